From an optimization exercise on the open Yosys and OpenROAD flow, aimed at small area; shortcuts taken in it are not production practice. In this exercise RTL edits were held to simulation tests only and were not proved equivalent to the original. Order is by start time. A run may have started before the one above it ended, and the first run may already hold edits. The series may have gaps, and a smaller design here may also do less where the tests do not look. The clock cells of runs 4 to 7 come from the design's own scripts or RTL, not from TritonCTS. No driver is modelled on the clock port, so clock power and skew are understated where the tree is cut down; a real chip needs a root buffer or a tree. Power is estimated from default activity; no workload was simulated.

## run.sh

```bash
#!/bin/bash
# synth_recipe.tcl (not shown) runs the flow's synth.tcl, then flattens the netlist and writes it again
# the make line also repeats each setting of config.mk as NAME=value (left out here)
make -C /OpenROAD-flow-scripts/flow DESIGN_CONFIG=/design/flow/config.mk WORK_HOME=/design/flow/orfs CLKGATE_MAP_FILE= SYNTH_SCRIPT=/design/flow/synth_recipe.tcl finish
```

## config.mk

```make
export PLATFORM = sky130hd
export DESIGN_NAME = TopModule
export DESIGN_NICKNAME = TopModule
export VERILOG_FILES = /design/flow/design.v
export SDC_FILE = /design/flow/constraint.sdc
export NUM_CORES = 4
export LEC_CHECK = 0
export CAP_MARGIN = 20
export CORE_MARGIN = 2
export CORE_UTILIZATION = 40
export PLACE_DENSITY = 0.6
export SLEW_MARGIN = 20
```

## design.v

```verilog
`timescale 1ns / 1ps
module Divisor_1x10_7 (
	input wire clk,
	input wire reset,
	output reg s_clk,
	output wire tick_o
    );
reg [13:0] cuenta;
assign tick_o = (cuenta == 14'd10000) & ~s_clk;
always @(posedge clk,posedge reset)
	begin
		if (reset)
			begin
				s_clk <= 0;
				cuenta <= 0;
			end
		else
			begin
				if (cuenta == 14'd10000)
					begin
						cuenta <= 14'h0;
						s_clk <= ~s_clk;
					end
				else
					cuenta <= cuenta + 1'b1;
			end
	end
endmodule
module Divisor_5x10_6 (
	input wire clk,
	input wire reset,
	output reg s_clk,
	output wire tick_o
    );
reg [12:0] cuenta;
assign tick_o = (cuenta == 13'd5000) & ~s_clk;
always @(posedge clk,posedge reset)
	begin
		if (reset)
			begin
				s_clk <= 0;
				cuenta <= 0;
			end
		else
			begin
				if (cuenta == 13'd5000)
					begin
						cuenta <= 13'h0;
						s_clk <= ~s_clk;
					end
				else
					cuenta <= cuenta + 1'b1;
			end
	end
endmodule
module Divisor_500 (
	input wire clk,
	input wire reset,
	output reg s_clk,
	output wire tick_o
    );
reg [7:0] cuenta;
assign tick_o = (cuenta == 8'd200) & ~s_clk;
always @(posedge clk,posedge reset)
	begin
		if (reset)
			begin
				s_clk <= 0;
				cuenta <= 0;
			end
		else
			begin
				if (cuenta == 8'd200)
					begin
						cuenta <= 8'h0;
						s_clk <= ~s_clk;
					end
				else
					cuenta <= cuenta + 1'b1;
			end
	end
endmodule
`timescale 1ns / 1ps
module Count_BCD64
(input wire reset_rst_in, clock_clk_in, en_in,
 input wire down_in, up_in,
 output wire [7:0] q_o
);
reg [7:0] estado_actual, estado_siguiente;
always @(posedge clock_clk_in, posedge reset_rst_in)
	if (reset_rst_in)
		estado_actual <= 8'b00100000;
	else if (en_in)
		estado_actual <= estado_siguiente;
always @*
	if (up_in == 1'b1)
		begin
		estado_siguiente[3:0] = (estado_actual[3:0]==4'b1001)? 4'b0000 : estado_actual[3:0] + 1'b1;
		estado_siguiente[7:4] = (estado_actual[3:0]==4'b1001)? estado_actual[7:4] + 1'b1 : estado_actual[7:4];
		end
	else if (down_in == 1'b1)
		begin
		estado_siguiente[3:0] = (estado_actual[3:0]==4'b0000)? 4'b1001 : estado_actual[3:0] - 1'b1;
		estado_siguiente[7:4] = (estado_actual[3:0]==4'b0000)? estado_actual[7:4] - 1'b1 : estado_actual[7:4];
		end
	else
			estado_siguiente = estado_actual;
assign q_o = estado_actual;
endmodule
`timescale 1ns / 1ps
module ContadorUniversal
 #(parameter N=6)
(input wire reset_rst_in, clock_clk_in,
 input wire syn_clr_in , load_in, en_in, up_in,
 input wire [N-1:0] d_in,
 output wire max_tick_o, min_tick_o,
 output wire [N-1:0] q_o
);
reg [N-1:0] estado_actual, estado_siguiente;
always @(posedge clock_clk_in, posedge reset_rst_in)
if (reset_rst_in)
estado_actual <= 0;
else
estado_actual <= estado_siguiente;
always @*
if (syn_clr_in)
		estado_siguiente = 0;
else if (load_in)
		estado_siguiente = d_in;
else if (en_in & up_in)
		estado_siguiente = estado_actual + 1'b1;
else if (en_in & ~up_in)
		estado_siguiente = estado_actual - 1'b1;
else
		estado_siguiente = estado_actual;
assign q_o = estado_actual;
assign max_tick_o = (estado_actual==2**N-1) ? 1'b1 : 1'b0;
assign min_tick_o = (estado_actual==0) ? 1'b1 : 1'b0;
endmodule
`timescale 1ns / 1ps
module FSM(
    input wire clk, en, rst, Conect_i, Listo_C1_i, Listo_C2_i,
	 input wire [8:0] temperatura_i,
    output reg EN_C1_o, EN_C2_o,
	 output reg [1:0] state,
	 output reg [3:0] primer_disp,segundo_disp,tercer_disp,cuarto_disp
    );
	parameter s1=2'b00; parameter s2=2'b01;
	parameter s3=2'b10; parameter s4=2'b11;
	reg [1:0] Conect;
always@(posedge clk or posedge rst)
	begin
		if (rst)
			begin
				state <= s1;Conect <= 2'b00;
			end
		else if (en)
			begin
				if (Conect_i == 1'b1)
					Conect [0] <= 1'b1;
				else Conect [0] <= Conect [0];
				case (state)
					s1:
						begin
							if (Listo_C1_i == 1'b1)
								state <= s2;
							else
								state <= s1;
						end
					s2:
						begin
							if (Conect[0] == 1'b1)
								state <= s3;
							else
								state <= s1;
						end
					s3:
						begin
							if (Listo_C1_i==1'b1)
								state <= s4;
							else
								state <= s3;
						end
					s4:
						begin
							if (Listo_C2_i==1'b1)
								begin
									state <= s1;
									Conect <= Conect + 1'b1;
								end
							else
								state <= s4;
						end
				endcase
			end
	end
	always@*
		begin
			cuarto_disp = {2'b00, state};
			if ((state == s1) | (state == s2))
					begin
						EN_C1_o = 1'b1; EN_C2_o = 1'b0;
						primer_disp = temperatura_i [3:0];
						segundo_disp = temperatura_i [7:4];
						tercer_disp = temperatura_i [8] ? 4'hA : 4'hC;
					end
			else if (state == s3)
					begin
						EN_C1_o = 1'b1; EN_C2_o = 1'b0;
						primer_disp = Conect[1]? 4'hE : 4'hB;
						segundo_disp = Conect[1]? 4'hD : 4'hC;
						tercer_disp = 4'hF;
					end
			else
					begin
						EN_C1_o = 1'b0; EN_C2_o = 1'b1;
						primer_disp = Conect[1]? 4'hE : 4'hB;
						segundo_disp = Conect[1]? 4'hD : 4'hC;
						tercer_disp = 4'hF;
					end
		end
endmodule
`timescale 1ns / 1ps
module BCD_to_7seg(
	input wire [3:0] bcd_i,
	output reg [7:0] sev_seg_o
    );
	always@*
		begin
			if (bcd_i == 4'h0)
				sev_seg_o = 8'b00000011;
			else if (bcd_i == 4'h1)
				sev_seg_o = 8'b10011111;
			else if (bcd_i == 4'h2)
				sev_seg_o = 8'b00100101;
			else if (bcd_i == 4'h3)
				sev_seg_o = 8'b00001101;
			else if (bcd_i == 4'h4)
				sev_seg_o = 8'b10011001;
			else if (bcd_i == 4'h5)
				sev_seg_o = 8'b01001001;
			else if (bcd_i == 4'h6)
				sev_seg_o = 8'b11000001;
			else if (bcd_i == 4'h7)
				sev_seg_o = 8'b00011111;
			else if (bcd_i == 4'h8)
				sev_seg_o = 8'b00000001;
			else if (bcd_i == 4'h9)
				sev_seg_o = 8'b00011001;
			else if (bcd_i == 4'hA)
				sev_seg_o = 8'b00010001;
			else if (bcd_i == 4'hB)
				sev_seg_o = 8'b11000100;
			else if (bcd_i == 4'hC)
				sev_seg_o = 8'b11100101;
			else if (bcd_i == 4'hD)
				sev_seg_o = 8'b10000101;
			else if (bcd_i == 4'hE)
				sev_seg_o = 8'b01100000;
			else
				sev_seg_o = 8'b11111111;
		end
endmodule
`timescale 1ns / 1ps
module escritor_7Seg(
	input wire clk_i, en_i, rst_i,
	input wire [3:0] primer_disp_i,segundo_disp_i,tercer_disp_i,cuarto_disp_i,
	output wire [7:0] catodo_o,
	output reg [3:0] anodo_o
    );
	reg [3:0] display;
	always@(posedge clk_i, posedge rst_i)
		begin
			if (rst_i)
				anodo_o <= 4'b1110;
			else if (en_i)
				begin
					if (anodo_o == 4'b0111)
						anodo_o <= 4'b1110;
					else
						anodo_o <= {anodo_o[2:0],1'b1};
				end
		end
	always@*
		display = (anodo_o == 4'b1110) ? primer_disp_i :
					  (anodo_o == 4'b1101) ? segundo_disp_i :
					  (anodo_o == 4'b1011) ? tercer_disp_i :
					  cuarto_disp_i;
	BCD_to_7seg bcd_to_7seg1 (
    .bcd_i(display),
    .sev_seg_o(catodo_o)
    );
endmodule
`timescale 1ns / 1ps
module Alarma(
    input wire [7:0] Temp_amb,
    input wire [7:0] Temp_corp,
    output reg Alarma,
    output reg Ventilacion,
	 output reg presencia
    );
	always@*
		begin
			if (Temp_corp[7:4] == 4'd3)
				begin
					Alarma = (Temp_corp[3:0] >= 4'd8);
					presencia = (Temp_corp[3:0] >= 4'd6);
				end
			else
				begin
					presencia = (Temp_corp[7:4] >= 4'd4)? 1'b1 : 1'b0;
					Alarma = (Temp_corp[7:4] >= 4'd4)? 1'b1 : 1'b0;
				end
			if (presencia)
				if (Temp_amb[7:4] == 4'd2)
						Ventilacion = (Temp_amb[3:0] >= 4'd5);
				else Ventilacion = (Temp_amb[7:4] >= 4'd3)? 1'b1 : 1'b0;
			else Ventilacion = 1'b0;
		end
endmodule
`timescale 1ns / 1ps
module TopModule(
input wire clk_i, rst_i, Conect_i, selector_temp_i,
input wire [1:0] T_corp_in, T_amb_in,
output wire [7:0] catodo_o,
output wire Alarma_o, Ventilacion_o, presencia_nino_o,
output wire [3:0] anodo_o,
output wire [1:0] state_o,
output wire recorre_pantalla_o, escribe_o
    );
wire s_clk, s_clk2, s_clk3;
wire s_tick, s_tick2, s_tick3;
Divisor_5x10_6 Para_escrituraLCD (
    .clk(clk_i),
    .reset(rst_i),
    .s_clk(s_clk),
    .tick_o(s_tick)
    );
Divisor_500 Para_7seg (
    .clk(clk_i),
    .reset(rst_i),
    .s_clk(s_clk2),
    .tick_o(s_tick2)
    );
Divisor_1x10_7 Para_recorrerLCD (
    .clk(clk_i),
    .reset(rst_i),
    .s_clk(s_clk3),
    .tick_o(s_tick3)
    );
wire [7:0] Temp_Corp_o, Temp_Amb_o;
wire [8:0] temperatura;  
wire [3:0] primer_disp, segundo_disp, tercer_disp, cuarto_disp;
wire Listo_C1_i, Listo_C2_i, EN_C1_o, EN_C2_o;
Count_BCD64 sensor_Temp_Corporal (
    .reset_rst_in(rst_i),
    .clock_clk_in(clk_i),
    .en_in(s_tick),
    .down_in(T_corp_in[0]),
    .up_in(T_corp_in[1]),
    .q_o(Temp_Corp_o)
    );
Count_BCD64 sensor_Temp_Ambiente (
    .reset_rst_in(rst_i),
    .clock_clk_in(clk_i),
    .en_in(s_tick),
    .down_in(T_amb_in[0]),
    .up_in(T_amb_in[1]),
    .q_o(Temp_Amb_o)
    );
assign temperatura = (selector_temp_i == 1'b1) ? {selector_temp_i ,Temp_Amb_o} : {selector_temp_i ,Temp_Corp_o};
FSM FSM1 (
    .clk(clk_i),
    .en(s_tick),
    .rst(rst_i),
    .Conect_i(Conect_i),
    .Listo_C1_i(Listo_C1_i),
    .Listo_C2_i(Listo_C2_i),
    .temperatura_i(temperatura),
    .EN_C1_o(EN_C1_o),
    .EN_C2_o(EN_C2_o),
    .state(state_o),
    .primer_disp(primer_disp),
    .segundo_disp(segundo_disp),
    .tercer_disp(tercer_disp),
    .cuarto_disp(cuarto_disp)
    );
escritor_7Seg escritor (
    .clk_i(clk_i),
    .en_i(s_tick2),
    .rst_i(rst_i),
    .primer_disp_i(primer_disp),
    .segundo_disp_i(segundo_disp),
    .tercer_disp_i(tercer_disp),
    .cuarto_disp_i(cuarto_disp),
    .catodo_o(catodo_o),
    .anodo_o(anodo_o)
    );
wire [5:0] escribe_q_o, recorre_q_o;
ContadorUniversal EscribeLCD(
    .reset_rst_in(rst_i),
    .clock_clk_in(clk_i),
    .syn_clr_in(~EN_C1_o),
    .load_in(1'd0),
    .en_in(s_tick),
    .up_in(1'd1),
    .d_in(6'd0),
    .max_tick_o(Listo_C1_i),
    .min_tick_o(),
    .q_o(escribe_q_o)
    );
ContadorUniversal recorre_pantalla(
    .reset_rst_in(rst_i),
    .clock_clk_in(clk_i),
    .syn_clr_in(~EN_C2_o | (s_tick & Listo_C2_i)),
    .load_in(1'b0),
    .en_in(s_tick3),
    .up_in(1'b1),
    .d_in(6'd0),
    .max_tick_o(Listo_C2_i),
    .min_tick_o(),
    .q_o(recorre_q_o)
    );
 assign recorre_pantalla_o = recorre_q_o[0];
 assign escribe_o = escribe_q_o[0];
Alarma Prevencion (
    .Temp_amb(Temp_Amb_o),
    .Temp_corp(Temp_Corp_o),
    .Alarma(Alarma_o),
    .Ventilacion(Ventilacion_o),
	 .presencia(presencia_nino_o)
    );
endmodule
```

## constraint.sdc

```tcl
create_clock -name core_clock -period 10.0 [get_ports {clk_i}]
set_input_delay 2.0000 -clock core_clock [delete_from_list [all_inputs] [get_ports {clk_i}]]
set_output_delay 2.0000 -clock core_clock [all_outputs]
set_load 0.01 [all_outputs]
```

==> run summary, run 1 <==
Layout:
- The post-synthesis to final-layout area growth is 14.27%.
- The count of filler cells inserted in the layout is 992.
- The number of antenna diodes is 0.
- The share of final-layout standard cells stronger than drive strength 1 is 8.351%.
- The final-stage net count is 484.

Worst setup path:
- Along the worst path, the maximum fanout reaches 11.
- The data required time of the critical path is 8000 ps.
- The arrival time at the worst endpoint is 4950 ps.
- The kind of start point of the critical path is a primary input.
- The worst setup path is of the in -> out kind.
- The type of element capturing the critical path is an output pin.

Floorplan:
- The area of the die is 0.01154 sq mm.
- In this run the count of I/O pins placed on the die edge is 27.
- The placeable core region is 0.01037 sq mm.
- The initial utilization of the core area, before any placement, comes to 41.26%.
- The floorplan row count is 37.
- The floorplan die width is 107.4 um.
- In this run the vertical extent of the chip is 107.4 um.

Power and ir drop:
- Summed over all cells, the static leakage comes to 2.209 nW.
- VDD sags by at most 0.07018 mV.
- The switching part of the total is 18.91%.
- Summed over all nets, the switching power comes to 0.1170 mW.
- For this design the ratio of total power to cell area is 126.6 mW/mm^2.
- Internal power comes to 0.5020 mW.
- The power share of the combinational group is 2.5%.
- Registers are responsible for 48.3% of the overall power.
- Per report_power, the clock group accounts for 49.1% of the total.

Yosys:
- The yosys synthesis warning count is 9.
- Synthesis produced a netlist with a net count of 468.
- The number of register bits inferred by synthesis is 74.
- In this run the cell area of the synthesized design comes to 0.004279 sq mm.
- Among all flip-flop cells after synthesis, the most frequent one is dfrtp_1.
- For this run, asynchronously set or reset flops after synthesis account for 100.0%.
- The cell taking the most area after synthesis is dfrtp_1.
- The count of distinct cell types in the synthesized netlist is 63.
- The share of synthesized area occupied by flip-flops and latches is 43.42%.
- The post-synthesis average cell area is 9.594 sq um.
- The top cell type by area accounts for 40.35% of the synthesized area.
- The number of instances in the synthesized netlist is 446.
- The number of enable-type register cells in the synthesized netlist is 0.
- In the post-synthesis netlist, the biggest area contributors are dfrtp_1 40%, xnor2_1 6.1%, xor2_1 5.5%, nor2_1 4.3%, ha_1 3.5%.

Global route:
- The via count of the first global-routing pass is 2998.
- The overall fraction of global-route tracks in use is 15.59%.
- The maximum number of pins on one net before global-route repair is 75.
- For this run the aggregate overflow at the end of global routing stands at 0.
- The number of antenna violations at the first check in global routing is 0.
- The first global-routing pass estimated 14430 um of wire.

Clocking:
- The deepest level of the CTS H-tree is 3.
- The TritonCTS buffer count is 9.
- The clock passes through at most 2 buffers.
- Post-CTS timing repair inserted 0 buffers for setup.
- The clock drives 74 sinks.
- Once the clock tree was built, the resizer swapped 0 gates to a different size.
- The clock tree from TritonCTS is yes.
- Clock latency on the worst-skew pair, taken at its later pin, is 340 ps.
- The cell sitting at the root of the clock tree is a clkbuf_8.
- The cts-stage hold buffer count is 0.
- After clock tree synthesis, the clock-pin slew on the worst setup and hold paths is 70 ps.

Job:
- The number of violations of the max-capacitance limit is 0.

STA:
- The final worst-path setup slack is 3053 ps.
- The number of pins with negative max-slew slack in the final report is 0.
- Timing would allow up to 144.0 MHz.
- The setup clock skew after layout is 12.18 ps.
- For the pin with the worst max-slew slack, the measured transition is 920.4 ps.
- Setup repair after global routing left no endpoint under its margin.
- The minimum clock period after layout is 6947 ps.
- The final period utilization is 69.47%.
- The count of endpoints failing hold in the final timing report came to 0.
- The setup violation total in the final timing report is 0.
- The tightest slew margin relative to the limit is 38.45%.
- After routing, the total negative slack on setup checks comes to 0 ps.

Place:
- The setup slack at placement is 3104 ps.
- Routability-driven placement finished with a final weighted congestion of 0.7732.
- During placement, the flow inserted port buffers numbering 26.
- Once detailed placement completed, the half-perimeter wirelength came to 5661 um.

Drt:
- The number of remaining DRC errors is 0.
- The routed design has 8163 um of wire.
- The number of design-rule violations left by the first detailed-router iteration is 143.
- The post-route antenna net violation count is 0.
- The number of vias per cell after detailed routing is 5.194.
- The total via count in the routed design is 3132.
- The number of iterations in the first detailed-routing pass is 4.
- In the final routed layout, each cell accounts on average for 13.54 um.

Status:
- The run finished with no timing, DRC or antenna violations.

Hold path:
- In this run the worst hold path is classified as reg -> reg.
==> per-stage QoR <==
stage / total power, mW / cells / area (sq um) / hold WS, ps / utilization (%)
6_report: 0.6190 / 603 / 4890 / 461.1 / 47.15
5_1_grt: 0.6433 / 603 / 4890 / 477.9 / 47.15
4_1_cts: 0.6293 / 603 / 4886 / 463.8 / 47.12
3_5_place_dp: 0.3213 / 587 / 4619 / 453.1 / 44.55
3_3_place_gp: 0.3209 / 587 / 4619 / 449.3 / 44.55
2_1_floorplan: 0.3153 / 446 / 4279 / 432.2 / -
==> power by group through the flow <==
stage	sequential, mW	combinational, mW	clock, mW
2_1_floorplan	0.305	0.0104	0
3_3_place_gp	0.305	0.0160	0
3_5_place_dp	0.305	0.0163	0
4_1_cts	0.299	0.0163	0.314
5_1_grt	0.299	0.0183	0.326
6_report	0.299	0.0157	0.304
==> cell usage after synthesis (5+ instances only) <==
cell	count
o21ai_1	9
and3_1	14
o21ai_0	11
nand4_1	10
a21oi_1	10
nand2_1	38
nand2b_1	6
ha_1	12
nor2_1	49
xnor2_1	30
or3_1	5
clkbuf_1	15
nor2b_1	10
xor2_1	27
mux2i_1	8
mux2_2	5
a31oi_1	7
nand3_1	18
inv_1	14
buf_2	6
dfrtp_1	69
dfstp_2	5
==> routing by layer <==
layer  vias up  routed length, um  track usage [%]
met1      1498               4103            22.27
li1       1580                  -                -
met5         -                  0                0
met3         6                293            2.542
met2        48               3682            23.60
met4         0                 83            6.319
==> sequential cells by signal (all words and copies together) (netlist names), 4 cells and up <==
name	flops
EscribeLCD.estado_actual	6
Para_escrituraLCD.cuenta	13
escritor.anodo_o	4
sensor_Temp_Corporal.estado_actual	8
recorre_pantalla.estado_actual	6
Para_recorrerLCD.cuenta	14
sensor_Temp_Ambiente.estado_actual	8
Para_7seg.cuenta	8
==> worst max-delay path, cell delays in order <==
cell and delay (ps):
clkdlybuf4s50_1 790, mux2i_1 260, a211oi_1 110, o32ai_1 820
o21ai_0 230, o22a_1 260, clkdlybuf4s50_1 470
==> path summary, 6_finish.rpt <==
path | from | end | depth (start not counted) | slack (ps)
worst min register to register | Para_escrituraLCD.cuenta[0] | Para_escrituraLCD.cuenta[0] | 1 | 460
max in group asynchronous | rst_i | Para_recorrerLCD.s_clk | 3 | 7140
min in group asynchronous | rst_i | Para_escrituraLCD.cuenta[2] | 3 | 2270
worst max register to register | Para_escrituraLCD.cuenta[0] | sensor_Temp_Corporal.estado_actual[5] | 7 | 7340
worst min-delay path | Para_escrituraLCD.cuenta[0] | Para_escrituraLCD.cuenta[0] | 1 | 460
worst max-delay path | selector_temp_i | catodo_o[4] | 7 | 3050
==> cell families (layout without fill, tap and decap cells) <==
kind of cell / Yosys count / count (layout) / synth area share, %
AO/OA/AOI/OAI: 72 / 72 / 11.02
multiplexers: 16 / 16 / 3.977
buffers and inverters: 38 / 59 / 3.684
AND/OR/NAND/NOR: 175 / 175 / 21.78
adder cells (fa/ha/maj): 14 / 14 / 4.444
XOR/XNOR: 57 / 57 / 11.67
flip-flops: 74 / 74 / 43.42
==> layout make-up <==
class | count | area, sq um | share of cell area, %
clock inverters | 5 | 125.1 | 2.559
multi-input cells | 334 | 2267 | 46.37
inverters | 16 | 60.06 | 1.228
flip-flops and latches | 74 | 1858 | 38.00
clock buffers | 11 | 141.4 | 2.892
repair buffers | 27 | 267.8 | 5.476
well taps | 136 | 170.2 | 3.480
==> layout by cell type, fill, tap and decap left out, drive strengths merged, types with 8 or more instances in the layout <==
cell and instances:
a21oi 10, and3 14, clkbuf 11, clkdlybuf4s50 26, dfrtp 69, ha 12, inv 16, mux2 8
mux2i 8, nand2 38, nand3 18, nand4 11, nor2 50, nor2b 10, o21ai 21, xnor2 30
xor2 27
==> inputs of run 2 (changes only) <==
==> design.v (replaced) <==
`timescale 1ns / 1ps
module TopModule(
input wire clk_i, rst_i, Conect_i, selector_temp_i,
input wire [1:0] T_corp_in, T_amb_in,
output wire [7:0] catodo_o,
output wire Alarma_o, Ventilacion_o, presencia_nino_o,
output wire [3:0] anodo_o,
output wire [1:0] state_o,
output wire recorre_pantalla_o, escribe_o
    );
localparam [8:0]  DR = 9'b100000100,  DE = 9'b100000010,  DM = 9'b110111110;
localparam [13:0] SR = 14'b00000110000000, SE = 14'b00000010000000, SM = 14'b11101111011011;
localparam [14:0] RR = 15'b001010110001000, RE = 15'b011101110000011, RM = 15'b011101111101111;
reg [8:0]  dv;
reg [13:0] sv;
reg [14:0] rv;
wire d_tick = ~|((dv ^ DE) & DM);
wire s_tick = ~|((sv ^ SE) & SM);
wire r_tick = ~|((rv ^ RE) & RM);
always @(posedge clk_i, posedge rst_i)
	if (rst_i) begin
		dv <= DR; sv <= SR; rv <= RR;
	end else begin
		dv <= {dv[7:0], dv[8] ^ dv[6]} | {1'b0, d_tick, 7'b0};
		sv <= {sv[12:0], sv[13] ^ sv[1] ^ sv[2] ^ sv[8]} | {7'b0, s_tick, 6'b0};
		rv <= {rv[13:0], rv[14] ^ rv[6]} | {9'b0, r_tick, 5'b0};
	end
reg [3:0] cu, ct, au, at;    
wire [3:0] cu_n, ct_n, au_n, at_n;
bcd_step corp_step (.en(s_tick), .in(T_corp_in), .u(cu), .t(ct), .u_n(cu_n), .t_n(ct_n));
bcd_step amb_step  (.en(s_tick), .in(T_amb_in),  .u(au), .t(at), .u_n(au_n), .t_n(at_n));
always @(posedge clk_i, posedge rst_i)
	if (rst_i) begin
		cu <= 4'd0; ct <= 4'd2; au <= 4'd0; at <= 4'd2;
	end else begin
		cu <= cu_n; ct <= ct_n; au <= au_n; at <= at_n;
	end
reg [1:0] st, C;
reg [5:0] cnt;    
wire s3 = st[1] & st[0];
wire c63 = &cnt;
wire inc = s3 ? (r_tick | (s_tick & c63)) : s_tick;
always @(posedge clk_i, posedge rst_i)
	if (rst_i) begin
		st <= 2'd0; C <= 2'd0; cnt <= 6'd0;
	end else begin
		if (inc) cnt <= cnt + 6'd1;
		if (s_tick) begin
			if (s3 & c63) C <= C + 2'd1;
			else if (Conect_i) C[0] <= 1'b1;
			case (st)
				2'd0: if (c63) st <= 2'd1;
				2'd1: st <= C[0] ? 2'd2 : 2'd0;
				2'd2: if (c63) st <= 2'd3;
				2'd3: if (c63) st <= 2'd0;
			endcase
		end
	end
assign state_o = st;
assign escribe_o = cnt[0] & ~s3;
assign recorre_pantalla_o = cnt[0] & s3;
assign presencia_nino_o = (ct == 4'd3) ? (cu[3] | (cu[2] & cu[1])) : (ct[3] | ct[2]);
assign Alarma_o = (ct == 4'd3) ? cu[3] : (ct[3] | ct[2]);
assign Ventilacion_o = presencia_nino_o &
	((at == 4'd2) ? (au[3] | (au[2] & (au[1] | au[0]))) : (at[3] | at[2] | (at[1] & at[0])));
reg [1:0] ai;
always @(posedge clk_i, posedge rst_i)
	if (rst_i) ai <= 2'd0;
	else if (d_tick) ai <= ai + 2'd1;
assign anodo_o = ~(4'b0001 << ai);
reg [3:0] digit;
always @* begin
	case (ai)
		2'd0: digit = st[1] ? (C[1] ? 4'hE : 4'hB) : (selector_temp_i ? au : cu);
		2'd1: digit = st[1] ? (C[1] ? 4'hD : 4'hC) : (selector_temp_i ? at : ct);
		2'd2: digit = st[1] ? 4'hF : (selector_temp_i ? 4'hA : 4'hC);
		default: digit = {2'b00, st};
	endcase
end
reg [7:0] seg;
always @* begin
	case (digit)
		4'h0: seg = 8'b00000011;
		4'h1: seg = 8'b10011111;
		4'h2: seg = 8'b00100101;
		4'h3: seg = 8'b00001101;
		4'h4: seg = 8'b10011001;
		4'h5: seg = 8'b01001001;
		4'h6: seg = 8'b11000001;
		4'h7: seg = 8'b00011111;
		4'h8: seg = 8'b00000001;
		4'h9: seg = 8'b00011001;
		4'hA: seg = 8'b00010001;
		4'hB: seg = 8'b11000100;
		4'hC: seg = 8'b11100101;
		4'hD: seg = 8'b10000101;
		4'hE: seg = 8'b01100000;
		default: seg = 8'b11111111;
	endcase
end
assign catodo_o = seg;
endmodule
module bcd_step(
input wire en,
input wire [1:0] in,
input wire [3:0] u, t,
output wire [3:0] u_n, t_n
    );
wire up = in[1];
wire dn = ~in[1];
wire e = en & (in[1] | in[0]);
wire [3:0] v = u ^ {4{dn}};
wire tu1 = up ? (u[0] & ~u[3]) : (~u[0] & (u[1] | u[2] | u[3]));
wire tu2 = v[0] & v[1] & (up | u[2] | u[3]);
wire tu3 = up ? (u[0] & (u[3] | (u[1] & u[2]))) : (~u[0] & ~u[1] & ~u[2]);
wire wrap = up ? (u[0] & u[3]) : ~(u[0] | u[1] | u[2] | u[3]);
wire c0 = e & wrap;
wire [3:0] w = t ^ {4{dn}};
wire c1 = c0 & w[0];
wire c2 = c1 & w[1];
wire c3 = c2 & w[2];
assign u_n = u ^ ({tu3, tu2, tu1, 1'b1} & {4{e}});
assign t_n = t ^ {c3, c2, c1, c0};
endmodule
--- a/config.mk
+++ b/config.mk
@@ -6,4 +6,5 @@
 export NUM_CORES = 4
 export LEC_CHECK = 0
+export ABC_AREA = 1
 export CAP_MARGIN = 20
 export CORE_MARGIN = 2
==> run 2 against run 1 <==
  * Clock skew fell by 5.0 ps
  * First-iteration DRC count down 16%
  * Cell count shrank 11%
  * Via count decreased by 17%
  * Final area down 18%
  * Critical path depth is 6 higher
  * Register-to-register slack gained 930 ps
  * Global-route usage is 0.73 points higher
  * Combinational power grew 110%
  * Synthesized cell count shrank 12%
  * Largest power group is now registers
==> run summary, run 2 <==
Status:
- Run status: timing/DRC/antenna clean (unchanged).

Floorplan:
- The floorplan row count was 33 (was 37).
- The effective utilization at floorplan is 41.25% (was 41.26%).
- The placeable core region is 0.008217 sq mm (was 0.01037 sq mm).
- The I/O pin count was 27 (unchanged).
- The floorplan die width is 96.05 um (was 107.4 um).
- The die boundary height is 96.05 um (was 107.4 um).
- The area of the die is 0.009226 sq mm (was 0.01154 sq mm).

Place:
- The count of buffers from port buffering is 26 (unchanged).
- The half-perimeter wire length after placement came to 4828 um (was 5661 um).
- The final weighted congestion in routability-driven placement is 0.9246 (was 0.7732).
- The setup slack at placement is 3439 ps (was 3104 ps).

Clocking:
- The clock tree from TritonCTS was yes (unchanged).
- The post-CTS repair timing setup buffer count is 0 (unchanged).
- The clock tree root buffer cell is clkbuf_8 (unchanged).
- The deepest level of the CTS H-tree is 3 (unchanged).
- The worst-skew pair later-pin latency is 350 ps (was 340 ps).
- The worst-case clock buffer depth was 2 (unchanged).
- The TritonCTS buffer count is 9 (unchanged).
- The clock sink count is 66 (was 74).
- The count of cells resized by post-cts repair came to 0 (unchanged).
- The cts-stage hold buffer count was 0 (unchanged).
- The clock-pin slew on the worst setup and hold paths came to 70 ps (about the same).

Worst setup path:
- The worst-case register-to-register setup slack is 8270 ps (was 7340 ps).
- The critical-path cell with the highest stage delay is clkdlybuf4s50_1 (was o32ai_1).
- The startpoint of the most critical register-to-register path is sv[7] (was Para_escrituraLCD.cuenta[0]).
- The classification of the worst setup path was in -> out (unchanged).
- The sum of buffers and inverters on the critical path is 3 (was 2).
- The arrival time at the worst endpoint is 4580 ps (was 4950 ps).
- The biggest cell delay along the critical path is 560 ps (was 820 ps).
- The beginning of the critical path is selector_temp_i (unchanged).
- The peak fanout along the critical path is 7 (was 11).
- The data required time of the critical path was 8000 ps (about the same).
- The cell with the most instances on the worst path is nand2_1 (was clkdlybuf4s50_1).
- The type of element capturing the critical path is an output pin (unchanged).
- The kind of start point of the critical path is a primary input (unchanged).
- Cell-by-cell trace of the critical path: clkdlybuf4s50_1 -> nor2_2 -> nand2_1 -> nand3_1 -> nand3_1 -> nand2_1 -> inv_1 -> ha_1 -> nand3_1 -> nand2_1 -> nand2_1 -> nand2_1 -> clkdlybuf4s50_1 (was clkdlybuf4s50_1 -> mux2i_1 -> a211oi_1 -> o32ai_1 -> o21ai_0 -> o22a_1 -> clkdlybuf4s50_1).
- The category of cells accounting for the largest share of critical-path delay is buffers and inverters (was compound AO/OA/AOI/OAI gates).

Layout:
- The number of flip-flops in the largest register was 15 (was 14).
- The post-synthesis to final-layout area growth is 17.72% (was 14.27%).
- The register with the most flip-flops is rv (was Para_recorrerLCD.cuenta).
- The final-stage net count is 450 (was 484).
- The most common library cell in the layout ignoring fill and taps is nand2_1 (was dfrtp_1).
- The number of antenna diodes is 0 (unchanged).
- The share of final-layout standard cells stronger than drive strength 1 came to 12.96% (was 8.351%).
- Regs by FF count: rv: 15 flops, sv: 14 flops, dv: 9 flops (was Para_recorrerLCD.cuenta: 14 flops, Para_escrituraLCD.cuenta: 13 flops).
- The post-route core utilization is 48.56% (was 47.15%).
- Commonest cells after routing, fill and taps aside: 99 x nand2_1, 55 x dfrtp_1, 40 x inv_1 (was 69 x dfrtp_1, 49 x nor2_1, 38 x nand2_1).

Job:
- The number of violations of the max-capacitance limit is 0 (unchanged).

STA:
- The setup TNS after final layout came to 0 ps (unchanged).
- The setup violation total in the final timing report is 0 (unchanged).
- The final worst-path setup slack is 3420 ps (was 3053 ps).
- The minimum clock period after layout is 6580 ps (was 6947 ps).
- The slew at the pin closest to its max-slew limit is 797.8 ps (was 920.4 ps).
- The count of endpoints failing hold in the final timing report is 0 (unchanged).
- The tightest slew margin relative to the limit is 46.82% (was 38.45%).
- The worst slack on hold paths is 363.4 ps (was 461.1 ps).
- The setup clock skew after layout was 7.153 ps (was 12.18 ps).
- The final period utilization is 65.80% (was 69.47%).
- The number of pins with negative max-slew slack in the final report is 0 (unchanged).
- RSZ-0062 raised after global routing: false (unchanged).
- The fmax was 152.0 MHz (was 144.0 MHz).

Hold path:
- The critical hold path startpoint was dv[0] (was Para_escrituraLCD.cuenta[0]).
- The class of the tightest hold or removal check is reg -> reg (unchanged).

Power and ir drop:
- The cell leakage power is 2.032 nW (was 2.209 nW).
- The power density relative to cell area is 137.6 mW/mm^2 (was 126.6 mW/mm^2).
- The maximum vdd drop was 0.08593 mV (was 0.07018 mV).
- The total power is 0.5490 mW (was 0.6190 mW).

Yosys:
- The share of the synthesized area in the top cell type is 40.61% (was 40.35%).
- Top cell types by occurrence after synthesis: 99 x nand2_1, 55 x dfrtp_1, 41 x inv_1, 35 x nor2_1, 34 x nand3_1 (was 69 x dfrtp_1, 49 x nor2_1, 38 x nand2_1, 30 x xnor2_1, 27 x xor2_1).
- Main area contributors after synthesis: dfrtp_1 41%, nand2_1 11%, dfstp_2 8.5%, ha_1 5.5%, xor2_1 5.2% (was dfrtp_1 40%, xnor2_1 6.1%, xor2_1 5.5%, nor2_1 4.3%, ha_1 3.5%).
- The share of synthesized area occupied by flip-flops and latches is 49.13% (was 43.42%).
- The post-synthesis average cell area is 8.647 sq um (was 9.594 sq um).
- The yosys synthesis warning count is 1 (was 9).
- The number of register bits inferred by synthesis is 66 (was 74).
- The number of enable-type register cells in the synthesized netlist is 0 (unchanged).
- The netlist area before placement is 0.003390 sq mm (was 0.004279 sq mm).
- The most frequent cell after synthesis is nand2_1 (was dfrtp_1).
- The fraction of registers with async set/reset is 100.0% (unchanged).
- The count of distinct cell types in the synthesized netlist is 32 (was 63).
- The leading register cell type out of synthesis is dfrtp_1 (unchanged).
- The number of instances in the synthesized netlist came to 392 (was 446).
- The cell taking the most area after synthesis is dfrtp_1 (unchanged).
- The post-synthesis net count is 415 (was 468).

Drt:
- The average wire length per cell after detail routing was 12.38 um (was 13.54 um).
- The wire length after detailed routing was 6648 um (was 8163 um).
- The post-route antenna net violation count is 0 (unchanged).
- The number of design-rule violations left by the first detailed-router iteration is 120 (was 143).
- The number of vias per cell after detailed routing is 4.853 (was 5.194).
- The total via count in the routed design is 2606 (was 3132).
- The number of iterations in the first detailed-routing pass is 4 (unchanged).
- The number of remaining DRC errors is 0 (unchanged).

Global route:
- The maximum number of pins on one net before global-route repair came to 67 (was 75).
- The via count of the first global-routing pass is 2434 (was 2998).
- The wire length of the first global-routing pass is 11500 um (was 14430 um).
- The number of antenna violations at the first check in global routing is 0 (unchanged).
- The remaining global-route overflow is 0 (unchanged).
- The overall fraction of global-route tracks in use is 16.33% (was 15.59%).
-- run 2: cell type report --
cell class,instances,area [sq um]
Tap cell,105,131.4
Inverter,49,183.9
Timing Repair Buffer,27,267.8
Clock inverter,7,98.84
Sequential cell,66,1665
Multi-Input combinational cell,274,1519
Fill cell,780,4227
Clock buffer,9,123.9
-- run 2: worst paths after layout --
path	to	cells past startpoint
setup / recovery	catodo_o[4]	13
hold / removal	dv[1]	0
setup reg to reg	at[3]	9
hold reg to reg	dv[1]	0
max in group asynchronous	dv[3]	3
min in group asynchronous	sv[13]	3
-- run 2: worst reg2reg max path, cell delays in order (launching register included) --
cell and delay (ps):
dfstp_2 530, inv_1 50, nor2_1 120, nand2_1 80, nor2_2 160, nand3_2 170, nor3_4 280, nand3_1 110
nand2_1 80, nand2_1 40
-- run 2: cell families (layout without fill, tap and decap cells) --
| family | count (synthesis) | after routing | synth area share, % |
|---|---|---|---|
| AO/OA/AOI/OAI | 28 | 28 | 4.836 |
| XOR/XNOR | 28 | 28 | 7.235 |
| adder cells (fa/ha/maj) | 15 | 15 | 5.537 |
| buffers and inverters | 52 | 92 | 6.054 |
| flip-flops | 66 | 66 | 49.13 |
| AND/OR/NAND/NOR | 203 | 203 | 27.21 |
-- run 2: per-stage QoR --
step                      area [sq um]  instances
after global placement            3767        521
after floorplan                   3390        392
after detailed placement          3767        521
after global routing              3990        537
after CTS                         3990        537
final                             3990        537
-- run 2: per-layer routing --
metal,part of all wire [%],track usage (%),wire (um)
met5,0,0,0
met4,0.63,5.000,42
met3,3.7,4.464,246
met2,45,23.38,3005
met1,50,24.03,3354
-- run 2: power breakdown --
part | internal, mW | leakage (nW) | total [mW] | switching (mW)
registers | 0.267 | 0.848 | 0.267 | 0.000210
clock network | 0.142 | 0.110 | 0.249 | 0.107
logic | 0.0125 | 1.07 | 0.0330 | 0.0205
total | 0.422 | 2.03 | 0.549 | 0.127
==> inputs of run 3 (changes only) <==
--- a/design.v
+++ b/design.v
@@ -36,23 +36,23 @@
 		cu <= cu_n; ct <= ct_n; au <= au_n; at <= at_n;
 	end
-reg [1:0] st, C;
+reg st1, st0;
+reg [1:0] C;
+wire [1:0] st = {st1, st0};
 reg [5:0] cnt;    
 wire s3 = st[1] & st[0];
 wire c63 = &cnt;
 wire inc = s3 ? (r_tick | (s_tick & c63)) : s_tick;
+wire t_st1 = s_tick & st0 & (st1 ? c63 : C[0]);
+wire t_st0 = s_tick & (c63 | (st0 & ~st1));
 always @(posedge clk_i, posedge rst_i)
 	if (rst_i) begin
-		st <= 2'd0; C <= 2'd0; cnt <= 6'd0;
+		st1 <= 1'b0; st0 <= 1'b0; C <= 2'd0; cnt <= 6'd0;
 	end else begin
+		if (t_st1) st1 <= ~st1;
+		if (t_st0) st0 <= ~st0;
 		if (inc) cnt <= cnt + 6'd1;
 		if (s_tick) begin
 			if (s3 & c63) C <= C + 2'd1;
 			else if (Conect_i) C[0] <= 1'b1;
-			case (st)
-				2'd0: if (c63) st <= 2'd1;
-				2'd1: st <= C[0] ? 2'd2 : 2'd0;
-				2'd2: if (c63) st <= 2'd3;
-				2'd3: if (c63) st <= 2'd0;
-			endcase
 		end
 	end
==> flow/run.sh (new file) <==
#!/bin/bash
set -euo pipefail
W=$(pwd)
F=$W/flow
cat > $W/own_synth.tcl <<EOT
proc synth {args} { yosys synth -nofsm -noshare {*}\$args }
proc extract_fa {args} { puts "extract_fa skipped" }
proc abc {args} {
  set i [lsearch -exact \$args -script]
  if {\$i >= 0} { set args [lreplace \$args [expr {\$i + 1}] [expr {\$i + 1}] $F/area.abc] }
  yosys abc {*}\$args
}
source \$::env(SCRIPTS_DIR)/synth.tcl
# left out here: clear keep_hierarchy, flatten, clean up
yosys rename -hide {w:*\$func\$*}
write_verilog -noattr -nohex -nodec \$::env(RESULTS_DIR)/1_2_yosys.v
EOT
EXTRA=(SYNTH_SCRIPT=$W/own_synth.tcl
  "BUFFER_PORTS_ARGS=-buffer_cell sky130_fd_sc_hd__buf_1"
  "CTS_ARGS=-sink_clustering_enable -repair_clock_nets -dont_use_dummy_load ${OWN_CTS_EXTRA:--buf_list sky130_fd_sc_hd__clkbuf_4}")
bash $W/standard.sh synth "${EXTRA[@]}" > $W/own_synth.log 2>&1
bash $W/standard.sh finish "${EXTRA[@]}" > $W/own_layout.log 2>&1
==> flow/area.abc (new file) <==
strash
ifraig
dc2
dch -f
amap
==> standard.sh (new file) <==
#!/bin/bash
# synth_recipe.tcl (not shown) runs the flow's synth.tcl, then flattens the netlist and writes it again
# the make line also repeats each setting of config.mk as NAME=value (left out here)
make -C /OpenROAD-flow-scripts/flow DESIGN_CONFIG=/design/flow/config.mk WORK_HOME=/design/flow/orfs CLKGATE_MAP_FILE= SYNTH_SCRIPT=/design/flow/synth_recipe.tcl "${@:-finish}"
--- a/config.mk
+++ b/config.mk
@@ -6,5 +6,4 @@
 export NUM_CORES = 4
 export LEC_CHECK = 0
-export ABC_AREA = 1
 export CAP_MARGIN = 20
 export CORE_MARGIN = 2
removed: run.sh
==> run 3 against run 2 <==
  * Critical path type unchanged
  * Final area is 22% lower
  * Area after synthesis down 16%
  * Cell count down 19%
  * Hold slack gained 1.5 ps
  * Still clean
  * Sequential power up 1%
==> run summary, run 3 <==
Floorplan:
- The effective utilization at floorplan was 41.63% (was 41.25%).
- The die boundary height is 88.32 um (was 96.05 um).
- The floorplan row count is 30 (was 33).
- The I/O pin count is 27 (unchanged).
- The floorplan die width is 88.32 um (was 96.05 um).
- The placeable core region is 0.006832 sq mm (was 0.008217 sq mm).
- The area of the die is 0.007800 sq mm (was 0.009226 sq mm).

STA:
- The final worst-path setup slack is 3659 ps (was 3420 ps).
- RSZ-0062 raised after global routing: false (unchanged).
- The setup violation total in the final timing report is 0 (unchanged).
- The slew at the pin closest to its max-slew limit is 802.8 ps (was 797.8 ps).
- The setup clock skew after layout is 19.47 ps (was 7.153 ps).
- The final period utilization was 63.41% (was 65.80%).
- The setup TNS after final layout came to 0 ps (unchanged).
- The minimum clock period after layout came to 6341 ps (was 6580 ps).
- The fmax is 157.7 MHz (was 152.0 MHz).
- The tightest slew margin relative to the limit was 46.48% (was 46.82%).
- The number of pins with negative max-slew slack in the final report is 0 (unchanged).
- The count of endpoints failing hold in the final timing report came to 0 (unchanged).

Worst setup path:
- The data required time of the critical path came to 8000 ps (about the same).
- The worst-case register-to-register setup slack is 7160 ps (was 8270 ps).
- The type of element capturing the critical path is an output pin (unchanged).
- The startpoint of the most critical register-to-register path is sv[1] (was sv[7]).
- The endpoint of the lowest-slack register-to-register path is at[3] (unchanged).
- The arrival time at the worst endpoint came to 4340 ps (was 4580 ps).
- The peak fanout along the critical path is 8 (was 7).
- The classification of the worst setup path is in -> out (unchanged).
- The number of cell instances on the worst register-to-register path came to 10 (was 9).
- The kind of start point of the critical path is a primary input (unchanged).

Layout:
- The share of final-layout standard cells stronger than drive strength 1 is 6.528% (was 12.96%).
- The most common library cell in the layout ignoring fill and taps is nor2_1 (was nand2_1).
- Regs by FF count: rv: 15 flops, sv: 14 flops, dv: 9 flops (unchanged).
- The number of flip-flops in the largest register came to 15 (unchanged).
- The final cell count without fillers is 433 (was 537).
- Commonest cells after routing, fill and taps aside: 56 x nor2_1, 55 x dfrtp_1, 41 x clkinv_1 (was 99 x nand2_1, 55 x dfrtp_1, 40 x inv_1).
- The register with the most flip-flops is rv (unchanged).
- The post-synthesis to final-layout area growth is 9.767% (was 17.72%).
- The number of antenna diodes is 0 (unchanged).
- The post-route cell area was 0.003122 sq mm (was 0.003990 sq mm).
- The final-stage net count is 347 (was 450).

Yosys:
- The share of synthesized area occupied by flip-flops and latches is 58.56% (was 49.13%).
- Main area contributors after synthesis: dfrtp_1 48%, dfstp_2 10%, nor2_1 7.4%, clkinv_1 5.5%, a21oi_1 4.9% (was dfrtp_1 41%, nand2_1 11%, dfstp_2 8.5%, ha_1 5.5%, xor2_1 5.2%).
- The number of enable-type register cells in the synthesized netlist is 0 (unchanged).
- The count of distinct cell types in the synthesized netlist came to 32 (unchanged).
- The number of instances in the synthesized netlist came to 303 (was 392).
- The leading register cell type out of synthesis is dfrtp_1 (unchanged).
- The cell taking the most area after synthesis is dfrtp_1 (unchanged).
- The post-synthesis net count is 311 (was 415).
- The netlist area before placement is 0.002844 sq mm (was 0.003390 sq mm).
- The most frequent cell after synthesis is nor2_1 (was nand2_1).
- The yosys synthesis warning count is 1 (unchanged).
- The share of the synthesized area in the top cell type is 48.39% (was 40.61%).
- Top cell types by occurrence after synthesis: 56 x nor2_1, 55 x dfrtp_1, 42 x clkinv_1, 28 x a21oi_1, 22 x nand2_1 (was 99 x nand2_1, 55 x dfrtp_1, 41 x inv_1, 35 x nor2_1, 34 x nand3_1).
- The number of register bits inferred by synthesis is 66 (unchanged).
- The post-synthesis average cell area is 9.386 sq um (was 8.647 sq um).
- The fraction of registers with async set/reset came to 100.0% (unchanged).

Clocking:
- The TritonCTS buffer count is 9 (unchanged).
- The clock-pin slew on the worst setup and hold paths is 100 ps (was 70 ps).
- The clock tree root buffer cell is clkbuf_4 (was clkbuf_8).
- The clock tree from TritonCTS is yes (unchanged).
- The worst-case clock buffer depth was 2 (unchanged).
- The cts-stage hold buffer count is 0 (unchanged).
- The clock sink count is 66 (unchanged).
- The deepest level of the CTS H-tree is 3 (unchanged).
- The post-CTS repair timing setup buffer count was 0 (unchanged).
- The worst-skew pair later-pin latency is 370 ps (was 350 ps).
- The count of cells resized by post-cts repair was 0 (unchanged).

Drt:
- The post-route antenna net violation count is 0 (unchanged).
- The number of remaining DRC errors is 0 (unchanged).
- The average wire length per cell after detail routing was 12.91 um (was 12.38 um).
- The number of vias per cell after detailed routing is 5.104 (was 4.853).
- The number of iterations in the first detailed-routing pass was 4 (unchanged).
- The number of design-rule violations left by the first detailed-router iteration is 66 (was 120).
- The wire length after detailed routing is 5590 um (was 6648 um).
- The total via count in the routed design is 2210 (was 2606).

Power and ir drop:
- The cell leakage power is 1.310 nW (was 2.032 nW).
- The maximum vdd drop was 0.07878 mV (was 0.08593 mV).
- The power density relative to cell area is 135.2 mW/mm^2 (was 137.6 mW/mm^2).

Global route:
- The via count of the first global-routing pass is 2124 (was 2434).
- The remaining global-route overflow is 0 (unchanged).
- The number of antenna violations at the first check in global routing is 0 (unchanged).
- The global routing usage on met2 was 23.44% (was 23.38%).
- The wire length of the first global-routing pass came to 9694 um (was 11500 um).
- The met1 layer usage reported by global route is 22.81% (was 24.03%).
- The overall fraction of global-route tracks in use is 16.08% (was 16.33%).
- The maximum number of pins on one net before global-route repair was 67 (unchanged).
- The met3 track demand over resource came to 3.825% (was 4.464%).
- The routing layer with the top usage in global route is met2 (was met1).

Place:
- The post-placement cell count is 424 (was 521).
- The count of buffers from port buffering is 26 (unchanged).
- The setup slack at placement is 3712 ps (was 3439 ps).
- The final weighted congestion in routability-driven placement is 0.8416 (was 0.9246).
- The cell area after placement is 0.003054 sq mm (was 0.003767 sq mm).
- The half-perimeter wire length after placement came to 4071 um (was 4828 um).

Status:
- Run status: timing/DRC/antenna clean (unchanged).

Hold path:
- The critical hold path startpoint is sv[10] (was dv[0]).
- The worst hold path depth is 0 (unchanged).
- The terminating pin of the worst hold path is sv[11] (was dv[1]).
- The class of the tightest hold or removal check was reg -> reg (unchanged).

Job:
- The number of violations of the max-capacitance limit is 0 (unchanged).
-- run 3: cell types whose count changed in the layout (fill, tap and decap cells not counted), sizes merged, moves of 20 or more --
cell | previous run | this run
nand3 | 35 | 4
a21oi | 7 | 28
clkinv | 2 | 41
nand2 | 103 | 22
clkdlybuf4s50 | 26 | 0
xor2 | 20 | 0
buf | 1 | 27
inv | 51 | 1
-- run 3: worst max-delay path: stages --
cell	delay, ps
buf_1	110
nor2_1	370
a21oi_1	130
a222oi_1	570
clkinv_1	260
nand2_1	190
clkinv_1	100
nor2_1	120
nor2_1	70
o32a_1	300
buf_1	130
-- run 3: power breakdown --
group | internal (mW) | total (mW) | switching (mW)
clock network | 0.0419 | 0.119 | 0.0773
registers | 0.269 | 0.271 | 0.00223
logic | 0.00974 | 0.0320 | 0.0223
total | 0.320 | 0.422 | 0.102
-- run 3: cell type report --
cell class | instances | area [sq um]
clock buffers | 9 | 67.56
fillers | 702 | 3710
inverters | 42 | 157.7
multi-input cells | 193 | 1006
flip-flops and latches | 66 | 1665
well taps | 96 | 120.1
repair buffers | 27 | 105.1
-- run 3: cell families after synthesis --
| group | Yosys count | share of synthesized area, % |
|---|---|---|
| simple gates | 108 | 16.76 |
| compound gates | 84 | 18.30 |
| flops | 66 | 58.56 |
| xor+xnor | 1 | 0.3080 |
| buf+inv | 44 | 6.071 |
-- run 3: layer usage --
metal | routed length, um | up-vias
met2 | 2433 | 39
met1 | 2893 | 1032
met5 | 0 | -
met3 | 196 | 7
met4 | 66 | 0
li1 | - | 1132
-- run 3: worst max-delay path by stage --
stage / startpoint / endpoint / slack (ps) / cells past startpoint
floorplan: selector_temp_i / catodo_o[4] / 4180 / 9
global placement: selector_temp_i / catodo_o[4] / 3800 / 11
detailed placement: selector_temp_i / catodo_o[4] / 3710 / 11
CTS: selector_temp_i / catodo_o[4] / 3710 / 11
global route: selector_temp_i / catodo_o[4] / 3400 / 11
finish: selector_temp_i / catodo_o[4] / 3660 / 11
-- run 3: through the flow --
stage | power (mW) | hold WS, ps | utilization (%)
floorplan | 0.2978 | 331.2 | -
global placement | 0.3076 | 333.5 | 44.71
detailed placement | 0.3081 | 336.4 | 44.71
CTS | 0.4279 | 354.5 | 45.70
global route | 0.4449 | 354.7 | 45.70
finish | 0.4220 | 364.9 | 45.70
==> inputs of run 4 (changes only) <==
--- a/design.v
+++ b/design.v
@@ -9,21 +9,32 @@
 output wire recorre_pantalla_o, escribe_o
     );
-localparam [8:0]  DR = 9'b100000100,  DE = 9'b100000010,  DM = 9'b110111110;
-localparam [13:0] SR = 14'b00000110000000, SE = 14'b00000010000000, SM = 14'b11101111011011;
-localparam [14:0] RR = 15'b001010110001000, RE = 15'b011101110000011, RM = 15'b011101111101111;
-reg [8:0]  dv;
-reg [13:0] sv;
-reg [14:0] rv;
-wire d_tick = ~|((dv ^ DE) & DM);
-wire s_tick = ~|((sv ^ SE) & SM);
-wire r_tick = ~|((rv ^ RE) & RM);
+reg ph2;         
+reg [1:0] ph3;   
 always @(posedge clk_i, posedge rst_i)
 	if (rst_i) begin
-		dv <= DR; sv <= SR; rv <= RR;
+		ph2 <= 1'b0; ph3 <= 2'b00;
 	end else begin
-		dv <= {dv[7:0], dv[8] ^ dv[6]} | {1'b0, d_tick, 7'b0};
-		sv <= {sv[12:0], sv[13] ^ sv[1] ^ sv[2] ^ sv[8]} | {7'b0, s_tick, 6'b0};
-		rv <= {rv[13:0], rv[14] ^ rv[6]} | {9'b0, r_tick, 5'b0};
+		ph2 <= ~ph2;
+		ph3 <= {ph3[0], ~(ph3[0] | ph3[1])};
 	end
+reg [10:0] l3;
+wire l3_e = l3[10] & ~l3[9] & ~l3[8] & ~l3[7] & l3[6] & l3[5] & ~l3[2] & l3[1] & ~l3[0];
+reg [6:0] l67;
+wire l67_e = l67[6] & ~l67[5] & ~l67[4] & ~l67[0];
+reg [13:0] l10;
+wire l10_e = l10[13] & l10[12] & ~l10[11] & ~l10[10] & l10[9] & ~l10[7] & ~l10[6] & l10[5] & ~l10[4] & ~l10[3] & ~l10[2] & l10[1];
+always @(posedge clk_i, posedge rst_i)
+	if (rst_i) begin
+		l3 <= 11'b00011000100;
+		l67 <= 7'b0000001;
+		l10 <= 14'b00010001000110;
+	end else begin
+		l3 <= {l3[9], l3[8], l3[7], l3[6], l3[5], (l3[4] & ~l3_e), l3[3], l3[2], l3[1], l3[0], (l3[10] ^ l3[1])};
+		l67 <= {l67[5], l67[4], l67[3], l67[2], (l67[1] & ~l67_e), l67[0], (l67[6] ^ l67[2])};
+		l10 <= {(l10[12] & ~l10_e), l10[11], l10[10], l10[9], l10[8], l10[7], l10[6], l10[5], l10[4], l10[3], l10[2], l10[1], l10[0], (l10[13] ^ l10[12])};
+	end
+wire s_tick = ~ph2 & ph3[1] & l3_e;
+wire d_tick = ~ph2 & ph3[1] & l67_e;
+wire r_tick = ~ph2 & l10_e;
 reg [3:0] cu, ct, au, at;    
 wire [3:0] cu_n, ct_n, au_n, at_n;
--- a/flow/run.sh
+++ b/flow/run.sh
@@ -1,3 +1,9 @@
 #!/bin/bash
+# Own layout flow: the standard ORFS flow (standard.sh) with these changes:
+#  * port buffers: buf_1 instead of the resizer's default choice;
+#  * clock: instead of TritonCTS's H-tree, one clock buffer placed at the
+#    centre of the registers drives every register clock pin (all registers
+#    see the same buffer, so no skew is added between them).
+# Each tool's output goes to its own log file in the work folder.
 set -euo pipefail
 W=$(pwd)
@@ -16,7 +22,9 @@
 write_verilog -noattr -nohex -nodec \$::env(RESULTS_DIR)/1_2_yosys.v
 EOT
+export OWN_CLKBUF=${OWN_CLKBUF:-sky130_fd_sc_hd__buf_6}
+export OWN_CLK_GROUPS=${OWN_CLK_GROUPS:-4}
+export PRE_CTS_TCL=$F/clock_buffer.tcl
 EXTRA=(SYNTH_SCRIPT=$W/own_synth.tcl
-  "BUFFER_PORTS_ARGS=-buffer_cell sky130_fd_sc_hd__buf_1"
-  "CTS_ARGS=-sink_clustering_enable -repair_clock_nets -dont_use_dummy_load ${OWN_CTS_EXTRA:--buf_list sky130_fd_sc_hd__clkbuf_4}")
+  "BUFFER_PORTS_ARGS=-buffer_cell sky130_fd_sc_hd__buf_1")
 bash $W/standard.sh synth "${EXTRA[@]}" > $W/own_synth.log 2>&1
 bash $W/standard.sh finish "${EXTRA[@]}" > $W/own_layout.log 2>&1
==> flow/area.abc (replaced) <==
strash
&get -n
&deepsyn -T 20
&put
dch -f
amap
==> flow/clock_buffer.tcl (new file) <==
# Sourced by ORFS's cts.tcl before clock tree synthesis (PRE_CTS_TCL).
# Replaces clock_tree_synthesis with a one-level clock tree: the clock sinks
# are split into $OWN_CLK_GROUPS groups by position (halves by x, then halves
# by y), and one buffer ($OWN_CLKBUF) at the centre of each group drives it.
# The clock port drives only these buffers. cts.tcl then legalises the
# placement and repairs timing.
rename clock_tree_synthesis orfs_clock_tree_synthesis
proc own_split {items key} {
  set s [lsort -real -index $key $items]
  set h [expr {[llength $s] / 2}]
  return [list [lrange $s 0 [expr {$h - 1}]] [lrange $s $h end]]
}
proc clock_tree_synthesis {args} {
  set block [ord::get_db_block]
  set clk_port [lindex [get_property [lindex [all_clocks] 0] sources] 0]
  set clk [$block findNet [get_full_name $clk_port]]
  set master [[ord::get_db] findMaster $::env(OWN_CLKBUF)]
  set sinks {}
  foreach it [$clk getITerms] {
    set bbox [[$it getInst] getBBox]
    lappend sinks [list [expr {([$bbox xMin] + [$bbox xMax]) / 2}] \
      [expr {([$bbox yMin] + [$bbox yMax]) / 2}] $it]
  }
  set groups [list $sinks]
  if {$::env(OWN_CLK_GROUPS) >= 2} { set groups [own_split $sinks 0] }
  if {$::env(OWN_CLK_GROUPS) >= 4} {
    set g4 {}
    foreach g $groups { lappend g4 {*}[own_split $g 1] }
    set groups $g4
  }
  set k 0
  foreach g $groups {
    set buf [odb::dbInst_create $block $master clkbuf_leaf_$k]
    set net [odb::dbNet_create $block clknet_leaf_$k]
    $net setSigType CLOCK
    set sx 0; set sy 0
    foreach s $g {
      lassign $s x y it
      set sx [expr {$sx + $x}]; set sy [expr {$sy + $y}]
      $it disconnect
      $it connect $net
    }
    [$buf findITerm A] connect $clk
    [$buf findITerm X] connect $net
    $buf setLocation [expr {$sx / [llength $g]}] [expr {$sy / [llength $g]}]
    $buf setPlacementStatus PLACED
    puts "clock_buffer: $::env(OWN_CLKBUF) clkbuf_leaf_$k drives [llength $g] clock sinks"
    incr k
  }
}
--- a/config.mk
+++ b/config.mk
@@ -8,5 +8,5 @@
 export CAP_MARGIN = 20
 export CORE_MARGIN = 2
-export CORE_UTILIZATION = 40
-export PLACE_DENSITY = 0.6
+export CORE_UTILIZATION = 60
+export PLACE_DENSITY = 0.85
 export SLEW_MARGIN = 20
==> run 4 against run 3 <==
  * Still clean
  * Die area fell by 36%
  * Sequential power is 1% higher
  * Combinational power increased by 24%
  * Register-to-register slack worse by 750 ps
  * Final area fell by 8.1%
  * Utilization is 21 points higher
  * Clock skew is 2.4 ps higher
  * Sequential share of layout area is 2.1 points higher
  * Critical path depth increased by 2
  * Area after synthesis is 6.2% lower
  * Global-route usage increased by 4.8 points
  * Critical path type unchanged
==> run summary, run 4 <==
Power and ir drop:
- The total power is 0.4060 mW (was 0.4220 mW).
- The cell leakage power came to 1.218 nW (was 1.310 nW).
- The maximum vdd drop was 0.1016 mV (was 0.07878 mV).
- The power density relative to cell area came to 141.6 mW/mm^2 (was 135.2 mW/mm^2).

Clocking:
- The post-CTS repair timing setup buffer count is 0 (unchanged).
- The worst-skew pair later-pin latency came to 140 ps (was 370 ps).
- The cts-stage hold buffer count is 0 (unchanged).
- The clock-pin slew on the worst setup and hold paths came to 90 ps (was 100 ps).
- The count of cells resized by post-cts repair is 0 (unchanged).

Global route:
- The overall fraction of global-route tracks in use is 20.92% (was 16.08%).
- The remaining global-route overflow is 0 (unchanged).
- The number of antenna violations at the first check in global routing is 0 (unchanged).
- The via count of the first global-routing pass was 1934 (was 2124).
- The met3 track demand over resource is 1.140% (was 3.825%).
- The met1 layer usage reported by global route is 32.16% (was 22.81%).
- The wire length of the first global-routing pass was 8728 um (was 9694 um).
- The routing layer with the top usage in global route is met2 (unchanged).
- The maximum number of pins on one net before global-route repair was 64 (was 67).
- The global routing usage on met2 was 34.07% (was 23.44%).

STA:
- The count of endpoints failing hold in the final timing report is 0 (unchanged).
- The fmax is 147.4 MHz (was 157.7 MHz).
- RSZ-0062 raised after global routing: false (unchanged).
- The slew at the pin closest to its max-slew limit is 752.9 ps (was 802.8 ps).
- The final period utilization is 67.85% (was 63.41%).
- The setup clock skew after layout is 21.82 ps (was 19.47 ps).
- The setup violation total in the final timing report is 0 (unchanged).
- The number of pins with negative max-slew slack in the final report was 0 (unchanged).
- The tightest slew margin relative to the limit was 49.81% (was 46.48%).
- The minimum clock period after layout came to 6785 ps (was 6341 ps).
- The setup TNS after final layout is 0 ps (unchanged).

Floorplan:
- The area of the die is 0.004995 sq mm (was 0.007800 sq mm).
- The placeable core region was 0.004324 sq mm (was 0.006832 sq mm).
- The floorplan row count is 24 (was 30).
- The floorplan die width came to 70.68 um (was 88.32 um).
- The effective utilization at floorplan is 61.69% (was 41.63%).
- The die boundary height came to 70.68 um (was 88.32 um).
- The I/O pin count came to 27 (unchanged).

Place:
- The half-perimeter wire length after placement is 3769 um (was 4071 um).
- The post-placement cell count is 358 (was 424).
- The count of buffers from port buffering is 26 (unchanged).
- The final weighted congestion in routability-driven placement is 1.039 (was 0.8416).

Worst setup path:
- The classification of the worst setup path was in -> out (unchanged).
- The sum of buffers and inverters on the critical path was 4 (unchanged).
- The category of cells accounting for the largest share of critical-path delay is compound AO/OA/AOI/OAI gates (unchanged).
- The critical-path cell with the highest stage delay is o21ai_0 (was a222oi_1).
- The kind of start point of the critical path is a primary input (unchanged).
- The endpoint of the lowest-slack register-to-register path is at[3] (unchanged).
- The peak fanout along the critical path is 11 (was 8).
- The data required time of the critical path is 8000 ps (about the same).
- The number of cell instances on the worst register-to-register path is 13 (was 10).
- Cell-by-cell trace of the critical path: buf_1 -> clkinv_1 -> o221ai_1 -> nand2_1 -> o21ai_0 -> clkinv_1 -> o21ai_0 -> nor2_1 -> nor2_1 -> nand2_1 -> nor3_1 -> o21bai_1 -> buf_1 (was buf_1 -> nor2_1 -> a21oi_1 -> a222oi_1 -> clkinv_1 -> nand2_1 -> clkinv_1 -> nor2_1 -> nor2_1 -> o32a_1 -> buf_1).
- The arrival time at the worst endpoint is 4780 ps (was 4340 ps).
- The type of element capturing the critical path is an output pin (unchanged).
- The biggest cell delay along the critical path is 500 ps (was 570 ps).
- The startpoint of the most critical register-to-register path is l3[6] (was sv[1]).
- The worst-case register-to-register setup slack was 6410 ps (was 7160 ps).

Layout:
- The share of final-layout standard cells stronger than drive strength 1 is 5.161% (was 6.528%).
- The count of filler cells inserted in the layout is 366 (was 702).
- The number of antenna diodes came to 0 (unchanged).
- The final cell count without fillers is 362 (was 433).
- The most common library cell in the layout ignoring fill and taps is dfrtp_1 (was nor2_1).
- The register with the most flip-flops was l10 (was rv).
- The number of flip-flops in the largest register was 14 (was 15).
- The final-stage net count is 320 (was 347).
- The post-route core utilization came to 66.32% (was 45.70%).
- Regs by FF count: l10: 14 flops, l3: 11 flops, l67: 7 flops (was rv: 15 flops, sv: 14 flops, dv: 9 flops).
- Commonest cells after routing, fill and taps aside: 53 x dfrtp_1, 47 x nor2_1, 41 x clkinv_1 (was 56 x nor2_1, 55 x dfrtp_1, 41 x clkinv_1).
- The post-synthesis to final-layout area growth came to 7.505% (was 9.767%).

Yosys:
- The share of the synthesized area in the top cell type is 49.72% (was 48.39%).
- The fraction of registers with async set/reset is 100.0% (unchanged).
- The leading register cell type out of synthesis is dfrtp_1 (unchanged).
- The yosys synthesis warning count is 1 (unchanged).
- The share of synthesized area occupied by flip-flops and latches is 59.57% (was 58.56%).
- The post-synthesis average cell area came to 9.493 sq um (was 9.386 sq um).
- Main area contributors after synthesis: dfrtp_1 50%, dfstp_2 9.8%, nor2_1 6.6%, clkinv_1 5.9%, a21oi_1 3.9% (was dfrtp_1 48%, dfstp_2 10%, nor2_1 7.4%, clkinv_1 5.5%, a21oi_1 4.9%).
- The number of enable-type register cells in the synthesized netlist is 0 (unchanged).
- The post-synthesis net count came to 289 (was 311).
- Top cell types by occurrence after synthesis: 53 x dfrtp_1, 47 x nor2_1, 42 x clkinv_1, 21 x a21oi_1, 19 x o21ai_0 (was 56 x nor2_1, 55 x dfrtp_1, 42 x clkinv_1, 28 x a21oi_1, 22 x nand2_1).
- The count of distinct cell types in the synthesized netlist is 32 (unchanged).
- The number of register bits inferred by synthesis is 63 (was 66).
- The netlist area before placement is 0.002668 sq mm (was 0.002844 sq mm).
- The number of instances in the synthesized netlist is 281 (was 303).
- The cell taking the most area after synthesis is dfrtp_1 (unchanged).
- The most frequent cell after synthesis is dfrtp_1 (was nor2_1).

Drt:
- The number of iterations in the first detailed-routing pass is 5 (was 4).
- The wire length after detailed routing is 5052 um (was 5590 um).
- The number of vias per cell after detailed routing is 5.710 (was 5.104).
- The post-route antenna net violation count is 0 (unchanged).
- The number of remaining DRC errors is 0 (unchanged).
- The average wire length per cell after detail routing is 13.96 um (was 12.91 um).
- The number of design-rule violations left by the first detailed-router iteration was 152 (was 66).
- The total via count in the routed design came to 2067 (was 2210).

Hold path:
- The worst hold path depth was 0 (unchanged).
- The class of the tightest hold or removal check was reg -> reg (unchanged).
- The critical hold path startpoint was l3[3] (was sv[10]).
- The terminating pin of the worst hold path is l3[4] (was sv[11]).

Status:
- Run status: timing/DRC/antenna clean (unchanged).

Job:
- The number of violations of the max-capacitance limit came to 0 (unchanged).
==> run 4: area by class of cell <==
cell class	instances	area, sq um	area share, %
plain buffers	4	45.04	1.571
well taps	52	65.06	2.269
inverters	42	157.7	5.497
flip-flops and latches	63	1589	55.41
multi-input cells	174	905.9	31.59
repair buffers	27	105.1	3.665
==> run 4: worst register-to-register path: cells and delay by family (launching register included) <==
kind	cells	cell delay (ps)
and+or+nand+nor	7	2050
AOI/OAI and AO/OA	4	560
DFF	1	550
buffers and inverters	2	350
==> run 4: how the worst max path moves through the flow <==
stage | start | to | slack [ps] | cells past startpoint
after global routing | selector_temp_i | catodo_o[6] | 2810 | 13
after CTS | selector_temp_i | catodo_o[6] | 3260 | 13
final | selector_temp_i | catodo_o[6] | 3220 | 13
after floorplan | selector_temp_i | catodo_o[6] | 4150 | 11
after detailed placement | selector_temp_i | catodo_o[6] | 3290 | 13
after global placement | selector_temp_i | catodo_o[6] | 3480 | 13
==> run 4: per-stage QoR <==
step	cell area (sq um)	setup WS (ps)	hold WS [ps]
2_1_floorplan	2668	4150	331.2
3_3_place_gp	2823	3480	333.0
3_5_place_dp	2823	3287	338.7
4_1_cts	2868	3264	338.7
5_1_grt	2868	2810	370.1
6_report	2868	3215	355.6
==> run 4: where the power goes <==
group	internal [mW]	total [mW]	leakage [nW]	switching (mW)
Clock	0.0322	0.0908	0.0242	0.0586
Sequential	0.264	0.275	0.807	0.0112
Combinational	0.0134	0.0398	0.387	0.0264
Total	0.310	0.406	1.22	0.0962
==> run 4: cell families (layout without fill, tap and decap cells) <==
family | Yosys count | count (layout) | share of synthesized area (%)
AOI/OAI and AO/OA | 72 | 72 | 16.56
and+or+nand+nor | 102 | 102 | 17.40
buffers and inverters | 44 | 73 | 6.473
DFF | 63 | 63 | 59.57
==> run 4: metal layers <==
metal,vias up,wire (um)
met5,-,0
met4,0,101
met3,11,268
met2,59,2363
met1,963,2319
li1,1034,-
==> inputs of run 5 (changes only) <==
--- a/design.v
+++ b/design.v
@@ -6,5 +6,5 @@
 output wire Alarma_o, Ventilacion_o, presencia_nino_o,
 output wire [3:0] anodo_o,
-output wire [1:0] state_o,
+output reg [1:0] state_o,
 output wire recorre_pantalla_o, escribe_o
     );
@@ -47,19 +47,17 @@
 		cu <= cu_n; ct <= ct_n; au <= au_n; at <= at_n;
 	end
-reg st1, st0;
 reg [1:0] C;
-wire [1:0] st = {st1, st0};
 reg [5:0] cnt;    
-wire s3 = st[1] & st[0];
+wire s3 = state_o[1] & state_o[0];
 wire c63 = &cnt;
 wire inc = s3 ? (r_tick | (s_tick & c63)) : s_tick;
-wire t_st1 = s_tick & st0 & (st1 ? c63 : C[0]);
-wire t_st0 = s_tick & (c63 | (st0 & ~st1));
+wire t_st1 = s_tick & state_o[0] & (state_o[1] ? c63 : C[0]);
+wire t_st0 = s_tick & (c63 | (state_o[0] & ~state_o[1]));
 always @(posedge clk_i, posedge rst_i)
 	if (rst_i) begin
-		st1 <= 1'b0; st0 <= 1'b0; C <= 2'd0; cnt <= 6'd0;
+		state_o <= 2'd0; C <= 2'd0; cnt <= 6'd0;
 	end else begin
-		if (t_st1) st1 <= ~st1;
-		if (t_st0) st0 <= ~st0;
+		if (t_st1) state_o[1] <= ~state_o[1];
+		if (t_st0) state_o[0] <= ~state_o[0];
 		if (inc) cnt <= cnt + 6'd1;
 		if (s_tick) begin
@@ -68,5 +66,4 @@
 		end
 	end
-assign state_o = st;
 assign escribe_o = cnt[0] & ~s3;
 assign recorre_pantalla_o = cnt[0] & s3;
@@ -83,8 +80,8 @@
 always @* begin
 	case (ai)
-		2'd0: digit = st[1] ? (C[1] ? 4'hE : 4'hB) : (selector_temp_i ? au : cu);
-		2'd1: digit = st[1] ? (C[1] ? 4'hD : 4'hC) : (selector_temp_i ? at : ct);
-		2'd2: digit = st[1] ? 4'hF : (selector_temp_i ? 4'hA : 4'hC);
-		default: digit = {2'b00, st};
+		2'd0: digit = state_o[1] ? (C[1] ? 4'hE : 4'hB) : (selector_temp_i ? au : cu);
+		2'd1: digit = state_o[1] ? (C[1] ? 4'hD : 4'hC) : (selector_temp_i ? at : ct);
+		2'd2: digit = state_o[1] ? 4'hF : (selector_temp_i ? 4'hA : 4'hC);
+		default: digit = {2'b00, state_o};
 	endcase
 end
--- a/flow/run.sh
+++ b/flow/run.sh
@@ -13,7 +13,18 @@
 proc extract_fa {args} { puts "extract_fa skipped" }
 proc abc {args} {
-  set i [lsearch -exact \$args -script]
-  if {\$i >= 0} { set args [lreplace \$args [expr {\$i + 1}] [expr {\$i + 1}] $F/area.abc] }
-  yosys abc {*}\$args
+  set si [lsearch -exact \$args -script]
+  set lib [lindex \$args [expr {[lsearch -exact \$args -liberty] + 1}]]
+  yosys design -save own_abc_in
+  set best 1e18
+  foreach s [lsort [glob $F/abc_*.script]] {
+    yosys design -load own_abc_in
+    yosys abc {*}[lreplace \$args [expr {\$si + 1}] [expr {\$si + 1}] \$s]
+    set out [yosys tee -q -s result.string stat -liberty \$lib]
+    regexp {Chip area for module '[^']*': ([0-9.]+)} \$out -> area
+    puts "own abc: [file tail \$s] area \$area"
+    if {\$area < \$best} { set best \$area; set best_s \$s; yosys design -save own_abc_best }
+  }
+  yosys design -load own_abc_best
+  puts "own abc: chose [file tail \$best_s] area \$best"
 }
 source \$::env(SCRIPTS_DIR)/synth.tcl
==> flow/abc_am0.script (new file) <==
strash
&get -n
&deepsyn -J 100 -T 600 -S 0
&put
dch -f
amap
==> flow/abc_am1.script (new file) <==
strash
&get -n
&deepsyn -J 100 -T 600 -S 1
&put
dch -f
amap
==> flow/abc_am2.script (new file) <==
strash
&get -n
&deepsyn -J 100 -T 600 -S 2
&put
dch -f
amap
==> flow/abc_am3.script (new file) <==
strash
&get -n
&deepsyn -J 100 -T 600 -S 3
&put
dch -f
amap
==> flow/abc_nf0.script (new file) <==
strash
&get -n
&deepsyn -J 100 -T 600 -S 0
&put
&get -n
&nf -R 1000 -p
&put
==> flow/abc_nf1.script (new file) <==
strash
&get -n
&deepsyn -J 100 -T 600 -S 1
&put
&get -n
&nf -R 1000 -p
&put
==> flow/abc_nf2.script (new file) <==
strash
&get -n
&deepsyn -J 100 -T 600 -S 2
&put
&get -n
&nf -R 1000 -p
&put
==> flow/abc_nf3.script (new file) <==
strash
&get -n
&deepsyn -J 100 -T 600 -S 3
&put
&get -n
&nf -R 1000 -p
&put
removed: flow/area.abc
==> run 5 against run 4 <==
  * First-iteration DRC count grew 1.3%
  * Sequential share of layout area grew 0.073 points
  * Setup slack gained 570 ps
  * Combinational power shrank 52%
  * Maximum frequency grew 9.2%
  * Utilization grew 0.38 points
  * Critical path type unchanged
  * Highest routed layer unchanged
==> run summary, run 5 <==
Status:
- Run status: timing/DRC/antenna clean (unchanged).

Drt:
- The number of remaining DRC errors is 0 (unchanged).
- The wire length after detailed routing is 4716 um (was 5052 um).
- The number of iterations in the first detailed-routing pass came to 6 (was 5).
- The post-route antenna net violation count is 0 (unchanged).
- The average wire length per cell after detail routing came to 14.38 um (was 13.96 um).
- The number of design-rule violations left by the first detailed-router iteration is 154 (was 152).
- The number of vias per cell after detailed routing is 5.872 (was 5.710).
- The total via count in the routed design was 1926 (was 2067).

Floorplan:
- The I/O pin count came to 27 (unchanged).
- The floorplan die width was 70.44 um (was 70.68 um).
- The area of the die is 0.004962 sq mm (was 0.004995 sq mm).
- The die boundary height is 70.44 um (was 70.68 um).
- The placeable core region is 0.004294 sq mm (was 0.004324 sq mm).
- The floorplan row count is 24 (unchanged).
- The effective utilization at floorplan came to 61.68% (was 61.69%).

Layout:
- The register with the most flip-flops was l10 (unchanged).
- The most common library cell in the layout ignoring fill and taps is dfrtp_1 (unchanged).
- The number of antenna diodes came to 0 (unchanged).
- The final-stage net count was 286 (was 320).
- The number of flip-flops in the largest register is 14 (unchanged).
- Commonest cells after routing, fill and taps aside: 53 x dfrtp_1, 26 x buf_1, 21 x nor2_1 (was 53 x dfrtp_1, 47 x nor2_1, 41 x clkinv_1).
- Regs by FF count: l10: 14 flops, l3: 11 flops, l67: 7 flops (unchanged).
- The post-synthesis to final-layout area growth was 8.125% (was 7.505%).
- The share of final-layout standard cells stronger than drive strength 1 is 5.797% (was 5.161%).
- The count of filler cells inserted in the layout came to 335 (was 366).

Yosys:
- The number of instances in the synthesized netlist is 245 (was 281).
- The number of register bits inferred by synthesis was 63 (unchanged).
- Main area contributors after synthesis: dfrtp_1 50%, dfstp_2 9.9%, xnor2_1 4.6%, o21ai_0 3.4%, nor2_1 3.0% (was dfrtp_1 50%, dfstp_2 9.8%, nor2_1 6.6%, clkinv_1 5.9%, a21oi_1 3.9%).
- The most frequent cell after synthesis is dfrtp_1 (unchanged).
- The leading register cell type out of synthesis is dfrtp_1 (unchanged).
- The share of synthesized area occupied by flip-flops and latches came to 59.99% (was 59.57%).
- The yosys synthesis warning count is 1 (unchanged).
- The post-synthesis average cell area was 10.81 sq um (was 9.493 sq um).
- The share of the synthesized area in the top cell type is 50.07% (was 49.72%).
- Top cell types by occurrence after synthesis: 53 x dfrtp_1, 21 x nor2_1, 18 x o21ai_0, 17 x nand2_1, 14 x xnor2_1 (was 53 x dfrtp_1, 47 x nor2_1, 42 x clkinv_1, 21 x a21oi_1, 19 x o21ai_0).
- The number of enable-type register cells in the synthesized netlist is 0 (unchanged).
- The netlist area before placement was 0.002649 sq mm (was 0.002668 sq mm).
- The post-synthesis net count is 253 (was 289).
- The count of distinct cell types in the synthesized netlist is 39 (was 32).
- The fraction of registers with async set/reset is 100.0% (unchanged).
- The cell taking the most area after synthesis is dfrtp_1 (unchanged).

STA:
- RSZ-0062 raised after global routing: false (unchanged).
- The setup TNS after final layout came to 0 ps (unchanged).
- The fmax was 160.9 MHz (was 147.4 MHz).
- The number of pins with negative max-slew slack in the final report is 0 (unchanged).
- The slew at the pin closest to its max-slew limit is 760.3 ps (was 752.9 ps).
- The tightest slew margin relative to the limit came to 49.31% (was 49.81%).
- The setup clock skew after layout came to 19.77 ps (was 21.82 ps).
- The worst slack on hold paths came to 338.7 ps (was 355.6 ps).
- The final period utilization is 62.15% (was 67.85%).
- The minimum clock period after layout is 6215 ps (was 6785 ps).
- The count of endpoints failing hold in the final timing report is 0 (unchanged).
- The setup violation total in the final timing report is 0 (unchanged).

Place:
- The count of buffers from port buffering is 26 (unchanged).
- The final weighted congestion in routability-driven placement is 0.8576 (was 1.039).
- The half-perimeter wire length after placement was 3422 um (was 3769 um).

Clocking:
- The worst-skew pair later-pin latency came to 140 ps (about the same).
- The cts-stage hold buffer count is 0 (unchanged).
- The post-CTS repair timing setup buffer count is 0 (unchanged).
- The clock-pin slew on the worst setup and hold paths is 100 ps (was 90 ps).
- The count of cells resized by post-cts repair is 0 (unchanged).

Worst setup path:
- The kind of start point of the critical path is a primary input (unchanged).
- The arrival time at the worst endpoint is 4220 ps (was 4780 ps).
- The worst-case register-to-register setup slack is 6850 ps (was 6410 ps).
- The number of cell instances on the worst register-to-register path is 12 (was 13).
- The peak fanout along the critical path is 8 (was 11).
- The type of element capturing the critical path is an output pin (unchanged).
- The data required time of the critical path is 8000 ps (about the same).
- The classification of the worst setup path is in -> out (unchanged).

Global route:
- The maximum number of pins on one net before global-route repair is 64 (unchanged).
- The via count of the first global-routing pass came to 1825 (was 1934).
- The wire length of the first global-routing pass was 8431 um (was 8728 um).
- The met3 track demand over resource is 1.299% (was 1.140%).
- The overall fraction of global-route tracks in use is 20.55% (was 20.92%).
- The remaining global-route overflow is 0 (unchanged).
- The global routing usage on met2 is 33.44% (was 34.07%).
- The routing layer with the top usage in global route was met2 (unchanged).
- The met1 layer usage reported by global route was 31.06% (was 32.16%).
- The number of antenna violations at the first check in global routing is 0 (unchanged).

Hold path:
- The class of the tightest hold or removal check is reg -> reg (unchanged).
- The worst hold path depth came to 0 (unchanged).

Power and ir drop:
- The cell leakage power came to 1.292 nW (was 1.218 nW).
- The power density relative to cell area is 127.6 mW/mm^2 (was 141.6 mW/mm^2).
- The maximum vdd drop was 0.1132 mV (was 0.1016 mV).

Job:
- The number of violations of the max-capacitance limit came to 0 (unchanged).
## run 5: changes by cell type after synthesis, moves of 3 or more
cell / change
nor2b_1: +6
o31ai_1: +4
nand3_1: +3
xor2_1: +7
xnor2_1: +14
nor2_1: -26
nand2b_1: +3
o221ai_1: -4
clkinv_1: -29
a31oi_1: -3
o22ai_1: -6
a21oi_1: -8
## run 5: cells by family after synthesis
kind of cell           share of synthesized area [%]
multiplexers                                  0.7558
AND/OR/NAND/NOR                                17.53
AO/OA/AOI/OAI                                  12.94
buffers and inverters                          1.842
flip-flops                                     59.99
XOR/XNOR                                       6.944
## run 5: worst max-delay path, cell delays in order
cell      delay, ps
buf_1           260
clkinv_1        180
o311a_1         360
o21ai_0         470
nor2b_1         240
clkinv_1        100
a21oi_1         140
o22ai_1         120
o21ai_0         180
buf_1           170
## run 5: path summary, 6_finish.rpt
| check | from | to |
|---|---|---|
| min reg2reg | l67[3] | l67[4] |
| min | l67[3] | l67[4] |
| max in group asynchronous | rst_i | l10[12] |
| max reg2reg | l3[0] | at[3] |
| max | selector_temp_i | catodo_o[4] |
| min in group asynchronous | rst_i | l3[0] |
## run 5: where the power goes
group	switching, mW	internal, mW	total, mW
sequential	0	0.255	0.255
clock	0.0590	0.0322	0.0912
combinational	0.0139	0.00535	0.0193
total	0.0729	0.292	0.365
## run 5: area by class of cell
cell class,instances,area (sq um),share of cell area (%)
multi-input combinational,169,1011,35.30
tap,52,65.06,2.272
buffer,4,45.04,1.573
sequential,63,1589,55.48
inverter,13,48.80,1.704
timing repair buffer,27,105.1,3.670
## run 5: routing by layer
metal  up-vias  part of all wire [%]
met5         -                     0
met4         0                   2.6
met3        15                   5.2
met2        76                    46
met1       903                    46
li1        932                     -
## run 5: stage by stage
| stage | instances | util [%] | cell area (sq um) | setup WS [ps] | total power [mW] |
|---|---|---|---|---|---|
| after floorplan | 245 | - | 2649 | 4321 | 0.2725 |
| after global placement | 324 | 65.65 | 2819 | 3958 | 0.2786 |
| after detailed placement | 324 | 65.65 | 2819 | 3842 | 0.2791 |
| after CTS | 328 | 66.70 | 2864 | 3831 | 0.3491 |
| after global routing | 328 | 66.70 | 2864 | 3481 | 0.3816 |
| final | 328 | 66.70 | 2864 | 3785 | 0.3654 |
==> inputs of run 6 (changes only) <==
==> flow/abc_am0.script (replaced) <==
strash
&get -n
&deepsyn -J 200 -T 900 -S 0
&put
dch -f
amap
==> flow/abc_am1.script (replaced) <==
strash
&get -n
&deepsyn -J 200 -T 900 -S 1
&put
dch -f
amap
==> flow/abc_am2.script (replaced) <==
strash
&get -n
&deepsyn -J 200 -T 900 -S 2
&put
dch -f
amap
==> flow/abc_am3.script (replaced) <==
strash
&get -n
&deepsyn -J 200 -T 900 -S 3
&put
dch -f
amap
==> flow/abc_am4.script (new file) <==
strash
&get -n
&deepsyn -J 200 -T 900 -S 4
&put
dch -f
amap
==> flow/abc_am5.script (new file) <==
strash
&get -n
&deepsyn -J 200 -T 900 -S 5
&put
dch -f
amap
==> flow/abc_am6.script (new file) <==
strash
&get -n
&deepsyn -J 200 -T 900 -S 6
&put
dch -f
amap
==> flow/abc_am7.script (new file) <==
strash
&get -n
&deepsyn -J 200 -T 900 -S 7
&put
dch -f
amap
==> flow/abc_nf0.script (replaced) <==
strash
&get -n
&deepsyn -J 200 -T 900 -S 0
&put
&get -n
&nf -R 1000 -p
&put
==> flow/abc_nf1.script (replaced) <==
strash
&get -n
&deepsyn -J 200 -T 900 -S 1
&put
&get -n
&nf -R 1000 -p
&put
==> flow/abc_nf2.script (replaced) <==
strash
&get -n
&deepsyn -J 200 -T 900 -S 2
&put
&get -n
&nf -R 1000 -p
&put
==> flow/abc_nf3.script (replaced) <==
strash
&get -n
&deepsyn -J 200 -T 900 -S 3
&put
&get -n
&nf -R 1000 -p
&put
==> flow/abc_nf4.script (new file) <==
strash
&get -n
&deepsyn -J 200 -T 900 -S 4
&put
&get -n
&nf -R 1000 -p
&put
==> flow/abc_nf5.script (new file) <==
strash
&get -n
&deepsyn -J 200 -T 900 -S 5
&put
&get -n
&nf -R 1000 -p
&put
==> flow/abc_nf6.script (new file) <==
strash
&get -n
&deepsyn -J 200 -T 900 -S 6
&put
&get -n
&nf -R 1000 -p
&put
==> flow/abc_nf7.script (new file) <==
strash
&get -n
&deepsyn -J 200 -T 900 -S 7
&put
&get -n
&nf -R 1000 -p
&put
==> run 6 against run 5 <==
  * Still clean
  * Critical path depth up 2
  * Via count decreased by 5.8%
  * Sequential share of layout area grew 0.59 points
  * Critical endpoint is now catodo_o[0]
  * Highest routed layer unchanged
==> run summary, run 6 <==
Clocking:
- The worst-skew pair later-pin latency was 130 ps (was 140 ps).
- The cts-stage hold buffer count is 0 (unchanged).
- The post-CTS repair timing setup buffer count is 0 (unchanged).
- The count of cells resized by post-cts repair is 0 (unchanged).
- The clock-pin slew on the worst setup and hold paths came to 90 ps (was 100 ps).

Worst setup path:
- The classification of the worst setup path is in -> out (unchanged).
- The kind of start point of the critical path is a primary input (unchanged).
- The arrival time at the worst endpoint is 4150 ps (was 4220 ps).
- The category of cells accounting for the largest share of critical-path delay is simple AND/OR/NAND/NOR gates (was compound AO/OA/AOI/OAI gates).
- The biggest cell delay along the critical path is 400 ps (was 470 ps).
- The endpoint of the lowest-slack register-to-register path is at[2] (was at[3]).
- The sum of buffers and inverters on the critical path is 3 (was 4).
- The peak fanout along the critical path is 8 (unchanged).
- The startpoint of the most critical register-to-register path is l3[8] (was l3[0]).
- The critical-path cell with the highest stage delay was nor4_1 (was o21ai_0).
- The type of element capturing the critical path is an output pin (unchanged).
- The data required time of the critical path is 8000 ps (about the same).
- The beginning of the critical path was selector_temp_i (unchanged).
- The instance count on the critical path was 12 (was 10).
- The worst-case register-to-register setup slack was 6950 ps (was 6850 ps).
- Cell-by-cell trace of the critical path: buf_1 -> mux2i_1 -> nor3_1 -> nor4_1 -> nand2_1 -> o21ai_0 -> clkinv_1 -> a21oi_1 -> nor2b_1 -> o21ai_0 -> nand2b_1 -> buf_1 (was buf_1 -> clkinv_1 -> o311a_1 -> o21ai_0 -> nor2b_1 -> clkinv_1 -> a21oi_1 -> o22ai_1 -> o21ai_0 -> buf_1).
- The number of cell instances on the worst register-to-register path was 12 (unchanged).

STA:
- The number of pins with negative max-slew slack in the final report came to 0 (unchanged).
- The setup violation total in the final timing report came to 0 (unchanged).
- The setup TNS after final layout is 0 ps (unchanged).
- The count of endpoints failing hold in the final timing report is 0 (unchanged).
- The tightest slew margin relative to the limit is 50.69% (was 49.31%).
- The final worst-path setup slack is 3849 ps (was 3785 ps).
- The setup clock skew after layout is 16.44 ps (was 19.77 ps).
- The final period utilization was 61.51% (was 62.15%).
- The slew at the pin closest to its max-slew limit came to 739.7 ps (was 760.3 ps).
- RSZ-0062 raised after global routing: false (unchanged).
- The minimum clock period after layout is 6151 ps (was 6215 ps).
- The fmax came to 162.6 MHz (was 160.9 MHz).

Yosys:
- The leading register cell type out of synthesis is dfrtp_1 (unchanged).
- The number of register bits inferred by synthesis is 63 (unchanged).
- The netlist area before placement is 0.002619 sq mm (was 0.002649 sq mm).
- The yosys synthesis warning count is 1 (unchanged).
- The most frequent cell after synthesis is dfrtp_1 (unchanged).
- The number of enable-type register cells in the synthesized netlist is 0 (unchanged).
- The post-synthesis net count is 248 (was 253).
- The number of instances in the synthesized netlist is 240 (was 245).
- The fraction of registers with async set/reset was 100.0% (unchanged).
- The share of the synthesized area in the top cell type is 50.65% (was 50.07%).
- Main area contributors after synthesis: dfrtp_1 51%, dfstp_2 10%, xnor2_1 4.7%, o21ai_0 3.4%, nor2_1 3.2% (was dfrtp_1 50%, dfstp_2 9.9%, xnor2_1 4.6%, o21ai_0 3.4%, nor2_1 3.0%).
- The count of distinct cell types in the synthesized netlist is 35 (was 39).
- The share of synthesized area occupied by flip-flops and latches was 60.68% (was 59.99%).
- The post-synthesis average cell area came to 10.91 sq um (was 10.81 sq um).
- The cell taking the most area after synthesis is dfrtp_1 (unchanged).
- Top cell types by occurrence after synthesis: 53 x dfrtp_1, 22 x nor2_1, 20 x nand2_1, 18 x o21ai_0, 14 x xnor2_1 (was 53 x dfrtp_1, 21 x nor2_1, 18 x o21ai_0, 17 x nand2_1, 14 x xnor2_1).

Floorplan:
- The effective utilization at floorplan is 61.41% (was 61.68%).
- The placeable core region is 0.004264 sq mm (was 0.004294 sq mm).
- The floorplan die width is 70.07 um (was 70.44 um).
- The area of the die is 0.004909 sq mm (was 0.004962 sq mm).
- The die boundary height was 70.07 um (was 70.44 um).
- The I/O pin count is 27 (unchanged).
- The floorplan row count is 24 (unchanged).

Place:
- The final weighted congestion in routability-driven placement came to 0.9642 (was 0.8576).
- The setup slack at placement is 3906 ps (was 3842 ps).
- The count of buffers from port buffering is 26 (unchanged).
- The half-perimeter wire length after placement was 3313 um (was 3422 um).
- The post-placement cell count is 319 (was 324).

Drt:
- The number of iterations in the first detailed-routing pass is 4 (was 6).
- The post-route antenna net violation count was 0 (unchanged).
- The number of design-rule violations left by the first detailed-router iteration is 165 (was 154).
- The number of vias per cell after detailed routing came to 5.619 (was 5.872).
- The wire length after detailed routing is 4584 um (was 4716 um).
- The average wire length per cell after detail routing is 14.19 um (was 14.38 um).
- The total via count in the routed design was 1815 (was 1926).
- The number of remaining DRC errors came to 0 (unchanged).

Hold path:
- The critical hold path startpoint is l10[8] (was l67[3]).
- The terminating pin of the worst hold path is l10[9] (was l67[4]).
- The class of the tightest hold or removal check is reg -> reg (unchanged).
- The worst hold path depth is 0 (unchanged).

Global route:
- The remaining global-route overflow was 0 (unchanged).
- The number of antenna violations at the first check in global routing is 0 (unchanged).
- The overall fraction of global-route tracks in use is 19.61% (was 20.55%).
- The via count of the first global-routing pass came to 1804 (was 1825).
- The maximum number of pins on one net before global-route repair is 64 (unchanged).
- The wire length of the first global-routing pass came to 8066 um (was 8431 um).

Layout:
- Regs by FF count: l10: 14 flops, l3: 11 flops, l67: 7 flops (unchanged).
- The number of flip-flops in the largest register is 14 (unchanged).
- The area taken by flip-flops and latches is 0.001589 sq mm (unchanged).
- The register with the most flip-flops is l10 (unchanged).
- The final-stage net count is 281 (was 286).
- The share of final-layout standard cells stronger than drive strength 1 was 5.904% (was 5.797%).
- Commonest cells after routing, fill and taps aside: 53 x dfrtp_1, 26 x buf_1, 22 x nor2_1 (was 53 x dfrtp_1, 26 x buf_1, 21 x nor2_1).
- The number of antenna diodes is 0 (unchanged).
- The area taken by multi-input logic gates is 992.2 sq um (was 0.001011 sq mm).
- The final cell count without fillers is 323 (was 328).
- The most common library cell in the layout ignoring fill and taps is dfrtp_1 (unchanged).
- The post-synthesis to final-layout area growth is 8.218% (was 8.125%).
- The count of filler cells inserted in the layout is 331 (was 335).

Power and ir drop:
- The maximum vdd drop is 0.1121 mV (was 0.1132 mV).
- The cell leakage power was 1.283 nW (was 1.292 nW).
- The power density relative to cell area is 125.9 mW/mm^2 (was 127.6 mW/mm^2).

Job:
- The number of violations of the max-capacitance limit came to 0 (unchanged).

Status:
- Run status: timing/DRC/antenna clean (unchanged).
## run 6: cell count changes in the layout (fill, tap and decap cells not counted), sizes merged, moves of 2 or more
cell / before / now
clkinv: 12 / 9
a22o: 0 / 5
a22oi: 0 / 2
nand2: 17 / 20
nand3: 11 / 7
nor3: 12 / 10
o31ai: 4 / 0
or2: 2 / 0
nand2b: 3 / 7
a221o: 2 / 0
## run 6: area by class of cell
type	count	share of cell area, %
tap	52	2.296
multi-input combinational	167	35.01
inverter	10	1.325
timing repair buffer	27	3.709
sequential	63	56.07
buffer	4	1.589
## run 6: how the worst max path moves through the flow
| stage | slack (ps) | end |
|---|---|---|
| floorplan | 4270 | catodo_o[0] |
| global placement | 3990 | catodo_o[0] |
| detailed placement | 3910 | catodo_o[0] |
| CTS | 3900 | catodo_o[0] |
| global route | 3620 | catodo_o[0] |
| finish | 3850 | catodo_o[0] |
## run 6: through the flow
stage | hold WS (ps) | cell area (sq um) | util [%] | total power, mW
4_1_cts | 335.5 | 2834 | 66.46 | 0.3404
3_3_place_gp | 333.9 | 2789 | 65.40 | 0.2703
5_1_grt | 364.2 | 2834 | 66.46 | 0.3713
2_1_floorplan | 331.2 | 2619 | - | 0.2664
6_report | 357.5 | 2834 | 66.46 | 0.3567
3_5_place_dp | 345.8 | 2789 | 65.40 | 0.2704
## run 6: per-layer routing
layer  track usage [%]  vias up  part of all wire [%]
met5                 0        -                     0
met4             2.991        0                  0.87
met3             2.165        4                   4.9
met2             33.33       45                    46
met1             28.27      869                    48
li1                  -      897                     -
## run 6: cell families after synthesis
group / synth area share [%]
simple gates: 17.06
buf+inv: 1.434
xor+xnor: 7.358
flops: 60.68
compound gates: 12.33
mux: 1.147
## run 6: where the power goes
group,internal (mW),switching [mW]
combinational,0.00264,0.00779
clock,0.0322,0.0592
sequential,0.255,0
==> inputs of run 7 (changes only) <==
--- a/flow/run.sh
+++ b/flow/run.sh
@@ -2,7 +2,8 @@
 # Own layout flow: the standard ORFS flow (standard.sh) with these changes:
 #  * port buffers: buf_1 instead of the resizer's default choice;
-#  * clock: instead of TritonCTS's H-tree, one clock buffer placed at the
-#    centre of the registers drives every register clock pin (all registers
-#    see the same buffer, so no skew is added between them).
+#  * clock: instead of TritonCTS's H-tree, a two-level inverter tree: the
+#    clock port drives one root inverter, which drives four leaf inverters,
+#    each placed at the centre of a quarter of the registers and driving
+#    their clock pins (same depth to every register, no skew is added).
 # Each tool's output goes to its own log file in the work folder.
 set -euo pipefail
@@ -33,7 +34,10 @@
 write_verilog -noattr -nohex -nodec \$::env(RESULTS_DIR)/1_2_yosys.v
 EOT
-export OWN_CLKBUF=${OWN_CLKBUF:-sky130_fd_sc_hd__buf_6}
+export OWN_CLK_ROOT=${OWN_CLK_ROOT-sky130_fd_sc_hd__inv_2}
+export OWN_CLKBUF=${OWN_CLKBUF:-sky130_fd_sc_hd__inv_6}
 export OWN_CLK_GROUPS=${OWN_CLK_GROUPS:-4}
 export PRE_CTS_TCL=$F/clock_buffer.tcl
+export OWN_RST_INV=${OWN_RST_INV:-sky130_fd_sc_hd__inv_4}
+export PRE_FLOORPLAN_TCL=$F/reset_driver.tcl
 EXTRA=(SYNTH_SCRIPT=$W/own_synth.tcl
   "BUFFER_PORTS_ARGS=-buffer_cell sky130_fd_sc_hd__buf_1")
--- a/flow/clock_buffer.tcl
+++ b/flow/clock_buffer.tcl
@@ -1,7 +1,10 @@
 # Sourced by ORFS's cts.tcl before clock tree synthesis (PRE_CTS_TCL).
-# Replaces clock_tree_synthesis with a one-level clock tree: the clock sinks
-# are split into $OWN_CLK_GROUPS groups by position (halves by x, then halves
-# by y), and one buffer ($OWN_CLKBUF) at the centre of each group drives it.
-# The clock port drives only these buffers. cts.tcl then legalises the
+# Replaces clock_tree_synthesis with a small clock tree: the clock sinks are
+# split into $OWN_CLK_GROUPS groups by position (halves by x, then halves by
+# y), and one cell ($OWN_CLKBUF, a buffer or an inverter) at the centre of
+# each group drives it. With $OWN_CLK_ROOT set (an inverter, used when the
+# group cells are inverters too), the clock port drives that root cell at the
+# centre of all sinks and the root drives the group cells; otherwise the port
+# drives the group cells directly. cts.tcl then legalises the
 # placement and repairs timing.
 rename clock_tree_synthesis orfs_clock_tree_synthesis
@@ -29,4 +32,18 @@
     set groups $g4
   }
+  set src $clk
+  if {[info exists ::env(OWN_CLK_ROOT)] && $::env(OWN_CLK_ROOT) ne ""} {
+    set root [odb::dbInst_create $block [[ord::get_db] findMaster $::env(OWN_CLK_ROOT)] clkbuf_root]
+    set src [odb::dbNet_create $block clknet_root]
+    $src setSigType CLOCK
+    [$root findITerm A] connect $clk
+    [$root findITerm Y] connect $src
+    set rx 0; set ry 0
+    foreach s $sinks { set rx [expr {$rx + [lindex $s 0]}]; set ry [expr {$ry + [lindex $s 1]}] }
+    $root setLocation [expr {$rx / [llength $sinks]}] [expr {$ry / [llength $sinks]}]
+    $root setPlacementStatus PLACED
+    puts "clock_buffer: root $::env(OWN_CLK_ROOT)"
+  }
+  set opin [expr {[$master findMTerm X] ne "NULL" ? "X" : "Y"}]
   set k 0
   foreach g $groups {
@@ -41,6 +58,6 @@
       $it connect $net
     }
-    [$buf findITerm A] connect $clk
-    [$buf findITerm X] connect $net
+    [$buf findITerm A] connect $src
+    [$buf findITerm $opin] connect $net
     $buf setLocation [expr {$sx / [llength $g]}] [expr {$sy / [llength $g]}]
     $buf setPlacementStatus PLACED
==> flow/reset_driver.tcl (new file) <==
# Sourced by ORFS's floorplan.tcl before floorplanning (PRE_FLOORPLAN_TCL).
# The inverter that synthesis puts between the reset port and the registers'
# active-low reset/set pins drives every register; give it the drive
# strength $OWN_RST_INV up front instead of leaving repair_design to add a
# buffer after it.
set block [ord::get_db_block]
foreach inst [$block getInsts] {
  set m [[$inst getMaster] getName]
  if {![string match "sky130_fd_sc_hd__*inv_*" $m]} continue
  set y [$inst findITerm Y]
  set net [$y getNet]
  if {$net eq "NULL"} continue
  set n 0
  foreach it [$net getITerms] {
    if {[[$it getMTerm] getName] in {RESET_B SET_B}} { incr n }
  }
  if {$n >= 16} {
    $inst swapMaster [[ord::get_db] findMaster $::env(OWN_RST_INV)]
    puts "reset_driver: [$inst getName] $m -> $::env(OWN_RST_INV) ($n reset pins)"
  }
}
==> run 7 against run 6 <==
  * Still clean
  * Register-to-register slack improved by 80 ps
  * Synthesized cell count did not move
  * Power increased by 0.65%
  * Global-route usage is 1.3 points higher
  * Critical path depth is the same
  * First-iteration DRC count down 42%
  * Sequential share of layout area grew 0.22 points
  * Sequential power barely moved
  * Setup slack lost 13 ps
  * Wire length increased by 2.9%
  * Flip-flop and latch count stayed put
  * Largest power group unchanged
==> run summary, run 7 <==
Status:
- Run status: timing/DRC/antenna clean (unchanged).

Drt:
- The number of vias per cell after detailed routing is 5.728 (was 5.619).
- The number of design-rule violations left by the first detailed-router iteration is 95 (was 165).
- The wire length after detailed routing is 4717 um (was 4584 um).
- The post-route antenna net violation count is 0 (unchanged).
- The number of iterations in the first detailed-routing pass is 4 (unchanged).
- The number of remaining DRC errors is 0 (unchanged).
- The average wire length per cell after detail routing came to 14.60 um (was 14.19 um).
- The total via count in the routed design is 1850 (was 1815).

Worst setup path:
- Cell-by-cell trace of the critical path: buf_1 -> mux2i_1 -> nor3_1 -> nor4_1 -> nand2_1 -> o21ai_0 -> clkinv_1 -> a21oi_1 -> nor2b_1 -> o21ai_0 -> nand2b_1 -> buf_1 (unchanged).
- The data required time of the critical path is 8000 ps (about the same).
- The endpoint of the lowest-slack register-to-register path is ct[3] (was at[2]).
- The kind of start point of the critical path is a primary input (unchanged).
- The worst-case register-to-register setup slack is 7030 ps (was 6950 ps).
- The biggest cell delay along the critical path is 350 ps (was 400 ps).
- The arrival time at the worst endpoint is 4160 ps (was 4150 ps).
- The number of cell instances on the worst register-to-register path came to 12 (unchanged).
- The critical path capture point is catodo_o[0] (unchanged).
- The classification of the worst setup path is in -> out (unchanged).
- The beginning of the critical path is selector_temp_i (unchanged).
- The type of element capturing the critical path is an output pin (unchanged).
- The peak fanout along the critical path is 8 (unchanged).
- The startpoint of the most critical register-to-register path is l3[8] (unchanged).
- The critical-path cell with the highest stage delay is nor4_1 (unchanged).

Global route:
- The number of antenna violations at the first check in global routing was 0 (unchanged).
- The wire length of the first global-routing pass is 8590 um (was 8066 um).
- The via count of the first global-routing pass is 1868 (was 1804).
- The remaining global-route overflow is 0 (unchanged).
- The overall fraction of global-route tracks in use came to 20.95% (was 19.61%).
- The maximum number of pins on one net before global-route repair was 64 (unchanged).

Floorplan:
- The area of the die came to 0.004913 sq mm (was 0.004909 sq mm).
- The floorplan die width is 70.10 um (was 70.07 um).
- The effective utilization at floorplan is 61.04% (was 61.41%).
- The die boundary height was 70.10 um (was 70.07 um).
- The floorplan row count is 24 (unchanged).
- The I/O pin count is 27 (unchanged).
- The placeable core region was 0.004294 sq mm (was 0.004264 sq mm).

STA:
- RSZ-0062 raised after global routing: false (unchanged).
- The setup clock skew after layout is 20.81 ps (was 16.44 ps).
- The fmax is 162.2 MHz (was 162.6 MHz).
- The slew at the pin closest to its max-slew limit is 744.3 ps (was 739.7 ps).
- The setup TNS after final layout is 0 ps (unchanged).
- The worst slack on hold paths is 365.1 ps (was 357.5 ps).
- The setup violation total in the final timing report was 0 (unchanged).
- The minimum clock period after layout is 6164 ps (was 6151 ps).
- The final period utilization is 61.64% (was 61.51%).
- The tightest slew margin relative to the limit is 50.38% (was 50.69%).
- The count of endpoints failing hold in the final timing report was 0 (unchanged).
- The number of pins with negative max-slew slack in the final report came to 0 (unchanged).

Yosys:
- The share of the synthesized area in the top cell type is 50.65% (unchanged).
- The share of synthesized area occupied by flip-flops and latches is 60.68% (unchanged).
- The number of instances in the synthesized netlist is 240 (unchanged).
- The number of register bits inferred by synthesis was 63 (unchanged).
- The post-synthesis net count is 248 (unchanged).
- The number of enable-type register cells in the synthesized netlist is 0 (unchanged).
- The fraction of registers with async set/reset is 100.0% (unchanged).
- The most frequent cell after synthesis is dfrtp_1 (unchanged).
- The leading register cell type out of synthesis is dfrtp_1 (unchanged).
- The post-synthesis average cell area is 10.92 sq um (was 10.91 sq um).
- Main area contributors after synthesis: dfrtp_1 51%, dfstp_2 10%, xnor2_1 4.7%, o21ai_0 3.4%, nor2_1 3.2% (unchanged).
- Top cell types by occurrence after synthesis: 53 x dfrtp_1, 22 x nor2_1, 20 x nand2_1, 18 x o21ai_0, 14 x xnor2_1 (unchanged).
- The cell taking the most area after synthesis was dfrtp_1 (unchanged).
- The netlist area before placement is 0.002621 sq mm (was 0.002619 sq mm).
- The yosys synthesis warning count is 1 (unchanged).
- The count of distinct cell types in the synthesized netlist is 35 (unchanged).

Job:
- The number of violations of the max-capacitance limit was 0 (unchanged).

Clocking:
- The cts-stage hold buffer count was 0 (unchanged).
- The post-CTS repair timing setup buffer count is 0 (unchanged).
- The clock-pin slew on the worst setup and hold paths was 90 ps (about the same).
- The count of cells resized by post-cts repair came to 0 (unchanged).
- The worst-skew pair later-pin latency was 270 ps (was 130 ps).

Layout:
- Regs by FF count: l10: 14 flops, l3: 11 flops, l67: 7 flops (unchanged).
- The number of flip-flops in the largest register came to 14 (unchanged).
- The register with the most flip-flops is l10 (unchanged).
- The number of antenna diodes is 0 (unchanged).
- The share of final-layout standard cells stronger than drive strength 1 came to 5.904% (unchanged).
- The final-stage net count is 281 (unchanged).
- The post-synthesis to final-layout area growth is 7.685% (was 8.218%).
- Commonest cells after routing, fill and taps aside: 53 x dfrtp_1, 26 x buf_1, 22 x nor2_1 (unchanged).
- The most common library cell in the layout ignoring fill and taps is dfrtp_1 (unchanged).

Place:
- The half-perimeter wire length after placement was 3361 um (was 3313 um).
- The count of buffers from port buffering is 26 (unchanged).
- The final weighted congestion in routability-driven placement is 0.8912 (was 0.9642).

Power and ir drop:
- The maximum vdd drop is 0.09766 mV (was 0.1121 mV).
- The power density relative to cell area was 127.2 mW/mm^2 (was 125.9 mW/mm^2).
- The cell leakage power is 1.276 nW (was 1.283 nW).

Hold path:
- The class of the tightest hold or removal check is reg -> reg (unchanged).
- The worst hold path depth is 0 (unchanged).
[run 7: cell counts after synthesis]
No cell type changed its count.
[run 7: stage by stage]
stage | cell area [sq um] | setup WS (ps) | cells | total power [mW] | util (%)
CTS | 2823 | 3829 | 323 | 0.3407 | 65.73
detailed placement | 2784 | 3830 | 318 | 0.2703 | 64.83
global placement | 2784 | 3998 | 318 | 0.2701 | 64.83
global route | 2823 | 3472 | 323 | 0.3732 | 65.73
finish | 2823 | 3836 | 323 | 0.3590 | 65.73
floorplan | 2621 | 4271 | 240 | 0.2664 | -
[run 7: critical path: cells and delay by family]
family	cells	cell delay [ps]
muxes	1	260
AOI/OAI and AO/OA	3	580
and+or+nand+nor	5	780
buffers and inverters	3	530
[run 7: worst min-delay path by stage]
| stage | startpoint | slack, ps | end |
|---|---|---|---|
| after floorplan | l10[8] | 330 | l10[9] |
| after global placement | l3[3] | 340 | l3[4] |
| after detailed placement | l10[8] | 340 | l10[9] |
| after CTS | l10[8] | 340 | l10[9] |
| after global routing | l10[8] | 370 | l10[9] |
| final | l3[3] | 370 | l3[4] |
[run 7: cell type report]
cell class / count / area (sq um)
Timing Repair Buffer: 26 / 97.59
Multi-Input combinational cell: 167 / 992.2
Fill cell: 345 / 1471
Tap cell: 52 / 65.06
Sequential cell: 63 / 1589
Inverter: 15 / 78.83
[run 7: cells by family after synthesis]
group	after synthesis	share of synthesized area, %
and+or+nand+nor	90	17.06
DFF	63	60.68
AOI/OAI and AO/OA	52	12.33
xor gates and xnor gates	22	7.358
buffers and inverters	10	1.434
muxes	3	1.147
[run 7: layer usage]
metal	wire length [um]	global-route usage (%)	vias to the layer above	part of all wire [%]
li1	-	-	899	-
met1	2212	31.04	903	47
met2	2230	34.60	41	47
met3	197	2.309	7	4.2
met4	76	3.419	0	1.6
met5	0	0	-	0
[run 7: power breakdown]
group | internal, mW | switching (mW) | total (mW) | leakage (nW)
Combinational | 0.00243 | 0.00804 | 0.0105 | 0.419
Sequential | 0.255 | 0 | 0.255 | 0.835
Clock | 0.0108 | 0.0828 | 0.0936 | 0.0224

[what the ideal ports hide]
In the flow no input, the clock included, has a driving cell. The finished layouts below were timed again as built, in two steps. Step 1 assumes that a clkbuf_16 drives the clock port and a buf_2 every other input. Step 2 moves the port delays by t, midway between the first and last clock arrival at a register: inputs arrive t later, outputs are due t later. That takes back most of the time a late clock gives input paths. Slacks: ideal ports / drivers / drivers and shift; pairs: ideal ports / drivers.
run | t (ns) | setup WS [ns] | worst hold slack (ns) | worst slew at a driven data input, ns
run 1 | 0.361 | 3.053 / 3.022 / 3.022 | 0.461 / 0.461 / 0.461 | 0.03
run 2 | 0.368 | 3.420 / 3.395 / 3.395 | 0.363 / 0.363 / 0.363 | 0.03
run 3 | 0.389 | 3.659 / 3.633 / 3.633 | 0.365 / 0.365 / 0.365 | 0.03
run 4 | 0.183 | 3.215 / 3.177 / 3.177 | 0.356 / 0.356 / 0.356 | 0.04
run 5 | 0.183 | 3.785 / 3.754 / 3.754 | 0.339 / 0.339 / 0.339 | 0.03
run 6 | 0.182 | 3.849 / 3.816 / 3.816 | 0.358 / 0.358 / 0.358 | 0.04
run 7 | 0.288 | 3.836 / 3.814 / 3.814 | 0.365 / 0.365 / 0.365 | 0.03
After both steps every run listed still meets setup and hold. For run 4, which loses most, drivers alone change the setup slack by -0.038 ns; drivers and shift together by -0.038 ns.
